From an optimization exercise on the open Yosys and OpenROAD flow, aimed at small area; shortcuts taken in it are not production practice. Function was checked by simulation only, so behaviour that the tests miss may differ from the original. Order is by start time. A run may have started before the one above it ended, and the first run may already hold edits. Some runs may be left out. An edit can pass the tests and still lose a function that they never use. The flow treats the clock pin as an ideal source, which a real chip does not have. No activity file was given, so power comes from the tool's default toggle rates.

`design.v`:
```
`timescale 1ns / 1ps
module clock_divider(
    input clk,               
    input reset,             
    output reg clk_1hz       
);
    parameter COUNT_MAX = 5_000 - 1;       
    reg [12:0] counter;
    always @(posedge clk, posedge reset) begin
        if (reset) begin
            counter <= 0;
            clk_1hz <= 0;
        end else begin
            if (counter == COUNT_MAX) begin
                counter <= 0;               
                clk_1hz <= ~clk_1hz;        
            end else begin
                counter <= counter + 1;
            end
        end
    end
endmodule
`timescale 1ns / 1ps
module my_button_debounce(
    input i_clk,                 
    input i_reset,               
    input i_btn,                 
    output reg o_btn_stable,     
    output reg o_btn_pulse       
);
    parameter DEBOUNCE_TIME = 100;    
    reg [$clog2(DEBOUNCE_TIME)-1:0] counter;
    reg btn_prev;
    always @(posedge i_clk, posedge i_reset) begin
        if (i_reset) begin
            counter <= 0;        
            btn_prev <= 0;       
            o_btn_stable <= 0;   
            o_btn_pulse <= 0;    
        end
        else begin
            btn_prev <= o_btn_stable;
            if (i_btn == o_btn_stable) begin
                counter <= 0;
            end 
            else begin
                if (counter == DEBOUNCE_TIME - 1) begin
                    o_btn_stable <= i_btn;   
                    counter <= 0;            
                end 
                else begin
                    counter <= counter + 1;  
                end
            end
            o_btn_pulse <= (~btn_prev) & o_btn_stable;
        end
    end
endmodule
`timescale 1ns / 1ps
module timer_manager(
    input clk,               
    input clk_1hz,           
    input reset,             
    input add_10sec,         
    input add_1min,          
    input set_30sec,         
    input start_timer,       
    input pause_timer,       
    input resume_timer,      
    input clear_timer,       
    output reg [11:0] set_time_sec,      
    output reg [11:0] remaining_sec,     
    output reg timer_running,            
    output reg timer_paused,             
    output reg timer_completed           
);
    parameter MAX_TIME = 3600;           
    reg timer_active;
    reg clk_1hz_prev;
    wire second_pulse = clk_1hz & ~clk_1hz_prev;     
    always @(posedge clk, posedge reset) begin
        if (reset) begin
            clk_1hz_prev <= 0;
        end else begin
            clk_1hz_prev <= clk_1hz;            
        end
    end
    always @(posedge clk, posedge reset) begin
        if (reset) begin
            set_time_sec <= 0;
        end else if (clear_timer) begin
            set_time_sec <= 0;                  
        end else begin
            if (add_10sec && (set_time_sec + 10 <= MAX_TIME)) begin
                set_time_sec <= set_time_sec + 10;
            end
            else if (add_1min && (set_time_sec + 60 <= MAX_TIME)) begin
                set_time_sec <= set_time_sec + 60;
            end
            else if (set_30sec) begin
                set_time_sec <= 30;
            end
        end
    end
    always @(posedge clk, posedge reset) begin
        if (reset) begin
            remaining_sec <= 0;
            timer_running <= 0;
            timer_paused <= 0;
            timer_completed <= 0;
            timer_active <= 0;
        end else if (clear_timer) begin
            remaining_sec <= 0;
            timer_running <= 0;
            timer_paused <= 0;
            timer_completed <= 0;
            timer_active <= 0;
        end else begin
            if (start_timer && set_time_sec > 0 && !timer_active) begin
                remaining_sec <= set_time_sec;       
                timer_running <= 1;                  
                timer_paused <= 0;
                timer_completed <= 0;
                timer_active <= 1;                   
            end
            else if (pause_timer && timer_running) begin
                timer_running <= 0;                  
                timer_paused <= 1;                   
            end
            else if (resume_timer && timer_paused) begin
                timer_running <= 1;                  
                timer_paused <= 0;                   
            end
            else if (second_pulse && timer_running) begin
                if (remaining_sec > 0) begin
                    remaining_sec <= remaining_sec - 1;      
                end else begin
                    timer_running <= 0;
                    timer_paused <= 0;
                    timer_completed <= 1;            
                    timer_active <= 0;               
                end
            end
            else if (timer_paused) begin
                if (add_10sec && (remaining_sec + 10 <= MAX_TIME)) begin
                    remaining_sec <= remaining_sec + 10;     
                end else if (add_1min && (remaining_sec + 60 <= MAX_TIME)) begin
                    remaining_sec <= remaining_sec + 60;     
                end
            end
        end
    end
endmodule
`timescale 1ns / 1ps
module state_controller(
    input clk,                   
    input clk_1hz,               
    input reset,                 
    input btnC_pulse,            
    input btnU_pulse,            
    input btnR_pulse,            
    input btnL_stable,           
    input btnD_pulse,            
    input door_open,             
    input timer_completed,       
    input [11:0] set_time_sec,   
    input [11:0] remaining_sec,  
    output reg add_10sec,        
    output reg add_1min,         
    output reg set_30sec,        
    output reg start_timer,      
    output reg pause_timer,      
    output reg resume_timer,     
    output reg clear_timer,      
    output reg door_toggle,      
    output reg button_beep,      
    output reg completion_alarm, 
    output reg motor_enable,     
    output reg display_blink,    
    output reg idle_animation,   
    output reg [2:0] current_state,   
    output reg [13:0] display_data    
);
    parameter IDLE = 3'b000;         
    parameter SETTING = 3'b001;      
    parameter RUNNING = 3'b010;      
    parameter PAUSED = 3'b011;       
    parameter COMPLETE = 3'b100;     
    reg [2:0] state;
    reg [2:0] next_state;            
    reg [12:0] btnC_timer;
    reg btnC_first_click;
    reg btnC_double_click;
    parameter DOUBLE_CLICK_WINDOW = 5_000;  
    reg btnL_prev;
    wire btnL_edge = btnL_stable & ~btnL_prev;   
    reg [3:0] blink_count;
    reg [12:0] blink_timer;
    reg blink_state;
    reg completion_alarm_active;
    parameter BLINK_PERIOD = 5_000;  
    parameter MAX_BLINKS = 10;       
    always @(posedge clk, posedge reset) begin
        if (reset) begin
            state <= IDLE;               
            current_state <= IDLE;       
            btnL_prev <= 0;              
        end else begin
            state <= next_state;         
            current_state <= next_state;  
            btnL_prev <= btnL_stable;    
        end
    end
    always @(posedge clk, posedge reset) begin
        if (reset) begin
            btnC_timer <= 0;
            btnC_first_click <= 0;
            btnC_double_click <= 0;
        end else begin
            btnC_double_click <= 0;      
            if (btnC_pulse && state == IDLE && set_time_sec == 0) begin
                if (!btnC_first_click) begin
                    btnC_first_click <= 1;
                    btnC_timer <= 0;
                end else if (btnC_timer < DOUBLE_CLICK_WINDOW) begin
                    btnC_double_click <= 1;
                    btnC_first_click <= 0;
                    btnC_timer <= 0;
                end
            end else if (btnC_first_click) begin
                if (btnC_timer < DOUBLE_CLICK_WINDOW) begin
                    btnC_timer <= btnC_timer + 1;   
                end else begin
                    btnC_first_click <= 0;
                    btnC_timer <= 0;
                end
            end
        end
    end
    always @(posedge clk, posedge reset) begin
        if (reset) begin
            blink_count <= 0;
            blink_timer <= 0;
            blink_state <= 0;
            completion_alarm_active <= 0;
        end else if (state == COMPLETE) begin
            if (blink_count < MAX_BLINKS) begin
                if (blink_timer < BLINK_PERIOD - 1) begin
                    blink_timer <= blink_timer + 1;     
                end else begin
                    blink_timer <= 0;                   
                    blink_state <= ~blink_state;        
                    blink_count <= blink_count + 1;     
                    if (blink_count == 0) begin
                        completion_alarm_active <= 1;
                    end
                end
            end else begin
                completion_alarm_active <= 0;
            end
        end else begin
            blink_count <= 0;
            blink_timer <= 0;
            blink_state <= 0;
            completion_alarm_active <= 0;
        end
    end
    always @(*) begin
        next_state = state;          
        case (state)
            IDLE: begin
                if (btnD_pulse) begin
                    next_state = IDLE;       
                end else if (btnU_pulse || btnR_pulse) begin
                    next_state = SETTING;    
                end else if (btnC_pulse && set_time_sec == 0) begin
                    next_state = btnC_double_click ? RUNNING : SETTING;
                end else if (btnC_pulse && set_time_sec > 0 && !door_open) begin
                    next_state = RUNNING;    
                end
            end
            SETTING: begin
                if (btnD_pulse) begin
                    next_state = IDLE;       
                end else if (btnC_pulse && set_time_sec > 0 && !door_open) begin
                    next_state = RUNNING;    
                end
            end
            RUNNING: begin
                if (btnD_pulse) begin
                    next_state = IDLE;       
                end else if (btnC_pulse || door_open) begin
                    next_state = PAUSED;     
                end else if (timer_completed) begin
                    next_state = COMPLETE;   
                end
            end
            PAUSED: begin
                if (btnD_pulse) begin
                    next_state = IDLE;       
                end else if (btnC_pulse && !door_open) begin
                    next_state = RUNNING;    
                end
            end
            COMPLETE: begin
                if (btnD_pulse || (blink_count >= MAX_BLINKS)) begin
                    next_state = IDLE;       
                end
            end
            default: next_state = IDLE;  
        endcase
    end
    always @(posedge clk, posedge reset) begin
        if (reset) begin
            add_10sec <= 0; add_1min <= 0; set_30sec <= 0;
            start_timer <= 0; pause_timer <= 0; resume_timer <= 0; clear_timer <= 0;
            door_toggle <= 0; button_beep <= 0; completion_alarm <= 0;
            motor_enable <= 0; display_blink <= 1; idle_animation <= 0;
        end else begin
            add_10sec <= 0; add_1min <= 0; set_30sec <= 0;
            start_timer <= 0; pause_timer <= 0; resume_timer <= 0; clear_timer <= 0;
            door_toggle <= 0; button_beep <= 0; completion_alarm <= 0;
            display_blink <= (state == COMPLETE) ? blink_state : 1'b1;   
            motor_enable <= (state == RUNNING) ? 1'b1 : 1'b0;            
            idle_animation <= (state == IDLE && set_time_sec == 0) ? 1'b1 : 1'b0;  
            completion_alarm <= completion_alarm_active;                  
            if (btnU_pulse) begin
                button_beep <= 1;            
                if (state == SETTING || state == PAUSED) begin
                    add_10sec <= 1;          
                end
            end
            if (btnR_pulse) begin
                button_beep <= 1;
                if (state == SETTING || state == PAUSED) begin
                    add_1min <= 1;
                end
            end
            door_toggle <= btnL_stable;      
            if (btnL_stable) begin
                button_beep <= 1;            
            end
            if (btnD_pulse) begin
                button_beep <= 1;
                clear_timer <= 1;            
            end
            if (btnC_pulse) begin
                button_beep <= 1;
                case (state)
                    IDLE: begin
                        if (set_time_sec == 0) begin
                            set_30sec <= 1;         
                            if (btnC_double_click) begin
                                start_timer <= 1;    
                            end
                        end else if (!door_open) begin
                            start_timer <= 1;       
                        end
                    end
                    SETTING: begin
                        if (set_time_sec > 0 && !door_open) begin
                            start_timer <= 1;       
                        end
                    end
                    RUNNING: begin
                        pause_timer <= 1;           
                    end
                    PAUSED: begin
                        if (!door_open) begin
                            resume_timer <= 1;      
                        end
                    end
                endcase
            end
            if (state == RUNNING && door_open) begin
                pause_timer <= 1;                
            end
        end
    end
    always @(*) begin
        case (state)
            IDLE:    display_data = 14'd0;           
            SETTING: display_data = set_time_sec;    
            RUNNING, PAUSED: display_data = remaining_sec;  
            COMPLETE: display_data = 14'd0;          
            default: display_data = 14'd0;           
        endcase
    end
endmodule
`timescale 1ns / 1ps
module fnd_controller(
    input clk,                   
    input reset,                 
    input [13:0] input_data,     
    input idle_animation,        
    output [7:0] seg_data,       
    output [3:0] an              
    );
    wire [1:0] w_sel;            
    wire [3:0] w_d1, w_d10, w_d100, w_d1000;   
    reg [12:0] animation_counter;
    reg [2:0] animation_pattern;
    reg [7:0] animation_seg_reg;         
    reg [3:0] animation_an_reg;          
    parameter ANIMATION_SPEED = 6_700;  
    fnd_digit_select u_fnd_digit_select(
        .clk(clk),
        .reset(reset),
        .sel(w_sel)              
    );
    bin2bcd u_bin2bcd(
        .in_data(input_data),    
        .d1(w_d1),               
        .d10(w_d10),             
        .d100(w_d100),           
        .d1000(w_d1000)          
    );
    wire [7:0] normal_seg_data;
    wire [3:0] normal_an;
    fnd_display u_fnd_display(
        .digit_sel(w_sel),       
        .d1(w_d1),               
        .d10(w_d10),             
        .d100(w_d100),           
        .d1000(w_d1000),         
        .an(normal_an),          
        .seg(normal_seg_data)    
    );
    always @(posedge clk, posedge reset) begin
        if (reset) begin
            animation_counter <= 0;
            animation_pattern <= 0;
        end else if (idle_animation) begin
            if (animation_counter < ANIMATION_SPEED - 1) begin
                animation_counter <= animation_counter + 1;
            end else begin
                animation_counter <= 0;
                if (animation_pattern < 5) begin
                    animation_pattern <= animation_pattern + 1;
                end else begin
                    animation_pattern <= 0;
                end
            end
        end else begin
            animation_counter <= 0;
            animation_pattern <= 0;
        end
    end
    always @(*) begin
        animation_seg_reg = 8'b11111111;   
        animation_an_reg = 4'b1111;        
        if (idle_animation) begin
            case (animation_pattern)
                3'd0: animation_seg_reg = 8'b11111110;   
                3'd1: animation_seg_reg = 8'b11111101;   
                3'd2: animation_seg_reg = 8'b11111011;   
                3'd3: animation_seg_reg = 8'b11110111;   
                3'd4: animation_seg_reg = 8'b11101111;   
                3'd5: animation_seg_reg = 8'b11011111;   
                default: animation_seg_reg = 8'b11111111;  
            endcase
            animation_an_reg = 4'b0000;   
        end
    end
    assign seg_data = idle_animation ? animation_seg_reg : normal_seg_data;
    assign an = idle_animation ? animation_an_reg : normal_an;
endmodule
module fnd_digit_select(
    input clk,                   
    input reset,                 
    output reg [1:0] sel         
    );
    reg [3:0] r_1ms_counter;
    reg [1:0] r_digit_sel;
    always @(posedge clk, posedge reset) begin
        if (reset) begin
            r_1ms_counter <= 0;
            r_digit_sel <= 0;
            sel <= 0;
        end else begin
            if (r_1ms_counter == 10 - 1) begin  
                r_1ms_counter <= 0;
                r_digit_sel <= r_digit_sel + 1;     
                sel <= r_digit_sel;
            end else begin
                r_1ms_counter <= r_1ms_counter + 1;
            end
        end
    end
endmodule
module bin2bcd(
    input [13:0] in_data,        
    output [3:0] d1,             
    output [3:0] d10,            
    output [3:0] d100,           
    output [3:0] d1000           
);
    assign d1 = in_data % 10;            
    assign d10 = (in_data / 10) % 10;    
    assign d100 = (in_data / 100) % 10;  
    assign d1000 = (in_data / 1000) % 10;  
endmodule
module fnd_display(
    input [1:0] digit_sel,       
    input [3:0] d1,              
    input [3:0] d10,             
    input [3:0] d100,            
    input [3:0] d1000,           
    output reg [3:0] an,         
    output reg [7:0] seg         
);
    reg [3:0] bcd_data;          
    always @(*) begin
        case (digit_sel)
            2'b00: begin bcd_data = d1; an = 4'b1110; end       
            2'b01: begin bcd_data = d10; an = 4'b1101; end      
            2'b10: begin bcd_data = d100; an = 4'b1011; end     
            2'b11: begin bcd_data = d1000; an = 4'b0111; end    
            default: begin bcd_data = 4'b0000; an = 4'b1111; end  
        endcase
    end
    always @(*) begin
        case (bcd_data)
            4'd0: seg = 8'b11000000;     
            4'd1: seg = 8'b11111001;     
            4'd2: seg = 8'b10100100;     
            4'd3: seg = 8'b10110000;     
            4'd4: seg = 8'b10011001;     
            4'd5: seg = 8'b10010010;     
            4'd6: seg = 8'b10000010;     
            4'd7: seg = 8'b11111000;     
            4'd8: seg = 8'b10000000;     
            4'd9: seg = 8'b10010000;     
            default: seg = 8'b11111111;  
        endcase
    end
endmodule
`timescale 1ns / 1ps
module servo_controller(
    input clk,               
    input reset,             
    input door_toggle,       
    output reg servo,        
    output reg door_open     
);
    parameter PWM_PERIOD = 200;       
    parameter PULSE_0_DEG = 5;        
    parameter PULSE_90_DEG = 25;      
    reg [7:0] pwm_counter;
    reg [4:0] pulse_width;
    reg door_toggle_prev;
    reg door_toggle_stable;
    reg [2:0] toggle_counter;
    wire door_toggle_edge = door_toggle_stable & ~door_toggle_prev;
    always @(posedge clk, posedge reset) begin
        if (reset) begin
            door_toggle_stable <= 0;
            toggle_counter <= 0;
        end else begin
            if (door_toggle == door_toggle_stable) begin
                toggle_counter <= 0;
            end else begin
                toggle_counter <= toggle_counter + 1;
                if (toggle_counter == 3'h7) begin   
                    door_toggle_stable <= door_toggle;
                    toggle_counter <= 0;
                end
            end
        end
    end
    always @(posedge clk, posedge reset) begin
        if (reset) begin
            door_toggle_prev <= 0;
        end else begin
            door_toggle_prev <= door_toggle_stable;
        end
    end
    always @(posedge clk, posedge reset) begin
        if (reset) begin
            door_open <= 0;
            pulse_width <= PULSE_0_DEG;   
        end else if (door_toggle_edge) begin   
            door_open <= ~door_open;
            if (door_open == 0) begin   
                pulse_width <= PULSE_90_DEG;
            end else begin              
                pulse_width <= PULSE_0_DEG;
            end
        end
    end
    always @(posedge clk, posedge reset) begin
        if (reset) begin
            pwm_counter <= 0;
            servo <= 0;
        end else begin
            if (pwm_counter < PWM_PERIOD - 1) begin
                pwm_counter <= pwm_counter + 1;
            end else begin
                pwm_counter <= 0;
            end
            servo <= (pwm_counter < pulse_width) ? 1'b1 : 1'b0;
        end
    end
endmodule
`timescale 1ns / 1ps
module buzzer_controller(
    input clk,               
    input reset,             
    input button_pressed,    
    input completion_alarm,  
    output reg buzzer        
);
    parameter BUTTON_FREQ_COUNT = 5;       
    parameter ALARM_FREQ_COUNT = 6;        
    parameter BUTTON_DURATION = 1_000;     
    parameter ALARM_DURATION = 10_000;     
    reg [2:0] freq_counter;
    reg [13:0] duration_counter;
    reg [2:0] current_freq_count;
    reg [13:0] current_duration;
    reg buzzer_active;
    reg buzzer_tone;
    always @(posedge clk, posedge reset) begin
        if (reset) begin
            buzzer_active <= 0;
            current_freq_count <= 0;
            current_duration <= 0;
            duration_counter <= 0;
        end else begin
            if (button_pressed && !buzzer_active) begin
                buzzer_active <= 1;
                current_freq_count <= BUTTON_FREQ_COUNT;
                current_duration <= BUTTON_DURATION;
                duration_counter <= 0;
            end
            else if (completion_alarm && !buzzer_active) begin
                buzzer_active <= 1;
                current_freq_count <= ALARM_FREQ_COUNT;
                current_duration <= ALARM_DURATION;
                duration_counter <= 0;
            end
            else if (buzzer_active) begin
                if (duration_counter < current_duration - 1) begin
                    duration_counter <= duration_counter + 1;
                end else begin
                    buzzer_active <= 0;   
                    duration_counter <= 0;
                end
            end
        end
    end
    always @(posedge clk, posedge reset) begin
        if (reset) begin
            freq_counter <= 0;
            buzzer_tone <= 0;
        end else if (buzzer_active) begin
            if (freq_counter < current_freq_count - 1) begin
                freq_counter <= freq_counter + 1;
            end else begin
                freq_counter <= 0;
                buzzer_tone <= ~buzzer_tone;   
            end
        end else begin
            freq_counter <= 0;
            buzzer_tone <= 0;
        end
    end
    always @(*) begin
        buzzer = buzzer_active ? buzzer_tone : 1'b0;
    end
endmodule
`timescale 1ns / 1ps
module simple_dcmotor(
    input clk,                   
    input reset,                 
    input motor_enable,          
    output PWM_OUT,              
    output [1:0] in1_in2         
);
    reg [3:0] r_DUTY_CYCLE;
    reg [3:0] r_counter_PWM;
    always @(posedge clk, posedge reset) begin
        if (reset) begin
            r_DUTY_CYCLE <= 5;   
        end else begin
            if (motor_enable) begin
                r_DUTY_CYCLE <= 4'd3;   
            end else begin
                r_DUTY_CYCLE <= 4'd0;    
            end
        end
    end
    always @(posedge clk, posedge reset) begin
        if (reset) begin
            r_counter_PWM <= 0;
        end else begin
            r_counter_PWM <= r_counter_PWM + 1;
            if (r_counter_PWM >= 9) begin
                r_counter_PWM <= 0;
            end
        end
    end
    assign PWM_OUT = r_counter_PWM < r_DUTY_CYCLE ? 1'b1 : 1'b0;
    assign in1_in2[0] = motor_enable ? 1'b1 : 1'b0;   
    assign in1_in2[1] = 1'b0;                          
endmodule
`timescale 1ns / 1ps
module top_microwave(
    input clk,               
    input reset,             
    input btnC,              
    input btnU,              
    input btnR,              
    input btnL,              
    input btnD,              
    output [7:0] seg,        
    output [3:0] an,         
    output PWM_OUT,          
    output [1:0] in1_in2,    
    output servo,            
    output buzzer,           
    output [15:0] led        
);
    wire w_clk_1hz;                          
    wire w_btnC_stable, w_btnC_pulse;        
    wire w_btnU_stable, w_btnU_pulse;        
    wire w_btnR_stable, w_btnR_pulse;        
    wire w_btnL_stable, w_btnL_pulse;        
    wire w_btnD_stable, w_btnD_pulse;        
    wire w_add_10sec, w_add_1min, w_set_30sec;       
    wire w_start_timer, w_pause_timer, w_resume_timer, w_clear_timer;  
    wire w_door_toggle;                      
    wire w_button_beep, w_completion_alarm;  
    wire w_motor_enable;                     
    wire w_display_blink, w_idle_animation;  
    wire [2:0] w_current_state;              
    wire [13:0] w_display_data;              
    wire [11:0] w_set_time_sec, w_remaining_sec;     
    wire w_timer_running, w_timer_paused, w_timer_completed;  
    wire w_door_open;                        
    clock_divider u_clock_divider(
        .clk(clk),
        .reset(reset),
        .clk_1hz(w_clk_1hz)                  
    );
    my_button_debounce u_btnC_debounce(
        .i_clk(clk), .i_reset(reset), .i_btn(btnC),
        .o_btn_stable(w_btnC_stable), .o_btn_pulse(w_btnC_pulse)
    );
    my_button_debounce u_btnU_debounce(
        .i_clk(clk), .i_reset(reset), .i_btn(btnU),
        .o_btn_stable(w_btnU_stable), .o_btn_pulse(w_btnU_pulse)
    );
    my_button_debounce u_btnR_debounce(
        .i_clk(clk), .i_reset(reset), .i_btn(btnR),
        .o_btn_stable(w_btnR_stable), .o_btn_pulse(w_btnR_pulse)
    );
    my_button_debounce u_btnL_debounce(
        .i_clk(clk), .i_reset(reset), .i_btn(btnL),
        .o_btn_stable(w_btnL_stable), .o_btn_pulse(w_btnL_pulse)
    );
    my_button_debounce u_btnD_debounce(
        .i_clk(clk), .i_reset(reset), .i_btn(btnD),
        .o_btn_stable(w_btnD_stable), .o_btn_pulse(w_btnD_pulse)
    );
    timer_manager u_timer_manager(
        .clk(clk), .clk_1hz(w_clk_1hz), .reset(reset),
        .add_10sec(w_add_10sec), .add_1min(w_add_1min), .set_30sec(w_set_30sec),
        .start_timer(w_start_timer), .pause_timer(w_pause_timer),
        .resume_timer(w_resume_timer), .clear_timer(w_clear_timer),
        .set_time_sec(w_set_time_sec), .remaining_sec(w_remaining_sec),
        .timer_running(w_timer_running), .timer_paused(w_timer_paused),
        .timer_completed(w_timer_completed)
    );
    state_controller u_state_controller(
        .clk(clk), .clk_1hz(w_clk_1hz), .reset(reset),
        .btnC_pulse(w_btnC_pulse), .btnU_pulse(w_btnU_pulse),
        .btnR_pulse(w_btnR_pulse), .btnL_stable(w_btnL_stable),
        .btnD_pulse(w_btnD_pulse),
        .door_open(w_door_open), .timer_completed(w_timer_completed),
        .set_time_sec(w_set_time_sec), .remaining_sec(w_remaining_sec),
        .add_10sec(w_add_10sec), .add_1min(w_add_1min), .set_30sec(w_set_30sec),
        .start_timer(w_start_timer), .pause_timer(w_pause_timer),
        .resume_timer(w_resume_timer), .clear_timer(w_clear_timer),
        .door_toggle(w_door_toggle), .button_beep(w_button_beep),
        .completion_alarm(w_completion_alarm), .motor_enable(w_motor_enable),
        .display_blink(w_display_blink), .idle_animation(w_idle_animation),
        .current_state(w_current_state), .display_data(w_display_data)
    );
    wire [13:0] final_display_data;
    assign final_display_data = w_display_blink ? w_display_data : 14'd0;
    fnd_controller u_fnd_controller(
        .clk(clk), .reset(reset),
        .input_data(final_display_data),         
        .idle_animation(w_idle_animation),       
        .seg_data(seg), .an(an)                  
    );
    servo_controller u_servo_controller(
        .clk(clk), .reset(reset),
        .door_toggle(w_door_toggle),             
        .servo(servo),                           
        .door_open(w_door_open)                  
    );
    buzzer_controller u_buzzer_controller(
        .clk(clk), .reset(reset),
        .button_pressed(w_button_beep),          
        .completion_alarm(w_completion_alarm),   
        .buzzer(buzzer)                          
    );
    simple_dcmotor u_simple_dcmotor(
        .clk(clk), .reset(reset),
        .motor_enable(w_motor_enable),           
        .PWM_OUT(PWM_OUT), .in1_in2(in1_in2)    
    );
    assign led[0] = w_btnL_stable;               
    assign led[1] = 1'b0;                        
    assign led[2] = w_door_toggle;               
    assign led[3] = w_door_open;                 
    assign led[6:4] = w_current_state;           
    assign led[7] = w_timer_running;             
    assign led[8] = w_motor_enable;              
    assign led[15:9] = w_remaining_sec[6:0];     
endmodule
```
`config.mk`:
```
export PLATFORM = sky130hd
export DESIGN_NAME = top_microwave
export DESIGN_NICKNAME = top_microwave
export VERILOG_FILES = /design/flow/design.v
export SDC_FILE = /design/flow/constraint.sdc
export NUM_CORES = 4
export LEC_CHECK = 0
export CAP_MARGIN = 20
export CORE_MARGIN = 2
export CORE_UTILIZATION = 40
export PLACE_DENSITY = 0.6
export SLEW_MARGIN = 20
```
`run.sh`:
```
#!/bin/bash
# synth_recipe.tcl (not shown) runs the flow's synth.tcl, then flattens the netlist and writes it again
# the make line also repeats each setting of config.mk as NAME=value (left out here)
make -C /OpenROAD-flow-scripts/flow DESIGN_CONFIG=/design/flow/config.mk WORK_HOME=/design/flow/orfs CLKGATE_MAP_FILE= SYNTH_SCRIPT=/design/flow/synth_recipe.tcl finish
```
`constraint.sdc`:
```
create_clock -name core_clock -period 120.0 [get_ports {clk}]
set_input_delay 24.0000 -clock core_clock [delete_from_list [all_inputs] [get_ports {clk}]]
set_output_delay 24.0000 -clock core_clock [all_outputs]
set_load 0.01 [all_outputs]
```
==> results of run 1 <==
==> synth_stat cells, drive strengths merged, types with 76 or more instances <==
master  count  area [sq um]
clkbuf     77           289
inv       146           548
nand2     492          1860
a21o       81           608
ha        283          3540
nand3     169           868
nor3      143           783
dfrtp     205          5130
nor2      579          2190
o21ai     329          1660
xnor2     193          1700
xor2      116          1020
o21a       76           571
a21oi     327          1670
==> power by group <==
| group | switching [uW] | internal, uW |
|---|---|---|
| Combinational | 66.0 | 43.4 |
| Sequential | 16.4 | 78.9 |
| Clock | 32.6 | 43.3 |
| Total | 115 | 166 |
==> cell families (layout without fill, tap and decap cells) <==
logic type	Yosys count	after routing	synth area share
adder cells (fa/ha/maj)	288	288	0.105
buffers and inverters	290	251	0.0376
multiplexers	99	99	0.0307
XOR/XNOR	309	309	0.0791
flip-flops	209	209	0.153
AO/OA/AOI/OAI	1469	1469	0.300
other	2	26	0.000219
AND/OR/NAND/NOR	2008	2008	0.295
==> per-stage QoR <==
stage | setup WS [ns] | utilization | area (sq um)
3_5_place_dp | 20.44 | 0.419 | 35600
2_1_floorplan | 32.39 | - | 34400
6_report | 18.84 | 0.429 | 36500
3_3_place_gp | 22.32 | 0.419 | 35600
4_1_cts | 19.51 | 0.429 | 36500
5_1_grt | 12.28 | 0.429 | 36500
==> flip-flops by register name, summed over array words and instances (netlist names), 7 cells and up <==
| signal | flops |
|---|---|
| u_buzzer_controller.duration_counter | 14 |
| u_clock_divider.counter | 13 |
| u_fnd_controller.animation_counter | 13 |
| u_state_controller.blink_timer | 13 |
| u_state_controller.btnC_timer | 13 |
| u_timer_manager.remaining_sec | 12 |
| u_timer_manager.set_time_sec | 11 |
| u_servo_controller.pwm_counter | 8 |
| u_btnC_debounce.counter | 7 |
| u_btnD_debounce.counter | 7 |
| u_btnL_debounce.counter | 7 |
| u_btnR_debounce.counter | 7 |
| u_btnU_debounce.counter | 7 |
==> cell type report <==
cell class	instances	area, sq um	area share
sequential	209	5240	0.144
clock buffer	33	686	0.0188
inverter	146	557	0.0153
antenna	1	2.50	0.0000686
tap	1144	1430	0.0393
multi-input combinational	4198	27900	0.765
clock inverter	13	139	0.00381
timing repair buffer	59	531	0.0145
==> metal layers <==
layer,track usage,part of all wire,vias to the layer above
li1,-,-,17400
met1,0.311,0.47,16500
met2,0.361,0.45,1061
met3,0.0217,0.056,141
met4,0.0463,0.020,0
met5,0,0,-
==> worst max path at each step <==
stage             end  depth (start not counted)
3_5_place_dp   seg[4]                        285
6_report       seg[4]                        283
4_1_cts        seg[4]                        283
3_3_place_gp   seg[4]                        284
5_1_grt        seg[4]                        288
2_1_floorplan  seg[4]                        325
==> out/metrics.cfg, run 1 <==
[outcome]
status=no timing/DRC/antenna violations

[finish]
drive_above_1_share=0.0657
nNetsFinal=4929
layout_commonest_cell=nor2_1
final_cells=5803
layout_common_cells=nor2_1, nand2_1, a21oi_1
area_delta_synth_final_pct=6.31
n_fill_cell=8619

[place]
port_buffers=36
place_congestion=0.954
place_inst=5755
dpl.hpwl_um=79800

[detailed_routing]
vias=35100
drc=0
firstDrtPassIters=8
routed_via_density=6.05
routed_wl_um=102000
antenna_left=0
wl_per_cell_um=17.6
drtIter0Drc=3145

[yosys]
synth_edf_count=0
syn_avg_cell_area_sq_um=7.34
synth-main-ff-cell=dfrtp_1
async_flop_share=1.00
yosysWarnings=10
yosysUniqueCellTypes=143
synth-seq-cells=209
syn_area_sq_um=34300
yosysSeqAreaShare=0.153
syn_inst=4674

[sta]
finalSetupTns_ns=0
skew_ns=0.0133
hold_viol_final=0
period_share=0.843
layout_min_cycle_time_ns=101.16
slew_violations=0
setup_viol=0
timing.hold.ws_ns=0.389
fmax_mhz=9.89
rsz0062_at_grt=no
tightestPinTransition_ns=1.16
slew_headroom=0.218

[hold_path]
hold_class=register to register
hold_depth=1
min_delay_worst_endpoint=u_btnR_debounce.o_btn_pulse$_DFF_PP0_
min_from=u_btnR_debounce.btn_prev$_DFF_PP0_

[clocking]
clockRootBuffer=clkbuf_16
numCtsBuffers=25
postCtsHoldBufs=0
post_cts_buffers=0
worstSkewPairLatency_ns=0.55
cts.clk_slew.worst_paths_ns=0.06
cts_tree=yes
cts_buffer_depth=3
post_cts_resized=0
cts_max_level=1
clock_sinks=209

[floorplan]
core-area_sq_um=85000
die_x_um=297
initial_core_util=0.404
die_h_um=297
num_rows=107
die_area_sq_um=88100
ios=40

[global_routing]
grt_pass1_wl_um=165000
grt_usage=0.220
grt_max_degree=94
antenna_found_initial=0
grt_pass1_vias=31600
overflow=0

[power_and_ir_drop]
fin_total_pwr_uw=281
ir_worst_vdd_v=0.00000935
power_density_nw_per_um2=7.69
p_leak_uw=0.0162

[critical_path]
reg2reg_depth=19
worstReg2RegEnd=u_timer_manager.remaining_sec[8]$_DFFE_PP0P_
crit_path_end_kind=output port
crit_fanout=49
critPathBufInv=9
worst-setup-path-type=register to output port
cp.arrival_ns=77.16
slowest_stage=a2111oi_0
worst_path_largest_cell_delay_ns=0.89
crit_path_start=u_fnd_controller.u_fnd_digit_select.sel[1]$_DFFE_PP0N_
crit_path_start_kind=register
worst_path_most_repeated_cell=ha_1
rr_startpoint=u_timer_manager.remaining_sec[3]$_DFFE_PP0P_
cp_data_required_time_ns=96.00
critPathTopFamily=simple AND/OR/NAND/NOR gates
r2r_slack_ns=116.02

[flow_run]
drv_cap=0

==> run 2, diff against run 1 <==
==> design.v (replaced) <==
`timescale 1ns / 1ps
module my_button_debounce #(
    parameter PULSE = 1
)(
    input i_clk,
    input i_reset,
    input i_btn,
    output reg o_btn_stable,
    output o_btn_pulse
);
    reg [6:0] counter;
    always @(posedge i_clk, posedge i_reset) begin
        if (i_reset) begin
            counter <= 0;
            o_btn_stable <= 0;
        end else if (i_btn == o_btn_stable) begin
            counter <= 0;
        end else if (counter == 7'd99) begin
            o_btn_stable <= i_btn;
            counter <= 0;
        end else begin
            counter <= counter + 1'b1;
        end
    end
    generate
        if (PULSE) begin : g_pulse
            reg btn_prev, pulse;
            always @(posedge i_clk, posedge i_reset) begin
                if (i_reset) begin
                    btn_prev <= 0;
                    pulse <= 0;
                end else begin
                    btn_prev <= o_btn_stable;
                    pulse <= ~btn_prev & o_btn_stable;
                end
            end
            assign o_btn_pulse = pulse;
        end else begin : g_nopulse
            assign o_btn_pulse = 1'b0;
        end
    endgenerate
endmodule
`timescale 1ns / 1ps
module top_microwave(
    input clk,
    input reset,
    input btnC,
    input btnU,
    input btnR,
    input btnL,
    input btnD,
    output [7:0] seg,
    output [3:0] an,
    output PWM_OUT,
    output [1:0] in1_in2,
    output servo,
    output buzzer,
    output [15:0] led
);
    localparam IDLE = 3'd0, SETTING = 3'd1, RUNNING = 3'd2, PAUSED = 3'd3, COMPLETE = 3'd4;
    reg [3:0] c10;
    reg [4:0] c20;
    reg [5:0] c50;
    wire c10_wrap = (c10 == 4'd9);
    wire f0 = (c20 == 5'd19) || (c20 == 5'd20);      
    always @(posedge clk, posedge reset) begin
        if (reset) begin
            c10 <= 0;
            c20 <= 5'd20;
            c50 <= 0;
        end else begin
            c10 <= c10_wrap ? 4'd0 : c10 + 1'b1;
            if (c10_wrap) begin
                c20 <= f0 ? 5'd0 : c20 + 1'b1;
                if (c20 == 5'd18)
                    c50 <= (c50 == 6'd49) ? 6'd0 : c50 + 1'b1;
            end
        end
    end
    wire first = (c20 == 5'd20) && (c10 == 4'd0);
    wire c10_lt5 = (c10 < 4'd5);
    wire pwm_lt5 = f0 && c10_lt5;
    wire pwm_lt25 = f0 || (c20 == 5'd0) || ((c20 == 5'd1) && c10_lt5);
    wire sec_pulse = (c50 == 6'd25) && (c20 == 5'd19) && (c10 == 4'd0);
    wire [1:0] sel = c20[1:0];
    wire C_s, C_p, U_s, U_p, R_s, R_p, L_s, L_p, D_s, D_p;
    my_button_debounce #(.PULSE(1)) u_btnC(.i_clk(clk), .i_reset(reset), .i_btn(btnC), .o_btn_stable(C_s), .o_btn_pulse(C_p));
    my_button_debounce #(.PULSE(1)) u_btnU(.i_clk(clk), .i_reset(reset), .i_btn(btnU), .o_btn_stable(U_s), .o_btn_pulse(U_p));
    my_button_debounce #(.PULSE(1)) u_btnR(.i_clk(clk), .i_reset(reset), .i_btn(btnR), .o_btn_stable(R_s), .o_btn_pulse(R_p));
    my_button_debounce #(.PULSE(0)) u_btnL(.i_clk(clk), .i_reset(reset), .i_btn(btnL), .o_btn_stable(L_s), .o_btn_pulse(L_p));
    my_button_debounce #(.PULSE(1)) u_btnD(.i_clk(clk), .i_reset(reset), .i_btn(btnD), .o_btn_stable(D_s), .o_btn_pulse(D_p));
    reg door_toggle;
    reg [3:0] dk;
    reg door_open;
    reg servo_r;
    always @(posedge clk, posedge reset) begin
        if (reset) begin
            door_toggle <= 0;
            dk <= 0;
            door_open <= 0;
            servo_r <= 0;
        end else begin
            door_toggle <= L_s;
            if (L_s & ~door_toggle)
                dk <= 4'd1;
            else if (dk == 4'd9) begin
                dk <= 4'd0;
                door_open <= ~door_open;
            end else if (dk != 4'd0)
                dk <= dk + 1'b1;
            servo_r <= door_open ? pwm_lt25 : pwm_lt5;
        end
    end
    assign servo = servo_r;
    reg [2:0] state;
    reg [1:0] s2;
    reg [3:0] s1, s0;
    reg [1:0] r3;
    reg [3:0] r2, r1, r0;
    reg t_run, t_pause, t_done;
    wire t_active = t_run | t_pause;
    reg add10, add60, set30, start, pause, resume, clear;
    reg beep, completion_alarm, motor_enable, idle_anim;
    reg [12:0] X;
    reg [3:0] Y;
    reg alarm_act;
    wire set_zero = (s2 == 2'd0) && (s1 == 4'd0) && (s0 == 4'd0);
    wire set_can10 = !((s2 == 2'd3) && (s1 == 4'd6));                                   
    wire set_can60 = !((s2 == 2'd3) && ((s1 == 4'd6) || ((s1 == 4'd5) && (s0 >= 4'd5))));  
    wire rem_zero = (r3 == 2'd0) && (r2 == 4'd0) && (r1 == 4'd0) && (r0 == 4'd0);
    wire rem_can10 = !((r3 == 2'd3) && ((r2 >= 4'd6) || ((r2 == 4'd5) && (r1 == 4'd9) && (r0 != 4'd0))));
    wire rem_can60 = !((r3 == 2'd3) && ((r2 >= 4'd6) || ((r2 == 4'd5) && ((r1 > 4'd4) || ((r1 == 4'd4) && (r0 != 4'd0))))));
    wire st_idle = (state == IDLE);
    wire st_set = (state == SETTING);
    wire st_run = (state == RUNNING);
    wire st_pause = (state == PAUSED);
    wire st_done = (state == COMPLETE);
    reg [2:0] next_state;
    always @(*) begin
        next_state = state;
        case (state)
            IDLE: begin
                if (D_p) next_state = IDLE;
                else if (U_p || R_p) next_state = SETTING;
                else if (C_p && set_zero) next_state = SETTING;
                else if (C_p && !door_open) next_state = RUNNING;
            end
            SETTING: begin
                if (D_p) next_state = IDLE;
                else if (C_p && !set_zero && !door_open) next_state = RUNNING;
            end
            RUNNING: begin
                if (D_p) next_state = IDLE;
                else if (C_p || door_open) next_state = PAUSED;
                else if (t_done) next_state = COMPLETE;
            end
            PAUSED: begin
                if (D_p) next_state = IDLE;
                else if (C_p && !door_open) next_state = RUNNING;
            end
            COMPLETE: begin
                if (D_p || (Y >= 4'd10)) next_state = IDLE;
            end
            default: next_state = IDLE;
        endcase
    end
    always @(posedge clk, posedge reset) begin
        if (reset) begin
            state <= IDLE;
            add10 <= 0; add60 <= 0; set30 <= 0; start <= 0; pause <= 0; resume <= 0; clear <= 0;
            beep <= 0; completion_alarm <= 0; motor_enable <= 0; idle_anim <= 0;
        end else begin
            state <= next_state;
            add10 <= U_p && (st_set || st_pause);
            add60 <= R_p && (st_set || st_pause);
            set30 <= C_p && st_idle && set_zero;
            start <= C_p && (st_idle || st_set) && !set_zero && !door_open;
            pause <= st_run && (C_p || door_open);
            resume <= C_p && st_pause && !door_open;
            clear <= D_p;
            beep <= C_p || U_p || R_p || L_s || D_p;
            completion_alarm <= alarm_act;
            motor_enable <= st_run;
            idle_anim <= st_idle && set_zero;
        end
    end
    always @(posedge clk, posedge reset) begin
        if (reset) begin
            X <= 0;
            Y <= 0;
            alarm_act <= 0;
        end else begin
            alarm_act <= st_done && (Y < 4'd10) && (alarm_act || ((X == 13'd4999) && (Y == 4'd0)));
            if (idle_anim) begin
                if (X == 13'd6699) begin
                    X <= 0;
                    Y <= (Y == 4'd5) ? 4'd0 : Y + 1'b1;
                end else
                    X <= X + 1'b1;
            end else if (st_done) begin
                if (Y < 4'd10) begin
                    if (X == 13'd4999) begin
                        X <= 0;
                        Y <= Y + 1'b1;
                    end else
                        X <= X + 1'b1;
                end
            end else begin
                X <= 0;
                Y <= 0;
            end
        end
    end
    always @(posedge clk, posedge reset) begin
        if (reset) begin
            s2 <= 0; s1 <= 0; s0 <= 0;
        end else if (clear) begin
            s2 <= 0; s1 <= 0; s0 <= 0;
        end else if (add10 && set_can10) begin
            if (s0 == 4'd9) begin
                s0 <= 0;
                if (s1 == 4'd9) begin s1 <= 0; s2 <= s2 + 1'b1; end
                else s1 <= s1 + 1'b1;
            end else
                s0 <= s0 + 1'b1;
        end else if (add60 && set_can60) begin
            if (s0 >= 4'd4) begin
                s0 <= s0 - 4'd4;
                if (s1 == 4'd9) begin s1 <= 0; s2 <= s2 + 1'b1; end
                else s1 <= s1 + 1'b1;
            end else
                s0 <= s0 + 4'd6;
        end else if (set30) begin
            s2 <= 0; s1 <= 0; s0 <= 4'd3;
        end
    end
    always @(posedge clk, posedge reset) begin
        if (reset) begin
            r3 <= 0; r2 <= 0; r1 <= 0; r0 <= 0;
            t_run <= 0; t_pause <= 0; t_done <= 0;
        end else if (clear) begin
            r3 <= 0; r2 <= 0; r1 <= 0; r0 <= 0;
            t_run <= 0; t_pause <= 0; t_done <= 0;
        end else if (start && !set_zero && !t_active) begin
            r3 <= s2; r2 <= s1; r1 <= s0; r0 <= 0;
            t_run <= 1; t_pause <= 0; t_done <= 0;
        end else if (pause && t_run) begin
            t_run <= 0; t_pause <= 1;
        end else if (resume && t_pause) begin
            t_run <= 1; t_pause <= 0;
        end else if (sec_pulse && t_run) begin
            if (!rem_zero) begin
                if (r0 == 4'd0) begin
                    r0 <= 4'd9;
                    if (r1 == 4'd0) begin
                        r1 <= 4'd9;
                        if (r2 == 4'd0) begin r2 <= 4'd9; r3 <= r3 - 1'b1; end
                        else r2 <= r2 - 1'b1;
                    end else
                        r1 <= r1 - 1'b1;
                end else
                    r0 <= r0 - 1'b1;
            end else begin
                t_run <= 0; t_pause <= 0; t_done <= 1;
            end
        end else if (t_pause) begin
            if (add10 && rem_can10) begin
                if (r1 == 4'd9) begin
                    r1 <= 0;
                    if (r2 == 4'd9) begin r2 <= 0; r3 <= r3 + 1'b1; end
                    else r2 <= r2 + 1'b1;
                end else
                    r1 <= r1 + 1'b1;
            end else if (add60 && rem_can60) begin
                if (r1 >= 4'd4) begin
                    r1 <= r1 - 4'd4;
                    if (r2 == 4'd9) begin r2 <= 0; r3 <= r3 + 1'b1; end
                    else r2 <= r2 + 1'b1;
                end else
                    r1 <= r1 + 4'd6;
            end
        end
    end
    reg me_d;
    always @(posedge clk, posedge reset) begin
        if (reset) me_d <= 0;
        else me_d <= motor_enable;
    end
    assign PWM_OUT = first ? c10_lt5 : (me_d && (c10 < 4'd3));
    assign in1_in2 = {1'b0, motor_enable};
    reg b_act, b_alarm;
    reg [2:0] bf;
    reg [10:0] bq;
    wire b_end = b_alarm ? ((bq == 11'd1666) && (bf == 3'd3)) : ((bq == 11'd199) && (bf == 3'd4));
    wire bf_wrap = b_alarm ? (bf == 3'd5) : (bf == 3'd4);
    always @(posedge clk, posedge reset) begin
        if (reset) begin
            b_act <= 0; b_alarm <= 0; bf <= 0; bq <= 0;
        end else if (!b_act) begin
            bf <= 0; bq <= 0;
            if (beep) begin b_act <= 1; b_alarm <= 0; end
            else if (completion_alarm) begin b_act <= 1; b_alarm <= 1; end
        end else if (b_end) begin
            b_act <= 0; bf <= 0; bq <= 0;
        end else if (bf_wrap) begin
            bf <= 0; bq <= bq + 1'b1;
        end else
            bf <= bf + 1'b1;
    end
    assign buzzer = b_act & bq[0];
    reg [3:0] digit;
    always @(*) begin
        digit = 4'd0;
        if (st_set) begin
            case (sel)
                2'd0: digit = 4'd0;
                2'd1: digit = s0;
                2'd2: digit = s1;
                default: digit = {2'b00, s2};
            endcase
        end else if (st_run || st_pause) begin
            case (sel)
                2'd0: digit = r0;
                2'd1: digit = r1;
                2'd2: digit = r2;
                default: digit = {2'b00, r3};
            endcase
        end
    end
    reg [7:0] seg_n;
    always @(*) begin
        case (digit)
            4'd0: seg_n = 8'b11000000;
            4'd1: seg_n = 8'b11111001;
            4'd2: seg_n = 8'b10100100;
            4'd3: seg_n = 8'b10110000;
            4'd4: seg_n = 8'b10011001;
            4'd5: seg_n = 8'b10010010;
            4'd6: seg_n = 8'b10000010;
            4'd7: seg_n = 8'b11111000;
            4'd8: seg_n = 8'b10000000;
            4'd9: seg_n = 8'b10010000;
            default: seg_n = 8'b11111111;
        endcase
    end
    reg [7:0] seg_a;
    always @(*) begin
        case (Y[2:0])
            3'd0: seg_a = 8'b11111110;
            3'd1: seg_a = 8'b11111101;
            3'd2: seg_a = 8'b11111011;
            3'd3: seg_a = 8'b11110111;
            3'd4: seg_a = 8'b11101111;
            3'd5: seg_a = 8'b11011111;
            default: seg_a = 8'b11111111;
        endcase
    end
    assign seg = idle_anim ? seg_a : seg_n;
    assign an = idle_anim ? 4'b0000 : ~(4'b0001 << sel);
    wire [6:0] rem_lo = r3 * 7'd104 + r2 * 7'd100 + r1 * 7'd10 + r0;
    assign led[0] = L_s;
    assign led[1] = 1'b0;
    assign led[2] = door_toggle;
    assign led[3] = door_open;
    assign led[6:4] = state;
    assign led[7] = t_run;
    assign led[8] = motor_enable;
    assign led[15:9] = rem_lo;
endmodule
==> run 2 against run 1 <==
Routed wire length is 80% lower. Fmax rose to 3.6 times the previous value. Core utilization is 3.3 points higher. Die area is 72% lower. Highest routed layer unchanged.
==> out/metrics.cfg, run 2 <==
[outcome]
status=no timing/DRC/antenna violations

[finish]
final_cells=1356  ; -77%
largest_reg_flops=13  ; -1
n_fill_cell=2207  ; -74%
diodes=0  ; -1
drive_above_1_share=0.0604  ; -0.00529
nNetsFinal=1119  ; -77%
largest_register=X
layout_common_cells=dfrtp_1, nor2_1, nand2_1, ha_1, inv_1
top_regs=X: 13 flops, bq: 11 flops
layout_commonest_cell=dfrtp_1
area_delta_synth_final_pct=13.1
utilization=0.462  ; +0.0334

[detailed_routing]
firstDrtPassIters=6  ; -2
routed_via_density=5.38  ; -11%
drc=0  ; unchanged
drtIter0Drc=567  ; -82%
wl_per_cell_um=15.2  ; -14%
antenna_left=0  ; unchanged
vias=7290  ; -79%
routed_wl_um=20600  ; -80%

[critical_path]
cp_cell_sequence=ha_1 -> ha_1 -> fa_1 -> inv_1 -> fa_1 -> inv_1 -> ha_1 -> ha_1 -> a21oi_1 -> xnor2_1 -> clkdlybuf4s50_1
reg2reg_depth=7  ; -12
cp_data_required_time_ns=96.00  ; about the same
worstReg2RegEnd=r2[1]$_DFFE_PP0P_
worst_path_largest_cell_delay_ns=0.55  ; -0.34 ns
slowest_stage=clkdlybuf4s50_1
crit_path_end_kind=output port
cp.arrival_ns=3.97  ; -73.19 ns
crit_fanout=8  ; -84%
crit_path_start_kind=register
r2r_slack_ns=117.04  ; +1.02 ns
worst_path_most_repeated_cell=ha_1
worst-setup-path-type=register to output port
rr_startpoint=c20[0]$_DFFE_PP0N_

[clocking]
clockRootBuffer=clkbuf_16
cts.clk_slew.worst_paths_ns=0.06  ; about the same
post_cts_resized=0  ; unchanged
cts_buffer_depth=2  ; -1
post_cts_buffers=0  ; unchanged
cts_tree=yes
clock_sinks=146  ; -30%
numCtsBuffers=17  ; -32%
worstSkewPairLatency_ns=0.43  ; -0.12 ns
postCtsHoldBufs=0  ; unchanged
cts_max_level=4  ; +3

[hold_path]
hold_class=register to register
min_from=alarm_act$_DFF_PP0_
hold_depth=0  ; -1
min_delay_worst_endpoint=completion_alarm$_DFF_PP0_

[place]
pre_cts_slack_ns=92.44  ; +72.00 ns
place_inst=1324  ; -77%
dpl.hpwl_um=14700  ; -82%
place_congestion=0.908  ; -4.8%
port_buffers=36  ; unchanged

[floorplan]
die_area_sq_um=24500  ; -72%
die_h_um=157  ; -47%
core-area_sq_um=22800  ; -73%
die_x_um=157  ; -47%
initial_core_util=0.409  ; +0.00523
num_rows=55  ; -49%
ios=40  ; unchanged

[yosys]
syn_inst=1009  ; -78%
synth-seq-cells=146  ; -30%
synth_area_leader_cell=dfrtp_1
async_flop_share=1.00  ; unchanged
synth-main-ff-cell=dfrtp_1
syn_avg_cell_area_sq_um=9.23  ; +26%
synth_top_cell_area_share=0.387  ; +0.237
synth_commonest_cells=dfrtp_1, nor2_1, ha_1, nand2_1, inv_1
synth_area_leaders=dfrtp_1, ha_1, nor2_1
synth_most_common_cell=dfrtp_1
yosysUniqueCellTypes=86  ; -40%
yosysSeqAreaShare=0.393  ; +0.240
synth_edf_count=0  ; unchanged
syn_area_sq_um=9310  ; -73%
yosysWarnings=3  ; -7

[sta]
slew_violations=0  ; unchanged
setup_viol=0  ; unchanged
period_share=0.233  ; -0.610
fmax_mhz=35.7  ; +260%
slew_headroom=0.324  ; +0.106
fin_ws_ns=92.03  ; +73.19 ns
hold_viol_final=0  ; unchanged
tightestPinTransition_ns=1.01  ; -0.156 ns
finalSetupTns_ns=0  ; unchanged
rsz0062_at_grt=no
skew_ns=0.0108  ; -0.00251 ns
layout_min_cycle_time_ns=27.97  ; -73.19 ns

[global_routing]
grt_max_degree=78  ; -17%
grt_usage=0.179  ; -0.0408
overflow=0  ; unchanged
grt_pass1_vias=7231  ; -77%
grt_pass1_wl_um=35600  ; -78%
antenna_found_initial=0  ; unchanged

[power_and_ir_drop]
power_density_nw_per_um2=20.9  ; +170%
fin_total_pwr_uw=220  ; -22%
p_leak_uw=0.00458  ; -72%
ir_worst_vdd_v=0.0000193  ; +110%

[flow_run]
drv_cap=0  ; unchanged

[run 2: area by class of cell]
class,count,area (sq um),area share
Timing Repair Buffer,38,375,0.0356
Tap cell,313,392,0.0372
Multi-Input combinational cell,753,5190,0.493
Clock buffer,17,425,0.0404
Sequential cell,146,3660,0.347
Clock inverter,15,206,0.0196
Inverter,74,283,0.0269
[run 2: cell families after synthesis]
group / count (synthesis) / synth area share
AOI/OAI and AO/OA: 223 / 0.161
xor gates and xnor gates: 63 / 0.0593
adders and majority gates: 82 / 0.116
buffers and inverters: 111 / 0.0499
DFF: 146 / 0.393
muxes: 12 / 0.0145
other: 2 / 0.000807
and+or+nand+nor: 370 / 0.206
[run 2: metal layers]
layer / vias up / wire length [um] / track usage
met5: - / 0 / 0
met3: 34 / 580 / 0.0258
met4: 0 / 437 / 0.0655
met2: 124 / 9630 / 0.290
li1: 3618 / - / -
met1: 3514 / 9930 / 0.244
[run 2: per-stage QoR]
stage	cell area [sq um]	hold slack, ns
detailed placement	9900	0.386
global placement	9900	0.376
floorplan	9310	0.354
CTS	10500	0.395
finish	10500	0.388
global route	10500	0.401
[run 2: worst max-delay path: cells and delay by family (launching register included)]
kind,cells,cell delay (ns)
AO/OA/AOI/OAI,1,0.17
flip-flops,1,0.50
buffers and inverters,3,0.64
XOR/XNOR,1,0.13
adder cells (fa/ha/maj),6,2.11
[run 2: worst max-delay path by stage]
stage / slack [ns] / from / depth (start not counted) / end
floorplan: 92.08 / reset / 1 / X[0]$_DFFE_PP0P_
global placement: 92.48 / r1[1]$_DFFE_PP0P_ / 11 / led[15]
detailed placement: 92.44 / r1[1]$_DFFE_PP0P_ / 11 / led[15]
CTS: 91.99 / r1[1]$_DFFE_PP0P_ / 11 / led[15]
global route: 91.81 / r1[1]$_DFFE_PP0P_ / 11 / led[15]
finish: 92.03 / r1[1]$_DFFE_PP0P_ / 11 / led[15]
[run 2: power by group]
part | switching [uW] | total [uW] | internal (uW)
clock | 22.3 | 57.4 | 35.1
sequential | 14.0 | 70.3 | 56.3
combinational | 47.2 | 92.2 | 45.0
total | 83.4 | 220 | 136
==> run 3, diff against run 2 <==
--- a/design.v
+++ b/design.v
@@ -17,3 +17,3 @@
             counter <= 0;
-        end else if (counter == 7'd99) begin
+        end else if (counter == 7'd7) begin            
             o_btn_stable <= i_btn;
@@ -21,3 +21,3 @@
         end else begin
-            counter <= counter + 1'b1;
+            counter <= {counter[5:0], ~(counter[6] ^ counter[0])};
         end
@@ -75,3 +75,3 @@
                 if (c20 == 5'd18)
-                    c50 <= (c50 == 6'd49) ? 6'd0 : c50 + 1'b1;
+                    c50 <= (c50 == 6'd51) ? 6'd0 : {c50[4:0], ~(c50[5] ^ c50[0])};
             end
@@ -79,3 +79,2 @@
     end
-    wire first = (c20 == 5'd20) && (c10 == 4'd0);
     wire c10_lt5 = (c10 < 4'd5);
@@ -83,3 +82,3 @@
     wire pwm_lt25 = f0 || (c20 == 5'd0) || ((c20 == 5'd1) && c10_lt5);
-    wire sec_pulse = (c50 == 6'd25) && (c20 == 5'd19) && (c10 == 4'd0);
+    wire sec_pulse = (c50 == 6'd27) && (c20 == 5'd19) && (c10 == 4'd0);
     wire [1:0] sel = c20[1:0];
@@ -119,4 +118,6 @@
     reg [3:0] r2, r1, r0;
-    reg t_run, t_pause, t_done;
-    wire t_active = t_run | t_pause;
+    reg [1:0] tm;
+    wire t_run = (tm == 2'b01);
+    wire t_pause = (tm == 2'b10);
+    wire t_done = (tm == 2'b11);
     reg add10, add60, set30, start, pause, resume, clear;
@@ -186,2 +187,3 @@
     end
+    wire [12:0] X_step = {X[11:0], ~(X[12] ^ X[4] ^ X[1] ^ X[0])};
     always @(posedge clk, posedge reset) begin
@@ -192,5 +194,5 @@
         end else begin
-            alarm_act <= st_done && (Y < 4'd10) && (alarm_act || ((X == 13'd4999) && (Y == 4'd0)));
+            alarm_act <= st_done && (Y < 4'd10) && (alarm_act || ((X == 13'd3001) && (Y == 4'd0)));
             if (idle_anim) begin
-                if (X == 13'd6699) begin
+                if (X == 13'd6196) begin
                     X <= 0;
@@ -198,6 +200,6 @@
                 end else
-                    X <= X + 1'b1;
+                    X <= X_step;
             end else if (st_done) begin
                 if (Y < 4'd10) begin
-                    if (X == 13'd4999) begin
+                    if (X == 13'd3001) begin
                         X <= 0;
@@ -205,3 +207,3 @@
                     end else
-                        X <= X + 1'b1;
+                        X <= X_step;
                 end
@@ -239,57 +241,67 @@
             r3 <= 0; r2 <= 0; r1 <= 0; r0 <= 0;
-            t_run <= 0; t_pause <= 0; t_done <= 0;
+            tm <= 2'b00;
         end else if (clear) begin
             r3 <= 0; r2 <= 0; r1 <= 0; r0 <= 0;
-            t_run <= 0; t_pause <= 0; t_done <= 0;
-        end else if (start && !set_zero && !t_active) begin
-            r3 <= s2; r2 <= s1; r1 <= s0; r0 <= 0;
-            t_run <= 1; t_pause <= 0; t_done <= 0;
-        end else if (pause && t_run) begin
-            t_run <= 0; t_pause <= 1;
-        end else if (resume && t_pause) begin
-            t_run <= 1; t_pause <= 0;
-        end else if (sec_pulse && t_run) begin
-            if (!rem_zero) begin
-                if (r0 == 4'd0) begin
-                    r0 <= 4'd9;
-                    if (r1 == 4'd0) begin
-                        r1 <= 4'd9;
-                        if (r2 == 4'd0) begin r2 <= 4'd9; r3 <= r3 - 1'b1; end
-                        else r2 <= r2 - 1'b1;
-                    end else
-                        r1 <= r1 - 1'b1;
-                end else
-                    r0 <= r0 - 1'b1;
-            end else begin
-                t_run <= 0; t_pause <= 0; t_done <= 1;
-            end
-        end else if (t_pause) begin
-            if (add10 && rem_can10) begin
-                if (r1 == 4'd9) begin
-                    r1 <= 0;
-                    if (r2 == 4'd9) begin r2 <= 0; r3 <= r3 + 1'b1; end
-                    else r2 <= r2 + 1'b1;
-                end else
-                    r1 <= r1 + 1'b1;
-            end else if (add60 && rem_can60) begin
-                if (r1 >= 4'd4) begin
-                    r1 <= r1 - 4'd4;
-                    if (r2 == 4'd9) begin r2 <= 0; r3 <= r3 + 1'b1; end
-                    else r2 <= r2 + 1'b1;
-                end else
-                    r1 <= r1 + 4'd6;
-            end
+            tm <= 2'b00;
+        end else begin
+            case (tm)
+                2'b01: begin
+                    if (pause)
+                        tm <= 2'b10;
+                    else if (sec_pulse) begin
+                        if (rem_zero)
+                            tm <= 2'b11;
+                        else begin
+                            r0 <= (r0 == 4'd0) ? 4'd9 : r0 - 1'b1;
+                            if (r0 == 4'd0) begin
+                                r1 <= (r1 == 4'd0) ? 4'd9 : r1 - 1'b1;
+                                if (r1 == 4'd0) begin
+                                    r2 <= (r2 == 4'd0) ? 4'd9 : r2 - 1'b1;
+                                    if (r2 == 4'd0) r3 <= r3 - 1'b1;
+                                end
+                            end
+                        end
+                    end
+                end
+                2'b10: begin
+                    if (resume)
+                        tm <= 2'b01;
+                    else if ((add10 && rem_can10) || (add60 && rem_can60)) begin
+                        if (add10 && rem_can10) begin
+                            r1 <= (r1 == 4'd9) ? 4'd0 : r1 + 1'b1;
+                            if (r1 == 4'd9) begin
+                                r2 <= (r2 == 4'd9) ? 4'd0 : r2 + 1'b1;
+                                if (r2 == 4'd9) r3 <= r3 + 1'b1;
+                            end
+                        end else begin
+                            r1 <= (r1 >= 4'd4) ? r1 - 4'd4 : r1 + 4'd6;
+                            if (r1 >= 4'd4) begin
+                                r2 <= (r2 == 4'd9) ? 4'd0 : r2 + 1'b1;
+                                if (r2 == 4'd9) r3 <= r3 + 1'b1;
+                            end
+                        end
+                    end
+                end
+                default: begin
+                    if (start && !set_zero) begin
+                        r3 <= s2; r2 <= s1; r1 <= s0; r0 <= 0;
+                        tm <= 2'b01;
+                    end
+                end
+            endcase
         end
     end
-    reg me_d;
+    reg pwm_r;
     always @(posedge clk, posedge reset) begin
-        if (reset) me_d <= 0;
-        else me_d <= motor_enable;
+        if (reset) pwm_r <= 1'b1;
+        else pwm_r <= motor_enable && ((c10 == 4'd9) || (c10 == 4'd0) || (c10 == 4'd1));
     end
-    assign PWM_OUT = first ? c10_lt5 : (me_d && (c10 < 4'd3));
+    assign PWM_OUT = pwm_r;
     assign in1_in2 = {1'b0, motor_enable};
-    reg b_act, b_alarm;
-    reg [2:0] bf;
-    reg [10:0] bq;
-    wire b_end = b_alarm ? ((bq == 11'd1666) && (bf == 3'd3)) : ((bq == 11'd199) && (bf == 3'd4));
+    reg [2:0] bf;        
+    reg b_alarm;
+    reg [10:0] bq;       
+    reg tone;
+    wire b_idle = (bf == 3'd7);
+    wire b_end = b_alarm ? ((bq == 11'd1742) && (bf == 3'd3)) : ((bq == 11'd1428) && (bf == 3'd4));
     wire bf_wrap = b_alarm ? (bf == 3'd5) : (bf == 3'd4);
@@ -297,11 +309,10 @@
         if (reset) begin
-            b_act <= 0; b_alarm <= 0; bf <= 0; bq <= 0;
-        end else if (!b_act) begin
-            bf <= 0; bq <= 0;
-            if (beep) begin b_act <= 1; b_alarm <= 0; end
-            else if (completion_alarm) begin b_act <= 1; b_alarm <= 1; end
+            bf <= 3'd7; b_alarm <= 0; bq <= 0; tone <= 0;
+        end else if (b_idle) begin
+            if (beep) begin bf <= 3'd0; b_alarm <= 0; end
+            else if (completion_alarm) begin bf <= 3'd0; b_alarm <= 1; end
         end else if (b_end) begin
-            b_act <= 0; bf <= 0; bq <= 0;
+            bf <= 3'd7; bq <= 0; tone <= 0;
         end else if (bf_wrap) begin
-            bf <= 0; bq <= bq + 1'b1;
+            bf <= 0; bq <= {bq[9:0], ~(bq[10] ^ bq[1])}; tone <= ~tone;
         end else
@@ -309,3 +320,3 @@
     end
-    assign buzzer = b_act & bq[0];
+    assign buzzer = tone;
     reg [3:0] digit;
@@ -329,30 +340,18 @@
     end
-    reg [7:0] seg_n;
-    always @(*) begin
-        case (digit)
-            4'd0: seg_n = 8'b11000000;
-            4'd1: seg_n = 8'b11111001;
-            4'd2: seg_n = 8'b10100100;
-            4'd3: seg_n = 8'b10110000;
-            4'd4: seg_n = 8'b10011001;
-            4'd5: seg_n = 8'b10010010;
-            4'd6: seg_n = 8'b10000010;
-            4'd7: seg_n = 8'b11111000;
-            4'd8: seg_n = 8'b10000000;
-            4'd9: seg_n = 8'b10010000;
-            default: seg_n = 8'b11111111;
-        endcase
-    end
-    reg [7:0] seg_a;
-    always @(*) begin
-        case (Y[2:0])
-            3'd0: seg_a = 8'b11111110;
-            3'd1: seg_a = 8'b11111101;
-            3'd2: seg_a = 8'b11111011;
-            3'd3: seg_a = 8'b11110111;
-            3'd4: seg_a = 8'b11101111;
-            3'd5: seg_a = 8'b11011111;
-            default: seg_a = 8'b11111111;
-        endcase
-    end
+    wire dA = digit[3], dB = digit[2], dC = digit[1], dD = digit[0];
+    wire sa = dA | dC | (dB & dD) | (~dB & ~dD);
+    wire sb = ~dB | (~dC & ~dD) | (dC & dD);
+    wire sc = dB | ~dC | dD;
+    wire sd = dA | (~dB & ~dD) | (~dB & dC) | (dC & ~dD) | (dB & ~dC & dD);
+    wire se = (~dB & ~dD) | (dC & ~dD);
+    wire sf = dA | (~dC & ~dD) | (dB & ~dC) | (dB & ~dD);
+    wire sg = dA | (~dB & dC) | (dB & ~dC) | (dC & ~dD);
+    wire [7:0] seg_n = {1'b1, ~sg, ~sf, ~se, ~sd, ~sc, ~sb, ~sa};
+    wire [7:0] seg_a = {2'b11,
+                        ~(Y[2] & Y[0]),
+                        ~(Y[2] & ~Y[0]),
+                        ~(Y[1] & Y[0]),
+                        ~(Y[1] & ~Y[0]),
+                        ~(~Y[2] & ~Y[1] & Y[0]),
+                        ~(~Y[2] & ~Y[1] & ~Y[0])};
     assign seg = idle_anim ? seg_a : seg_n;
==> flow/run.sh (new file) <==
#!/bin/bash
# Own layout flow: the standard ORFS flow (standard.sh) with
#  - synthesis: the standard script, but no adder-cell mapping and an
#    area-oriented abc script (flow/synth.tcl, flow/area.abc);
#  - port buffers: buf_1 instead of the default choice;
#  - CTS: clkbuf_8 buffers, no dummy loads.
# Every tool's output goes to logs under orfs/logs/ (ORFS) and to flow.log here.
set -euo pipefail
here="$(pwd)"
bash standard.sh \
  SYNTH_SCRIPT="$here/flow/synth.tcl" \
  ADDER_MAP_FILE= \
  BUFFER_PORTS_ARGS="-buffer_cell sky130_fd_sc_hd__buf_1" \
  CTS_ARGS="-sink_clustering_enable -repair_clock_nets -buf_list sky130_fd_sc_hd__clkbuf_8 -dont_use_dummy_load" \
  finish > "$here/flow.log" 2>&1
==> flow/area.abc (new file) <==
strash
&get -n
&deepsyn -T 60
&put
dch -f
amap
topo
==> flow/synth.tcl (new file) <==
# The standard synthesis (synth_recipe.tcl), with only abc's script replaced by
# an area-oriented one read from area.abc beside this file. Registers are
# untouched: abc only remaps the combinational logic between them.
set my_area_abc [file join [file dirname [file normalize [info script]]] area.abc]
proc synth {args} { yosys synth -nofsm -noshare {*}$args }
proc abc {args} {
  set i [lsearch -exact $args -script]
  if { $i >= 0 } { lset args [expr { $i + 1 }] $::my_area_abc }
  yosys abc {*}$args
}
source $::env(SCRIPTS_DIR)/synth.tcl
# left out here: clear keep_hierarchy, flatten, clean up, hide names made inside functions, write 1_2_yosys.v
==> standard.sh (new file) <==
#!/bin/bash
# synth_recipe.tcl (not shown) runs the flow's synth.tcl, then flattens the netlist and writes it again
# the make line also repeats each setting of config.mk as NAME=value (left out here)
make -C /OpenROAD-flow-scripts/flow DESIGN_CONFIG=/design/flow/config.mk WORK_HOME=/design/flow/orfs CLKGATE_MAP_FILE= SYNTH_SCRIPT=/design/flow/synth_recipe.tcl "${@:-finish}"
removed: run.sh
==> run 3 against run 2 <==
Global-route usage rose by 1.2 points. Synthesized cell count fell by 16%. Critical endpoint unchanged. Largest cell class is now flip-flops and latches. Largest power group unchanged. Via count fell by 18%.
==> out/metrics.cfg, run 3 <==
[detailed_routing]
antenna_left=0  ; unchanged
firstDrtPassIters=5  ; -1
routed_wl_um=16400  ; -20%
drc=0  ; unchanged
drtIter0Drc=468  ; -17%
wl_per_cell_um=14.7  ; -2.9%
vias=5975  ; -18%
routed_via_density=5.36  ; -0.23%

[yosys]
async_flop_share=1.00  ; unchanged
synth_top_cell_area_share=0.491  ; +0.104
synth-main-ff-cell=dfrtp_1
yosysUniqueCellTypes=42  ; -51%
synth_commonest_cells=nor2_1, clkinv_1, dfrtp_1
syn_avg_cell_area_sq_um=8.39  ; -9.0%
syn_area_sq_um=7080  ; -24%
synth_area_leader_cell=dfrtp_1
syn_inst=844  ; -16%
synth_edf_count=0  ; unchanged
synth_area_leaders=dfrtp_1, nor2_1, clkinv_1
yosysWarnings=3  ; unchanged
synth-seq-cells=145  ; -0.68%
synth_most_common_cell=nor2_1
yosysSeqAreaShare=0.513  ; +0.121

[floorplan]
core-area_sq_um=17300  ; -24%
num_rows=48  ; -13%
die_h_um=137  ; -12%
die_area_sq_um=18800  ; -23%
initial_core_util=0.410  ; +0.000771
ios=40  ; unchanged
die_x_um=137  ; -12%

[finish]
area_delta_synth_final_pct=8.36
final_cell_area_sq_um=7670  ; -27%
largest_reg_flops=13  ; unchanged
largest_register=X
drive_above_1_share=0.0281  ; -0.0323
n_fill_cell=1724  ; -22%
nNetsFinal=898  ; -20%
top_regs=X: 13 flops, bq: 11 flops
diodes=0  ; unchanged
layout_common_cells=nor2_1, dfrtp_1, clkinv_1
layout_commonest_cell=nor2_1

[clocking]
cts_max_level=4  ; unchanged
clock_sinks=145  ; -0.68%
cts.clk_slew.worst_paths_ns=0.07  ; about the same
numCtsBuffers=17  ; unchanged
worstSkewPairLatency_ns=0.44  ; about the same
clockRootBuffer=clkbuf_8
cts_tree=yes
post_cts_resized=0  ; unchanged
cts_buffer_depth=2  ; unchanged
post_cts_buffers=0  ; unchanged
postCtsHoldBufs=0  ; unchanged

[sta]
rsz0062_at_grt=no
setup_viol=0  ; unchanged
skew_ns=0.0198  ; +0.00900 ns
fmax_mhz=36.0  ; +0.81%
tightestPinTransition_ns=0.974  ; -0.0346 ns
slew_headroom=0.342  ; +0.0186
slew_violations=0  ; unchanged
hold_viol_final=0  ; unchanged
timing.hold.ws_ns=0.383  ; -0.00532 ns
finalSetupTns_ns=0  ; unchanged
period_share=0.231  ; -0.00186
layout_min_cycle_time_ns=27.75  ; -0.223 ns

[outcome]
status=no timing/DRC/antenna violations

[critical_path]
crit_path_start_kind=register
cp.arrival_ns=3.75  ; -0.22 ns
critPathBufInv=4  ; +1
cp_cell_sequence=clkinv_1 -> nor2_1 -> clkinv_1 -> o21ai_0 -> clkinv_1 -> a22oi_1 -> nand2_1 -> o21a_1 -> a21oi_1 -> nand2_1 -> o21ai_0 -> nor2_1 -> nor2_1 -> o22ai_1 -> o22ai_1 -> nor2_1 -> a21oi_1 -> nand2_1 -> o21ai_0 -> buf_1
worst_path_most_repeated_cell=nor2_1
worst-setup-path-type=register to output port
critPathTopFamily=compound AO/OA/AOI/OAI gates
slowest_stage=dfrtp_1
crit_path_end_kind=output port
crit_fanout=8  ; unchanged
cp_data_required_time_ns=96.00  ; about the same
worst_path_largest_cell_delay_ns=0.41  ; -0.14 ns

[power_and_ir_drop]
power_density_nw_per_um2=20.8  ; -0.31%
p_leak_uw=0.00310  ; -32%
ir_worst_vdd_v=0.0000106  ; -45%

[global_routing]
grt_pass1_vias=5631  ; -22%
grt_max_degree=84  ; +7.7%
overflow=0  ; unchanged
grt_usage=0.191  ; +0.0124
antenna_found_initial=0  ; unchanged
grt_pass1_wl_um=27900  ; -22%

[place]
port_buffers=36  ; unchanged
place_congestion=0.984  ; +8.3%
dpl.hpwl_um=12300  ; -16%
placed_area_sq_um=7440  ; -25%

[flow_run]
drv_cap=0  ; unchanged

[hold_path]
hold_class=register to register

run 3: cell types whose count changed in the layout (fill, tap and decap cells not counted), sizes merged, moves of 36 or more:
cell,delta
inv,-75
xnor2,-43
ha,-75
clkdlybuf4s50,-36
nor2,+72
clkinv,+130
run 3: where the power goes:
| part | switching (uW) | internal (uW) |
|---|---|---|
| Sequential | 8.91 | 56.8 |
| Clock | 15.3 | 12.5 |
| Combinational | 44.3 | 21.9 |
run 3: cells by family (layout without fill, tap and decap cells):
kind of cell / after synthesis / in the layout / share of synthesized area
buffers and inverters: 149 / 193 / 0.0843
other: 2 / 3 / 0.00106
flip-flops: 145 / 145 / 0.513
AO/OA/AOI/OAI: 206 / 206 / 0.189
AND/OR/NAND/NOR: 342 / 342 / 0.213
run 3: worst register-to-register path, stage by stage (launching register included):
cell	delay [ns]
dfrtp_1	0.48
clkinv_1	0.27
o22ai_1	0.29
nor2_1	0.08
a21oi_1	0.16
nor2_1	0.06
a21oi_1	0.27
o22ai_1	0.13
nand2_1	0.12
o21ai_0	0.10
nand2_1	0.10
o21ai_0	0.11
nor2_1	0.15
nor3_1	0.06
a21oi_1	0.16
nor2_1	0.09
a41oi_1	0.38
nand2_1	0.12
nand3_1	0.14
o221ai_1	0.17
a21oi_1	0.27
clkinv_1	0.20
nor2_1	0.28
o21ai_0	0.29
clkinv_1	0.14
o21ai_0	0.12
nor2b_1	0.15
o32ai_1	0.23
run 3: area by class of cell:
class | instances | area (sq um) | share of cell area
Clock buffer | 17 | 234 | 0.0305
Tap cell | 225 | 282 | 0.0367
Timing Repair Buffer | 37 | 143 | 0.0186
Sequential cell | 145 | 3640 | 0.474
Multi-Input combinational cell | 551 | 2850 | 0.372
Inverter | 139 | 527 | 0.0686
run 3: worst paths after layout:
| kind | from | endpoint | slack (ns) | cells after the start |
|---|---|---|---|---|
| max | r1[2]$_DFFE_PP0P_ | led[15] | 92.25 | 20 |
| min | u_btnD.o_btn_stable$_DFFE_PP0P_ | u_btnD.g_pulse.btn_prev$_DFF_PP0_ | 0.38 | 0 |
| max reg2reg | r1[3]$_DFFE_PP0P_ | r2[1]$_DFFE_PP0P_ | 114.78 | 27 |
| min reg2reg | u_btnD.o_btn_stable$_DFFE_PP0P_ | u_btnD.g_pulse.btn_prev$_DFF_PP0_ | 0.38 | 0 |
| max in group asynchronous | reset | s0[2]$_DFFE_PP0P_ | 95.06 | 3 |
| min in group asynchronous | reset | u_btnD.counter[6]$_DFF_PP0_ | 23.69 | 2 |
run 3: stage by stage:
stage	worst slack, ns	util	total power [uW]	std cells
4_1_cts	92.24	0.444	160	1114
3_3_place_gp	92.79	0.430	132	1097
6_report	92.25	0.444	160	1114
3_5_place_dp	92.72	0.430	132	1097
2_1_floorplan	93.25	-	114	845
5_1_grt	91.65	0.444	173	1114
run 3: metal layers:
| layer | share of wire | global-route usage | vias to the layer above |
|---|---|---|---|
| met2 | 0.45 | 0.294 | 147 |
| met5 | 0 | 0 | - |
| met1 | 0.47 | 0.258 | 2785 |
| li1 | - | - | 3006 |
| met3 | 0.053 | 0.0481 | 37 |
| met4 | 0.028 | 0.0790 | 0 |
==> run 4, diff against run 3 <==
==> design.v (replaced) <==
`timescale 1ns / 1ps
module my_button_debounce #(
    parameter PULSE = 1
)(
    input i_clk,
    input i_reset,
    input i_btn,
    output reg o_btn_stable,
    output o_btn_pulse
);
    reg [6:0] counter;
    always @(posedge i_clk, posedge i_reset) begin
        if (i_reset) begin
            counter <= 0;
            o_btn_stable <= 0;
        end else if (i_btn == o_btn_stable) begin
            counter <= 0;
        end else if (counter == 7'd7) begin            
            o_btn_stable <= i_btn;
            counter <= 0;
        end else begin
            counter <= {counter[5:0], ~(counter[6] ^ counter[0])};
        end
    end
    generate
        if (PULSE) begin : g_pulse
            reg btn_prev, pulse;
            always @(posedge i_clk, posedge i_reset) begin
                if (i_reset) begin
                    btn_prev <= 0;
                    pulse <= 0;
                end else begin
                    btn_prev <= o_btn_stable;
                    pulse <= ~btn_prev & o_btn_stable;
                end
            end
            assign o_btn_pulse = pulse;
        end else begin : g_nopulse
            assign o_btn_pulse = 1'b0;
        end
    endgenerate
endmodule
`timescale 1ns / 1ps
module top_microwave(
    input clk,
    input reset,
    input btnC,
    input btnU,
    input btnR,
    input btnL,
    input btnD,
    output [7:0] seg,
    output [3:0] an,
    output PWM_OUT,
    output [1:0] in1_in2,
    output servo,
    output buzzer,
    output [15:0] led
);
    function [3:0] inc10(input [3:0] d);         
        inc10 = {(d[2] & d[1] & d[0]) | (d[3] & ~d[0]),
                 d[2] ^ (d[1] & d[0]),
                 ~d[3] & (d[1] ^ d[0]),
                 ~d[0]};
    endfunction
    function [3:0] dec10(input [3:0] d);         
        dec10 = {(d[3] & d[0]) | (~d[3] & ~d[2] & ~d[1] & ~d[0]),
                 (d[2] & (d[1] | d[0])) | (d[3] & ~d[0]),
                 (d[1] & d[0]) | (~d[1] & ~d[0] & (d[3] | d[2])),
                 ~d[0]};
    endfunction
    function [3:0] add6(input [3:0] d);          
        add6 = {~d[2] & d[1],
                d[3] | (~d[2] & ~d[1]),
                ~d[3] & ~(d[2] ^ d[1]),
                d[0]};
    endfunction
    function is0(input [3:0] d); is0 = ~(d[3] | d[2] | d[1] | d[0]); endfunction
    function is9(input [3:0] d); is9 = d[3] & d[0]; endfunction
    function ge4(input [3:0] d); ge4 = d[3] | d[2]; endfunction
    reg [3:0] c10;
    reg [4:0] c20;
    reg [5:0] c50;
    wire c10_9 = is9(c10);
    wire c10_0 = is0(c10);
    wire c20_19 = c20[4] & c20[1] & c20[0];
    wire c20_18 = c20[4] & c20[1] & ~c20[0];
    wire f0 = c20_19 | (c20[4] & c20[2]);        
    wire c20_0 = ~(c20[4] | c20[3] | c20[2] | c20[1] | c20[0]);
    wire c20_1 = ~(c20[4] | c20[3] | c20[2] | c20[1]) & c20[0];
    wire c50_wrap = c50[5] & c50[4] & c50[1] & c50[0];
    wire c50_25 = c50[4] & c50[3] & c50[1] & c50[0];
    always @(posedge clk, posedge reset) begin
        if (reset) begin
            c10 <= 0;
            c20 <= 5'd20;
            c50 <= 0;
        end else begin
            c10 <= c10_9 ? 4'd0 : c10 + 1'b1;
            if (c10_9) begin
                c20 <= f0 ? 5'd0 : c20 + 1'b1;
                if (c20_18)
                    c50 <= c50_wrap ? 6'd0 : {c50[4:0], ~(c50[5] ^ c50[0])};
            end
        end
    end
    wire c10_lt5 = ~c10[3] & ~(c10[2] & (c10[1] | c10[0]));
    wire pwm_lt5 = f0 & c10_lt5;                                
    wire pwm_lt25 = f0 | c20_0 | (c20_1 & c10_lt5);             
    wire sec_pulse = c50_25 & c20_19 & c10_0;                   
    wire [1:0] sel = c20[1:0];
    wire C_s, C_p, U_s, U_p, R_s, R_p, L_s, L_p, D_s, D_p;
    my_button_debounce #(.PULSE(1)) u_btnC(.i_clk(clk), .i_reset(reset), .i_btn(btnC), .o_btn_stable(C_s), .o_btn_pulse(C_p));
    my_button_debounce #(.PULSE(1)) u_btnU(.i_clk(clk), .i_reset(reset), .i_btn(btnU), .o_btn_stable(U_s), .o_btn_pulse(U_p));
    my_button_debounce #(.PULSE(1)) u_btnR(.i_clk(clk), .i_reset(reset), .i_btn(btnR), .o_btn_stable(R_s), .o_btn_pulse(R_p));
    my_button_debounce #(.PULSE(0)) u_btnL(.i_clk(clk), .i_reset(reset), .i_btn(btnL), .o_btn_stable(L_s), .o_btn_pulse(L_p));
    my_button_debounce #(.PULSE(1)) u_btnD(.i_clk(clk), .i_reset(reset), .i_btn(btnD), .o_btn_stable(D_s), .o_btn_pulse(D_p));
    reg door_toggle;
    reg [3:0] dk;
    reg door_open;
    reg servo_r;
    always @(posedge clk, posedge reset) begin
        if (reset) begin
            door_toggle <= 0;
            dk <= 0;
            door_open <= 0;
            servo_r <= 0;
        end else begin
            door_toggle <= L_s;
            if (L_s & ~door_toggle)
                dk <= 4'd1;
            else if (~is0(dk))
                dk <= inc10(dk);
            if (is9(dk))
                door_open <= ~door_open;
            servo_r <= door_open ? pwm_lt25 : pwm_lt5;
        end
    end
    assign servo = servo_r;
    reg [2:0] state;
    wire st_idle = ~state[2] & ~state[1] & ~state[0];
    wire st_set = ~state[1] & state[0];
    wire st_run = state[1] & ~state[0];
    wire st_pause = state[1] & state[0];
    wire st_done = state[2];
    reg [1:0] s2;
    reg [3:0] s1, s0;
    reg [1:0] r3;
    reg [3:0] r2, r1, r0;
    reg [1:0] tm;
    wire t_run = ~tm[1] & tm[0];
    wire t_pause = tm[1] & ~tm[0];
    wire t_done = tm[1] & tm[0];
    reg add10, add60, set30, start, pause, resume, clear;
    reg motor_enable, idle_anim;
    reg [12:0] X;
    reg [3:0] Y;
    wire Y10 = Y[3] & Y[1];                      
    wire set_zero = ~(s2[1] | s2[0]) & is0(s1) & is0(s0);
    wire s2_3 = s2[1] & s2[0];
    wire set_can10 = ~(s2_3 & s1[2] & s1[1]);                                            
    wire set_can60 = ~(s2_3 & ((s1[2] & s1[1]) | (s1[2] & ~s1[1] & s1[0] & (s0[3] | (s0[2] & (s0[1] | s0[0]))))));  
    wire rem_zero = ~(r3[1] | r3[0]) & is0(r2) & is0(r1) & is0(r0);
    wire r3_3 = r3[1] & r3[0];
    wire r2_6 = r2[2] & r2[1];
    wire r2_5 = r2[2] & ~r2[1] & r2[0];
    wire rem_can10 = ~(r3_3 & (r2_6 | (r2_5 & is9(r1) & ~is0(r0))));                    
    wire rem_can60 = ~(r3_3 & (r2_6 | (r2_5 & ((r1[3] | (r1[2] & (r1[1] | r1[0]))) |
                                                (r1[2] & ~r1[1] & ~r1[0] & ~is0(r0))))));  
    reg [2:0] next_state;
    always @(*) begin
        if (D_p)
            next_state = 3'd0;
        else if (st_done)
            next_state = Y10 ? 3'd0 : 3'd4;
        else if (st_idle)
            next_state = (U_p | R_p | (C_p & set_zero)) ? 3'd1 : (C_p & ~door_open) ? 3'd2 : 3'd0;
        else if (st_set)
            next_state = (C_p & ~set_zero & ~door_open) ? 3'd2 : 3'd1;
        else if (st_run)
            next_state = (C_p | door_open) ? 3'd3 : t_done ? 3'd4 : 3'd2;
        else
            next_state = (C_p & ~door_open) ? 3'd2 : 3'd3;
    end
    always @(posedge clk, posedge reset) begin
        if (reset) begin
            state <= 3'd0;
            add10 <= 0; add60 <= 0; set30 <= 0; start <= 0; pause <= 0; resume <= 0; clear <= 0;
            motor_enable <= 0; idle_anim <= 0;
        end else begin
            state <= next_state;
            add10 <= U_p & state[0] & ~state[2];               
            add60 <= R_p & state[0] & ~state[2];
            set30 <= C_p & st_idle & set_zero;
            start <= C_p & ~state[1] & ~state[2] & ~set_zero & ~door_open;    
            pause <= st_run & (C_p | door_open);
            resume <= C_p & st_pause & ~door_open;
            clear <= D_p;
            motor_enable <= st_run;
            idle_anim <= st_idle & set_zero;
        end
    end
    wire [12:0] X_step = {X[11:0], ~(X[12] ^ X[4] ^ X[1] ^ X[0])};
    wire X_anim_end = X[12] & ~X[10] & ~X[9] & ~X[8] & ~X[7] & ~X[6] & X[5] & X[4] & ~X[3] & X[2] & ~X[1] & ~X[0];
    wire X_blink_end = ~X[12] & X[11] & X[9] & X[8] & X[7] & X[5] & X[4] & X[3] & ~X[2] & ~X[1] & X[0];
    wire alarm_act = (Y[3] | Y[2] | Y[1] | Y[0]) & ~(Y[3] & (Y[2] | (Y[1] & Y[0])));
    always @(posedge clk, posedge reset) begin
        if (reset) begin
            X <= 0;
            Y <= 0;
        end else if (idle_anim) begin
            if (X_anim_end) begin
                X <= 0;
                Y <= Y[3] ? Y + 1'b1 : 4'd11;
            end else
                X <= X_step;
        end else if (st_done) begin
            if (Y10)
                Y <= Y + 1'b1;
            else if (X_blink_end) begin
                X <= 0;
                Y <= Y + 1'b1;
            end else
                X <= X_step;
        end else begin
            X <= 0;
            Y <= 0;
        end
    end
    wire s_add1 = add10 & set_can10;
    wire s_add6 = ~s_add1 & add60 & set_can60;
    wire s_c0 = s_add1 ? is9(s0) : ge4(s0);
    wire s_c1 = s_c0 & is9(s1);
    always @(posedge clk, posedge reset) begin
        if (reset) begin
            s2 <= 0; s1 <= 0; s0 <= 0;
        end else if (clear) begin
            s2 <= 0; s1 <= 0; s0 <= 0;
        end else if (s_add1 | s_add6) begin
            s0 <= s_add1 ? inc10(s0) : add6(s0);
            if (s_c0) s1 <= inc10(s1);
            if (s_c1) s2 <= s2 + 1'b1;
        end else if (set30) begin
            s0 <= s0 | 4'd3;         
        end
    end
    wire t_ld = start & ~set_zero & (tm[0] ~^ tm[1]);
    wire t_dec = t_run & ~pause & sec_pulse & ~rem_zero;
    wire r_add1 = t_pause & ~resume & add10 & rem_can10;
    wire r_add6 = t_pause & ~resume & ~(add10 & rem_can10) & add60 & rem_can60;
    wire r_b0 = is0(r0);
    wire r_b1 = r_b0 & is0(r1);
    wire r_b2 = r_b1 & is0(r2);
    wire r_c1 = r_add1 ? is9(r1) : ge4(r1);
    wire r_c2 = r_c1 & is9(r2);
    always @(posedge clk, posedge reset) begin
        if (reset) begin
            r3 <= 0; r2 <= 0; r1 <= 0; r0 <= 0;
            tm <= 2'b00;
        end else if (clear) begin
            r3 <= 0; r2 <= 0; r1 <= 0; r0 <= 0;
            tm <= 2'b00;
        end else begin
            if (t_dec) begin
                r0 <= dec10(r0);
                if (r_b0) r1 <= dec10(r1);
                if (r_b1) r2 <= dec10(r2);
                if (r_b2) r3 <= r3 - 1'b1;
            end else if (r_add1 | r_add6) begin
                r1 <= r_add1 ? inc10(r1) : add6(r1);
                if (r_c1) r2 <= inc10(r2);
                if (r_c2) r3 <= r3 + 1'b1;
            end else if (t_ld) begin
                r1 <= r1 | s0;
                r2 <= r2 | s1;
                r3 <= r3 | s2;
            end
            case (tm)
                2'b01: if (pause) tm <= 2'b10;
                       else if (sec_pulse & rem_zero) tm <= 2'b11;
                2'b10: if (resume) tm <= 2'b01;
                default: if (t_ld) tm <= 2'b01;
            endcase
        end
    end
    reg pwm_r;
    always @(posedge clk, posedge reset) begin
        if (reset) pwm_r <= 1'b1;
        else pwm_r <= motor_enable & (c10_9 | (~c10[3] & ~c10[2] & ~c10[1]));
    end
    assign PWM_OUT = pwm_r;
    assign in1_in2 = {1'b0, motor_enable};
    reg [2:0] bf;
    reg b_alarm;
    reg [10:0] bq;
    reg tone;
    reg buzzer_r;
    wire beep = C_p | U_p | R_p | L_s | D_p;
    wire b_idle = bf[2] & bf[1] & bf[0];
    wire bq_btn_end = bq[7] & ~bq[5] & ~bq[3] & bq[2] & ~bq[1] & ~bq[0];
    wire bq_alarm_end = bq[9] & ~bq[8] & bq[7] & bq[6] & ~bq[5] & ~bq[4] & bq[3] & bq[2] & bq[1] & ~bq[0];
    wire b_end = b_alarm ? (bq_alarm_end & bf[1] & bf[0]) : (bq_btn_end & bf[2] & ~bf[0]);
    wire bf_wrap = b_alarm ? (bf[2] & bf[0]) : (bf[2] & ~bf[0]);
    always @(posedge clk, posedge reset) begin
        if (reset) begin
            bf <= 3'd7; b_alarm <= 0; bq <= 0; tone <= 0;
        end else if (b_idle) begin
            if (beep) begin bf <= 3'd0; b_alarm <= 0; end
            else if (alarm_act) begin bf <= 3'd0; b_alarm <= 1; end
        end else if (b_end) begin
            bf <= 3'd7; bq <= 0; tone <= 0;
        end else if (bf_wrap) begin
            bf <= 0; bq <= {bq[9:0], ~(bq[10] ^ bq[1])}; tone <= ~tone;
        end else
            bf <= bf + 1'b1;
    end
    always @(posedge clk, posedge reset) begin
        if (reset) buzzer_r <= 0;
        else buzzer_r <= tone;
    end
    assign buzzer = buzzer_r;
    reg [3:0] digit;
    always @(*) begin
        digit = 4'd0;
        if (st_set) begin
            case (sel)
                2'd0: digit = 4'd0;
                2'd1: digit = s0;
                2'd2: digit = s1;
                default: digit = {2'b00, s2};
            endcase
        end else if (state[1]) begin             
            case (sel)
                2'd0: digit = r0;
                2'd1: digit = r1;
                2'd2: digit = r2;
                default: digit = {2'b00, r3};
            endcase
        end
    end
    wire dA = digit[3], dB = digit[2], dC = digit[1], dD = digit[0];
    wire sa = dA | dC | (dB & dD) | (~dB & ~dD);
    wire sb = ~dB | (~dC & ~dD) | (dC & dD);
    wire sc = dB | ~dC | dD;
    wire sd = dA | (~dB & ~dD) | (~dB & dC) | (dC & ~dD) | (dB & ~dC & dD);
    wire se = (~dB & ~dD) | (dC & ~dD);
    wire sf = dA | (~dC & ~dD) | (dB & ~dC) | (dB & ~dD);
    wire sg = dA | (~dB & dC) | (dB & ~dC) | (dC & ~dD);
    wire [7:0] seg_n = {1'b1, ~sg, ~sf, ~se, ~sd, ~sc, ~sb, ~sa};
    wire [7:0] seg_a = {2'b11,
                        ~(Y[2] & Y[1] & Y[0]),
                        ~(Y[2] & Y[1] & ~Y[0]),
                        ~(Y[2] & ~Y[1] & Y[0]),
                        ~(Y[2] & ~Y[1] & ~Y[0]),
                        ~(Y[3] & ~Y[2]),
                        Y[3]};
    assign seg = idle_anim ? seg_a : seg_n;
    assign an = idle_anim ? 4'b0000 : ~(4'b0001 << sel);
    wire [6:0] rem_lo = r3 * 7'd104 + r2 * 7'd100 + r1 * 7'd10 + r0;    
    assign led[0] = L_s;
    assign led[1] = 1'b0;
    assign led[2] = door_toggle;
    assign led[3] = door_open;
    assign led[6:4] = state;
    assign led[7] = t_run;
    assign led[8] = motor_enable;
    assign led[15:9] = rem_lo;
endmodule
==> flow/area.abc (replaced) <==
strash
&get -n
&deepsyn -T 30 -S @SEED@
&put
dch -f
amap
topo
==> flow/synth.tcl (replaced) <==
# The standard synthesis (synth_recipe.tcl), with only abc's mapping changed:
# abc runs an area-oriented script (area.abc beside this file) with several
# random seeds and the smallest mapping is kept. Registers are untouched: abc
# only remaps the combinational logic between them.
set my_flow_dir [file dirname [file normalize [info script]]]
proc synth {args} { yosys synth -nofsm -noshare {*}$args }
proc my_mapped_area {} {
  set libs {}
  foreach lib $::env(LIB_FILES) { lappend libs -liberty $lib }
  set report [tee -q -s result.string stat {*}$libs]
  if { [regexp {Chip area for module[^:]*:\s*([0-9.eE+-]+)} $report -> area] } { return $area }
  return 1e30
}
proc abc {args} {
  set i [lsearch -exact $args -script]
  if { $i < 0 } { yosys abc {*}$args; return }
  set template [read [open [file join $::my_flow_dir area.abc]]]
  yosys design -save my_pre_abc
  set best 1e30
  foreach seed {1 2 3 4} {
    set script [file join $::env(OBJECTS_DIR) area_seed$seed.abc]
    set f [open $script w]
    puts -nonewline $f [string map [list @SEED@ $seed] $template]
    close $f
    yosys design -load my_pre_abc
    lset args [expr { $i + 1 }] $script
    yosys abc {*}$args
    set area [my_mapped_area]
    puts "bench abc seed $seed: area $area"
    if { $area < $best } {
      set best $area
      yosys design -save my_best_abc
    }
  }
  yosys design -load my_best_abc
  puts "bench abc kept area $best"
}
source $::env(SCRIPTS_DIR)/synth.tcl
# left out here: clear keep_hierarchy, flatten, clean up, hide names made inside functions, write 1_2_yosys.v
==> run 4 against run 3 <==
Critical path depth fell by 1. Via count fell by 4.6%. Largest power group is now sequential cells. Count of clock-buffer cells in the layout unchanged. Highest routed layer unchanged. Global-route usage is 1.0 points lower. Synthesized area is 2.5% lower. Largest cell class unchanged. Clock power is essentially flat. Power fell by 10%. Still clean. Synthesized cell count is 4.5% lower. Worst hold slack worse by 0.00077 ns.
==> out/metrics.cfg, run 4 <==
[detailed_routing]
wl_met1_um=7450  ; -2.7%
antenna_left=0  ; unchanged
wl_per_cell_um=14.4  ; -2.0%
routed_via_density=5.30  ; -1.3%
vias=5703  ; -4.6%
top_layer_used=met4
firstDrtPassIters=5  ; unchanged
met2_length_um=7090  ; -4.4%
routed_wl_um=15600  ; -5.2%
drtIter0Drc=406  ; -13%
drc=0  ; unchanged
wl_met3_um=688  ; -21%

[clocking]
postCtsHoldBufs=0  ; unchanged
post_cts_buffers=0  ; unchanged
post_cts_resized=0  ; unchanged
cts_tree=yes
cts.clk_slew.worst_paths_ns=0.07  ; about the same
clock_sinks=143  ; -1.4%
cts_buffer_depth=2  ; unchanged
worstSkewPairLatency_ns=0.44  ; about the same
cts_max_level=4  ; unchanged
clockRootBuffer=clkbuf_8
numCtsBuffers=17  ; unchanged

[finish]
area_delta_synth_final_pct=8.68
diodes=0  ; unchanged
drive_above_1_share=0.0317  ; +0.00357
top_regs=X: 13 flops, bq: 11 flops
layout_common_cells=nor2_1, dfrtp_1, clkinv_1
ff_latch_area_sq_um=3590  ; -1.4%
largest_register=X
largest_reg_flops=13  ; unchanged
n_fill_cell=1734  ; +0.58%
nNetsFinal=861  ; -4.1%
multi_input_area_sq_um=2780  ; -2.7%
layout_commonest_cell=nor2_1
final_cell_area_sq_um=7500  ; -2.2%

[floorplan]
initial_core_util=0.405  ; -0.00480
core-area_sq_um=17100  ; -1.4%
die_area_sq_um=18300  ; -2.5%
ios=40  ; unchanged
num_rows=48  ; unchanged
die_h_um=135  ; -1.2%
die_x_um=135  ; -1.2%

[global_routing]
grt_usage=0.181  ; -0.0105
overflow=0  ; unchanged
grt_pass1_wl_um=26300  ; -5.6%
antenna_found_initial=0  ; unchanged
grt_pass1_vias=5422  ; -3.7%
grt_max_degree=84  ; unchanged

[yosys]
synth_area_leader_cell=dfrtp_1
syn_avg_cell_area_sq_um=8.56  ; +2.1%
synth_top_cell_area_share=0.497  ; +0.00557
synth_area_leaders=dfrtp_1, nor2_1, clkinv_1
synth_most_common_cell=nor2_1
synth_edf_count=0  ; unchanged
async_flop_share=1.00  ; unchanged
yosysWarnings=3  ; unchanged
synth_commonest_cells=nor2_1, dfrtp_1, clkinv_1
syn_inst=806  ; -4.5%
yosysUniqueCellTypes=44  ; +4.8%
syn_area_sq_um=6900  ; -2.5%
synth-seq-cells=143  ; -1.4%
yosysSeqAreaShare=0.519  ; +0.00615
synth-main-ff-cell=dfrtp_1

[critical_path]
crit_path_end_kind=output port
rr_startpoint=r3[0]$_DFFE_PP0P_
crit_fanout=7  ; -1
worstReg2RegEnd=r2[1]$_DFFE_PP0P_
cp_data_required_time_ns=96.00  ; about the same
cp.arrival_ns=4.22  ; +0.47 ns
crit_path_start_kind=register
r2r_slack_ns=115.05  ; +0.27 ns
reg2reg_depth=21  ; -22%
worst-setup-path-type=register to output port

[sta]
finalSetupTns_ns=0  ; unchanged
period_share=0.235  ; +0.00393
setup_viol=0  ; unchanged
tightestPinTransition_ns=0.994  ; +0.0202 ns
fmax_mhz=35.4  ; -1.7%
slew_headroom=0.320  ; -0.0221
fin_ws_ns=91.78  ; -0.472 ns
skew_ns=0.0206  ; +0.000751 ns
layout_min_cycle_time_ns=28.22  ; +0.472 ns
hold_viol_final=0  ; unchanged
rsz0062_at_grt=no
timing.hold.ws_ns=0.382  ; -0.000768 ns
slew_violations=0  ; unchanged

[power_and_ir_drop]
fin_total_pwr_uw=143  ; -10%
p_leak_uw=0.00309  ; -0.56%
power_density_nw_per_um2=19.1  ; -8.1%
ir_worst_vdd_v=0.0000121  ; +14%

[place]
port_buffers=36  ; unchanged
place_congestion=0.933  ; -5.2%
placed_area_sq_um=7270  ; -2.3%
dpl.hpwl_um=11400  ; -7.7%
pre_cts_slack_ns=92.23  ; -0.487 ns

[hold_path]
min_delay_worst_endpoint=u_btnC.g_pulse.btn_prev$_DFF_PP0_
hold_class=register to register
hold_depth=0  ; unchanged
min_from=u_btnC.o_btn_stable$_DFFE_PP0P_

[flow_run]
drv_cap=0  ; unchanged

[outcome]
status=no timing/DRC/antenna violations

[run 4: cell count changes after synthesis, moves of 9 or more]
cell,delta
clkinv_1,-16
nor2_1,-12
nor3_1,+12
nor4_1,-10
nand2_1,-9
o22ai_1,-9
[run 4: logic make-up (layout without fill, tap and decap cells)]
| kind of cell | after synthesis | after routing | synth area share |
|---|---|---|---|
| and+or+nand+nor | 325 | 325 | 0.210 |
| DFF | 143 | 143 | 0.519 |
| xor gates and xnor gates | 2 | 2 | 0.00254 |
| other | 2 | 3 | 0.00109 |
| buffers and inverters | 134 | 179 | 0.0788 |
| AOI/OAI and AO/OA | 200 | 200 | 0.188 |
[run 4: final cells by class]
type | instances | share of cell area
multi-input cells | 530 | 0.370
repair buffers | 39 | 0.0210
clock buffers | 17 | 0.0312
inverters | 123 | 0.0622
flip-flops and latches | 143 | 0.478
well taps | 225 | 0.0375
[run 4: power by group]
| part | leakage [uW] | internal, uW | switching, uW |
|---|---|---|---|
| logic | 0.00110 | 18.4 | 33.8 |
| clock network | 0.000122 | 12.5 | 15.4 |
| registers | 0.00186 | 54.8 | 8.63 |
| total | 0.00309 | 85.6 | 57.8 |
[run 4: worst max path at each step]
stage,from,end
2_1_floorplan,r3[0]$_DFFE_PP0P_,led[15]
3_3_place_gp,r1[0]$_DFFE_PP0P_,led[15]
3_5_place_dp,r1[0]$_DFFE_PP0P_,led[15]
4_1_cts,r1[0]$_DFFE_PP0P_,led[15]
5_1_grt,r1[0]$_DFFE_PP0P_,led[15]
6_report,r1[0]$_DFFE_PP0P_,led[15]
[run 4: critical path, cell delays in order, from the launching register on]
cell and delay [ns]:
dfrtp_1 0.48, clkinv_1 0.22, nor2_1 0.26, nor2_1 0.08, a21oi_1 0.21, a21oi_1 0.09
o21ai_0 0.27, nor2b_1 0.17, o21a_1 0.13, or2_0 0.14, nor2_1 0.07, o32ai_1 0.26
or2_0 0.17, a21boi_0 0.25, o21ai_0 0.15, and2_0 0.19, o32ai_1 0.31, nor2_1 0.08
a21oi_1 0.11, buf_1 0.16
[run 4: per-layer routing]
metal | GRT usage | vias up
met4 | 0.0723 | 0
met1 | 0.249 | 2655
met5 | 0 | -
met3 | 0.0355 | 26
met2 | 0.283 | 138
li1 | - | 2884
[run 4: through the flow]
| step | util | cells |
|---|---|---|
| finish | 0.440 | 1077 |
| global route | 0.440 | 1077 |
| CTS | 0.440 | 1077 |
| detailed placement | 0.426 | 1060 |
| floorplan | - | 807 |
| global placement | 0.426 | 1060 |
==> run 5, diff against run 4 <==
--- a/design.v
+++ b/design.v
@@ -294,4 +294,4 @@
     reg b_alarm;
-    reg [10:0] bq;
-    reg tone;
+    reg [9:0] bl;
+    reg bt;
     reg buzzer_r;
@@ -299,5 +299,5 @@
     wire b_idle = bf[2] & bf[1] & bf[0];
-    wire bq_btn_end = bq[7] & ~bq[5] & ~bq[3] & bq[2] & ~bq[1] & ~bq[0];
-    wire bq_alarm_end = bq[9] & ~bq[8] & bq[7] & bq[6] & ~bq[5] & ~bq[4] & bq[3] & bq[2] & bq[1] & ~bq[0];
-    wire b_end = b_alarm ? (bq_alarm_end & bf[1] & bf[0]) : (bq_btn_end & bf[2] & ~bf[0]);
+    wire bl_btn_end = bl[9] & bl[6] & bl[3] & bl[2];
+    wire bl_alarm_end = bl[9] & ~bl[8] & ~bl[7] & bl[6] & bl[4] & ~bl[3] & ~bl[2] & ~bl[1];
+    wire b_end = b_alarm ? (bl_alarm_end & ~bt & bf[1] & bf[0]) : (bl_btn_end & bt & bf[2] & ~bf[0]);
     wire bf_wrap = b_alarm ? (bf[2] & bf[0]) : (bf[2] & ~bf[0]);
@@ -305,3 +305,3 @@
         if (reset) begin
-            bf <= 3'd7; b_alarm <= 0; bq <= 0; tone <= 0;
+            bf <= 3'd7; b_alarm <= 0; bl <= 0; bt <= 0;
         end else if (b_idle) begin
@@ -310,5 +310,7 @@
         end else if (b_end) begin
-            bf <= 3'd7; bq <= 0; tone <= 0;
+            bf <= 3'd7; bl <= 0; bt <= 0;
         end else if (bf_wrap) begin
-            bf <= 0; bq <= {bq[9:0], ~(bq[10] ^ bq[1])}; tone <= ~tone;
+            bf <= 0;
+            bt <= ~bt;
+            if (bt) bl <= {bl[8:0], ~(bl[9] ^ bl[2])};
         end else
@@ -318,3 +320,3 @@
         if (reset) buzzer_r <= 0;
-        else buzzer_r <= tone;
+        else buzzer_r <= bt;
     end
--- a/flow/run.sh
+++ b/flow/run.sh
@@ -5,3 +5,4 @@
 #  - port buffers: buf_1 instead of the default choice;
-#  - CTS: clkbuf_8 buffers, no dummy loads.
+#  - CTS: clkbuf_8 buffers, no dummy loads, then clkbuf_4 wherever the
+#    flip-flop clock pins stay well under the slew limit (flow/post_cts.tcl).
 # Every tool's output goes to logs under orfs/logs/ (ORFS) and to flow.log here.
@@ -14,2 +15,3 @@
   CTS_ARGS="-sink_clustering_enable -repair_clock_nets -buf_list sky130_fd_sc_hd__clkbuf_8 -dont_use_dummy_load" \
+  POST_CTS_TCL="$here/flow/post_cts.tcl" \
   finish > "$here/flow.log" 2>&1
==> flow/post_cts.tcl (new file) <==
set_propagated_clock [all_clocks]
estimate_parasitics -placement
proc my_worst_clk_slew {} {
  set worst 0
  foreach pin [all_registers -clock_pins] {
    foreach e {rise fall} {
      set s [sta::time_ui_sta [get_property $pin slew_max_$e]]
      if { $s > $worst } { set worst $s }
    }
  }
  return [expr { $worst * 1e12 }]
}
set my_small [get_lib_cells sky130_fd_sc_hd__clkbuf_4]
set my_big [get_lib_cells sky130_fd_sc_hd__clkbuf_8]
set my_n 0
puts "bench post-cts: worst clock pin slew [my_worst_clk_slew] ps"
foreach inst [get_cells -filter "ref_name == sky130_fd_sc_hd__clkbuf_8"] {
  replace_cell $inst $my_small
  estimate_parasitics -placement
  if { [my_worst_clk_slew] > 105 } {
    replace_cell $inst $my_big
    estimate_parasitics -placement
  } else {
    incr my_n
  }
}
puts "bench post-cts: $my_n clock buffers downsized, worst clock pin slew [my_worst_clk_slew] ps"
--- a/flow/synth.tcl
+++ b/flow/synth.tcl
@@ -19,3 +19,3 @@
   set best 1e30
-  foreach seed {1 2 3 4} {
+  foreach seed {1 2 3 4 5 6} {
     set script [file join $::env(OBJECTS_DIR) area_seed$seed.abc]
==> run 5 against run 4 <==
Power is 12% higher. Combinational power grew about 30%. Sequential share of layout area grew 0.15 points. Global-route usage increased by 0.20 points. Critical path type unchanged. Highest routed layer unchanged.
==> out/metrics.cfg, run 5 <==
[global_routing]
met1_usage=0.254  ; +0.00517
busiest_layer=met2
overflow=0  ; unchanged
use_met3=0.0443  ; +0.00875
grt_max_degree=80  ; -4.8%
grt_use_met2=0.276  ; -0.00649
grt_usage=0.183  ; +0.00197
grt_pass1_wl_um=26400  ; +0.37%
grt_pass1_vias=5372  ; -0.92%
antenna_found_initial=1  ; +1

[critical_path]
cp_data_required_time_ns=96.00  ; about the same
rr_startpoint=c20[0]$_DFFE_PP0P_
worst_path_largest_cell_delay_ns=0.53  ; +0.05 ns
worstReg2RegEnd=r1[3]$_DFFE_PP0P_
worst_path_most_repeated_cell=a21oi_1
r2r_slack_ns=116.22  ; +1.17 ns
cp_cell_sequence=clkinv_1 -> nor2_1 -> nor2_1 -> a21oi_1 -> a21oi_1 -> o21ai_0 -> nor2_1 -> a21oi_1 -> nand2_1 -> nor2_1 -> a21oi_1 -> or2_0 -> nor2_1 -> a21oi_1 -> a21oi_1 -> nand2_1 -> nand2_1 -> nor2_1 -> a21oi_1 -> buf_1
slowest_stage=dfrtp_1
crit_path_start_kind=register
reg2reg_depth=13  ; -38%
cp.arrival_ns=3.88  ; -0.34 ns
crit_fanout=9  ; +2
crit_path_end_kind=output port
worst-setup-path-type=register to output port

[yosys]
yosysWarnings=3  ; unchanged
synth_area_leaders=dfrtp_1, nor2_1, clkinv_1
synth_area_leader_cell=dfrtp_1
yosysSeqAreaShare=0.519  ; -0.000805
synth_top_cell_area_share=0.496  ; -0.000930
syn_avg_cell_area_sq_um=8.45  ; -1.3%
synth_commonest_cells=nor2_1, dfrtp_1, clkinv_1
synth-main-ff-cell=dfrtp_1
synth_most_common_cell=nor2_1
synth_edf_count=0  ; unchanged
syn_area_sq_um=6870  ; -0.54%
yosysUniqueCellTypes=45  ; +2.3%
async_flop_share=1.00  ; unchanged
syn_inst=812  ; +0.74%
synth-seq-cells=142  ; -0.70%

[finish]
largest_register=X
largest_reg_flops=13  ; unchanged
layout_commonest_cell=nor2_1
drive_above_1_share=0.0326  ; +0.000906
nNetsFinal=868  ; +0.81%
ff_latch_area_sq_um=3560  ; -0.70%
n_fill_cell=1723  ; -0.63%
multi_input_area_sq_um=2720  ; -1.9%
layout_common_cells=nor2_1, dfrtp_1, clkinv_1
top_regs=X: 13 flops, bl: 10 flops
final_cells=1080  ; +0.28%
area_delta_synth_final_pct=8.16

[power_and_ir_drop]
p_leak_uw=0.00299  ; -3.1%
pwr-share-clk=0.146  ; -0.048
ir_worst_vdd_v=0.0000251  ; +110%
seqPwrFrac=0.432  ; -0.010
p_sw_uw=70.0  ; +21%
power_frac_comb=0.422  ; +0.059
switching_share=0.436  ; +0.0335
power_density_nw_per_um2=21.6  ; +13%
p_int_uw=90.5  ; +5.6%

[detailed_routing]
routed_wl_um=15800  ; +1.7%
vias=5851  ; +2.6%
drtIter0Drc=501  ; +23%
drc=0  ; unchanged
antenna_left=0  ; unchanged
routed_via_density=5.42  ; +2.3%
firstDrtPassIters=5  ; unchanged
wl_per_cell_um=14.6  ; +1.4%

[hold_path]
min_delay_worst_endpoint=u_btnR.g_pulse.pulse$_DFF_PP0_
hold_depth=1  ; +1
min_from=u_btnR.g_pulse.btn_prev$_DFF_PP0_
hold_class=register to register

[sta]
setup_viol=0  ; unchanged
slew_violations=0  ; unchanged
rsz0062_at_grt=no
slew_headroom=0.422  ; +0.101
skew_ns=0.0328  ; +0.0122 ns
period_share=0.232  ; -0.00285
layout_min_cycle_time_ns=27.88  ; -0.342 ns
fmax_mhz=35.9  ; +1.2%
finalSetupTns_ns=0  ; unchanged
tightestPinTransition_ns=0.856  ; -0.138 ns
hold_viol_final=0  ; unchanged

[place]
dpl.hpwl_um=11700  ; +2.5%
place_inst=1061  ; +0.094%
port_buffers=36  ; unchanged
place_congestion=0.950  ; +1.8%

[clocking]
cts_tree=yes
clock_sinks=142  ; -0.70%
worstSkewPairLatency_ns=0.56  ; +0.12 ns
cts.clk_slew.worst_paths_ns=0.09  ; +0.02 ns

[floorplan]
die_h_um=135  ; -0.26%
die_x_um=135  ; -0.26%
die_area_sq_um=18200  ; -0.52%
num_rows=47  ; -2.1%
initial_core_util=0.411  ; +0.00636
core-area_sq_um=16700  ; -2.1%
ios=40  ; unchanged

[outcome]
status=no timing/DRC/antenna violations

[flow_run]
drv_cap=0  ; unchanged

run 5: worst max-delay path, delay by kind of cell, from the launching register on:
family,cells,cell delay (ns)
AOI/OAI and AO/OA,8,1.13
buffers and inverters,2,0.40
DFF,1,0.53
and+or+nand+nor,10,1.30
run 5: layout make-up:
| class | count | area share |
|---|---|---|
| multi-input combinational | 526 | 0.367 |
| inverter | 134 | 0.0684 |
| antenna | 1 | 0.000337 |
| sequential | 142 | 0.480 |
| clock buffer | 17 | 0.0231 |
| tap | 220 | 0.0371 |
| timing repair buffer | 40 | 0.0249 |
run 5: power by group through the flow:
stage	clock, uW	sequential (uW)	combinational, uW
finish	23.4	69.4	67.7
global route	26.7	70.9	76.3
detailed placement	0	70.2	67.0
global placement	0	70.0	66.8
floorplan	0	67.3	51.7
run 5: layer usage:
metal / vias up / wire length [um]
met1: 2718 / 7360
met4: 0 / 423
met5: - / 0
met2: 183 / 7180
met3: 39 / 853
li1: 2911 / -
run 5: worst max path at each step:
stage	startpoint	end	slack, ns
after floorplan	r1[0]$_DFFE_PP0P_	led[15]	93.21
after global placement	r1[0]$_DFFE_PP0P_	led[15]	92.89
after detailed placement	r1[0]$_DFFE_PP0P_	led[15]	92.74
after global routing	r1[0]$_DFFE_PP0P_	led[15]	91.55
final	r1[0]$_DFFE_PP0P_	led[15]	92.12
run 5: cells by family after synthesis:
group / Yosys count / synth area share
and+or+nand+nor: 308 / 0.194
other: 2 / 0.00109
buffers and inverters: 145 / 0.0853
DFF: 142 / 0.519
AOI/OAI and AO/OA: 215 / 0.201
run 5: metrics by stage:
step                      hold WS, ns  utilization  area (sq um)  setup WS (ns)  power, uW
after floorplan                 0.373            -          6870          93.21        119
after global placement          0.376        0.433          7220          92.89        137
after detailed placement        0.378        0.433          7220          92.74        137
after global routing            0.388        0.445          7430          91.55        174
final                           0.373        0.445          7430          92.12        161
==> run 6, diff against run 5 <==
--- a/design.v
+++ b/design.v
@@ -81,3 +81,4 @@
     reg [3:0] c10;
-    reg [4:0] c20;
+    reg [1:0] c4;
+    reg [2:0] c5;
     reg [5:0] c50;
@@ -85,7 +86,8 @@
     wire c10_0 = is0(c10);
-    wire c20_19 = c20[4] & c20[1] & c20[0];
-    wire c20_18 = c20[4] & c20[1] & ~c20[0];
-    wire f0 = c20_19 | (c20[4] & c20[2]);        
-    wire c20_0 = ~(c20[4] | c20[3] | c20[2] | c20[1] | c20[0]);
-    wire c20_1 = ~(c20[4] | c20[3] | c20[2] | c20[1]) & c20[0];
+    wire c_init = c5[2] & c5[0];                                         
+    wire c20_19 = c4[1] & c4[0] & c5[2] & ~c5[0];                        
+    wire c20_18 = c4[1] & ~c4[0] & ~c5[2] & c5[1] & c5[0];               
+    wire c20_0 = ~c4[1] & ~c4[0] & ~c5[2] & ~c5[1] & ~c5[0];             
+    wire c20_1 = ~c4[1] & c4[0] & ~c5[2] & ~c5[1] & c5[0];               
+    wire f0 = c20_19 | c_init;                   
     wire c50_wrap = c50[5] & c50[4] & c50[1] & c50[0];
@@ -95,3 +97,4 @@
             c10 <= 0;
-            c20 <= 5'd20;
+            c4 <= 0;
+            c5 <= 3'd5;
             c50 <= 0;
@@ -100,3 +103,4 @@
             if (c10_9) begin
-                c20 <= f0 ? 5'd0 : c20 + 1'b1;
+                c5 <= c5[2] ? 3'd0 : c5 + 1'b1;
+                if (!c_init) c4 <= c4 + 1'b1;
                 if (c20_18)
@@ -110,3 +114,3 @@
     wire sec_pulse = c50_25 & c20_19 & c10_0;                   
-    wire [1:0] sel = c20[1:0];
+    wire [1:0] sel = c4;
     wire C_s, C_p, U_s, U_p, R_s, R_p, L_s, L_p, D_s, D_p;
@@ -121,2 +125,3 @@
     reg servo_r;
+    wire dk_end = dk[3] & ~dk[1] & ~dk[0];
     always @(posedge clk, posedge reset) begin
@@ -124,3 +129,3 @@
             door_toggle <= 0;
-            dk <= 0;
+            dk <= 4'b1111;
             door_open <= 0;
@@ -130,6 +135,8 @@
             if (L_s & ~door_toggle)
-                dk <= 4'd1;
-            else if (~is0(dk))
-                dk <= inc10(dk);
-            if (is9(dk))
+                dk <= 4'b0000;
+            else if (dk_end)
+                dk <= 4'b1111;
+            else
+                dk <= {dk[2:0], ~(dk[3] ^ dk[2])};
+            if (dk_end)
                 door_open <= ~door_open;
@@ -298,10 +305,13 @@
     wire beep = C_p | U_p | R_p | L_s | D_p;
-    wire b_idle = bf[2] & bf[1] & bf[0];
+    wire b_idle = bf[2] & ~bf[1] & bf[0];
     wire bl_btn_end = bl[9] & bl[6] & bl[3] & bl[2];
     wire bl_alarm_end = bl[9] & ~bl[8] & ~bl[7] & bl[6] & bl[4] & ~bl[3] & ~bl[2] & ~bl[1];
-    wire b_end = b_alarm ? (bl_alarm_end & ~bt & bf[1] & bf[0]) : (bl_btn_end & bt & bf[2] & ~bf[0]);
-    wire bf_wrap = b_alarm ? (bf[2] & bf[0]) : (bf[2] & ~bf[0]);
+    wire bf_3 = bf[2] & bf[0];                   
+    wire bf_4 = bf[1] & ~bf[0];                  
+    wire bf_5 = bf[2] & ~bf[1];                  
+    wire b_end = b_alarm ? (bl_alarm_end & ~bt & bf_3) : (bl_btn_end & bt & bf_4);
+    wire bf_wrap = b_alarm ? bf_5 : bf_4;
     always @(posedge clk, posedge reset) begin
         if (reset) begin
-            bf <= 3'd7; b_alarm <= 0; bl <= 0; bt <= 0;
+            bf <= 3'b101; b_alarm <= 0; bl <= 0; bt <= 0;
         end else if (b_idle) begin
@@ -310,5 +320,5 @@
         end else if (b_end) begin
-            bf <= 3'd7; bl <= 0; bt <= 0;
+            bf <= 3'b101; bl <= 0; bt <= 0;
         end else if (bf_wrap) begin
-            bf <= 0;
+            bf <= 3'b000;
             bt <= ~bt;
@@ -316,3 +326,3 @@
         end else
-            bf <= bf + 1'b1;
+            bf <= {bf[1:0], ~bf[2]};
     end
==> run 6 against run 5 <==
Final cell count decreased by 1.2%. Still clean on timing, DRC and antenna. Worst hold slack got worse by 0.0011 ns. Die area is 0.67% lower. Clock power decreased by 3%. Non-clock buffer count is 2 lower.
==> out/metrics.cfg, run 6 <==
[outcome]
status=no timing/DRC/antenna violations

[clocking]
worstSkewPairLatency_ns=0.53  ; -0.03 ns
cts_tree=yes
clock_sinks=142  ; unchanged
cts.clk_slew.worst_paths_ns=0.09  ; about the same

[sta]
setup_viol=0  ; unchanged
finalSetupTns_ns=0  ; unchanged
hold_viol_final=0  ; unchanged
skew_ns=0.0265  ; -0.00636 ns
period_share=0.230  ; -0.00235
tightestPinTransition_ns=0.981  ; +0.125 ns
slew_headroom=0.339  ; -0.0826
rsz0062_at_grt=no
fin_ws_ns=92.40  ; +0.282 ns
layout_min_cycle_time_ns=27.60  ; -0.282 ns
slew_violations=0  ; unchanged
fmax_mhz=36.2  ; +1.0%

[detailed_routing]
firstDrtPassIters=5  ; unchanged
vias=5695  ; -2.7%
routed_wl_um=15600  ; -1.1%
drtIter0Drc=325  ; -35%
wl_per_cell_um=14.7  ; +0.12%
routed_via_density=5.34  ; -1.5%
drc=0  ; unchanged
antenna_left=0  ; unchanged

[yosys]
synth-main-ff-cell=dfrtp_1
synth-compound-area-share=0.196  ; -0.00521
synth_most_common_cell=nor2_1
syn_inst=801  ; -1.4%
yosysSeqAreaShare=0.523  ; +0.00417
synth_fa_ha_area_frac=0  ; unchanged
synth_edf_count=0  ; unchanged
syn_avg_cell_area_sq_um=8.51  ; +0.67%
synth_commonest_cells=nor2_1, dfrtp_1, clkinv_1
syn_area_sq_um=6820  ; -0.69%
synth_area_leader_cell=dfrtp_1
muxShareOfSynthArea=0  ; unchanged
yosysWarnings=3  ; unchanged
synth_top_family_by_area=simple AND/OR/NAND/NOR gates
synth-seq-cells=142  ; unchanged
synth_top_cell_area_share=0.488  ; -0.00755
synth_simple_gate_area_frac=0.203  ; +0.00924
yosysUniqueCellTypes=47  ; +4.4%
synth_area_leaders=dfrtp_1, nor2_1, clkinv_1
synthXorXnorAreaFrac=0  ; unchanged
async_flop_share=1.00  ; unchanged

[hold_path]
hold_class=register to register
min_from=u_btnD.o_btn_stable$_DFFE_PP0P_
hold_depth=0  ; -1
min_delay_worst_endpoint=u_btnD.g_pulse.btn_prev$_DFF_PP0_

[power_and_ir_drop]
switching_share=0.417  ; -0.0191
pwr-share-clk=0.160  ; +0.014
ir_worst_vdd_v=0.00000949  ; -62%
seqPwrFrac=0.453  ; +0.021
p_leak_uw=0.00299  ; about the same
p_int_uw=82.5  ; -8.8%
p_sw_uw=59.1  ; -16%
power_density_nw_per_um2=19.3  ; -11%
power_frac_comb=0.387  ; -0.035

[finish]
largest_reg_flops=13  ; unchanged
largest_register=X
n_fill_cell=1708  ; -0.87%
layout_commonest_cell=nor2_1
area_delta_synth_final_pct=7.52
drive_above_1_share=0.0343  ; +0.00168
nNetsFinal=855  ; -1.5%
layout_common_cells=nor2_1, dfrtp_1, clkinv_1
top_regs=X: 13 flops, bl: 10 flops

[floorplan]
die_area_sq_um=18100  ; -0.67%
core-area_sq_um=16600  ; -0.35%
die_x_um=135  ; -0.34%
die_h_um=135  ; -0.34%
initial_core_util=0.410  ; -0.00140
ios=40  ; unchanged
num_rows=47  ; unchanged

[critical_path]
cp_data_required_time_ns=96.00  ; about the same
crit_fanout=6  ; -3
r2r_slack_ns=115.38  ; -0.84 ns
crit_path_start_kind=register
reg2reg_depth=16  ; +3
cp.arrival_ns=3.60  ; -0.28 ns
rr_startpoint=r2[0]$_DFFE_PP0P_
worstReg2RegEnd=r3[1]$_DFFE_PP0P_
worst-setup-path-type=register to output port
crit_path_end_kind=output port

[global_routing]
grt_max_degree=86  ; +7.5%
grt_pass1_vias=5507  ; +2.5%
grt_usage=0.186  ; +0.00289
antenna_found_initial=1  ; unchanged
overflow=0  ; unchanged
grt_pass1_wl_um=26800  ; +1.5%

[place]
dpl.hpwl_um=11400  ; -2.5%
place_congestion=0.957  ; +0.69%
port_buffers=36  ; unchanged
pre_cts_slack_ns=93.04  ; +0.303 ns

[flow_run]
drv_cap=0  ; unchanged

==> run 6: routing by layer <==
layer	GRT usage	up-vias	routed length (um)
met2	0.289	144	7180
met1	0.256	2662	7470
li1	-	2861	-
met5	0	-	0
met4	0.0778	0	358
met3	0.0357	28	640
==> run 6: power groups by stage <==
stage | Clock (uW) | Combinational (uW) | Sequential, uW
2_1_floorplan | 0 | 41.9 | 62.7
3_3_place_gp | 0 | 54.2 | 64.8
3_5_place_dp | 0 | 54.7 | 64.7
5_1_grt | 25.4 | 63.4 | 65.2
6_report | 22.7 | 54.8 | 64.1
==> run 6: logic make-up (layout without fill, tap and decap cells) <==
logic type / Yosys count / after routing
simple gates: 316 / 316
compound gates: 212 / 212
flops: 142 / 142
buf+inv: 129 / 173
other cells: 2 / 4
==> run 6: cell type report <==
| class | instances | area, sq um | area share |
|---|---|---|---|
| diodes | 1 | 2.50 | 0.000341 |
| clock buffers | 17 | 159 | 0.0217 |
| inverters | 118 | 448 | 0.0611 |
| multi-input cells | 531 | 2730 | 0.373 |
| flip-flops and latches | 142 | 3560 | 0.486 |
| well taps | 220 | 275 | 0.0375 |
| repair buffers | 38 | 150 | 0.0205 |
==> run 6: worst max-delay path by stage <==
stage / startpoint / end / slack [ns] / depth (start not counted)
6_report: c4[1]$_DFFE_PP0P_ / seg[3] / 92.40 / 12
3_5_place_dp: c4[1]$_DFFE_PP0P_ / seg[3] / 93.04 / 12
3_3_place_gp: c4[1]$_DFFE_PP0P_ / seg[3] / 93.21 / 12
2_1_floorplan: reset / X[0]$_DFFE_PP0P_ / 93.51 / 1
5_1_grt: c4[1]$_DFFE_PP0P_ / seg[3] / 91.99 / 12
==> run 6: worst max-delay path: stages, from the launching register on <==
cell,delay [ns]
dfrtp_1,0.38
clkinv_1,0.11
nor2_1,0.32
clkinv_1,0.25
o21ai_0,0.18
a2111oi_0,0.08
a31oi_1,0.47
clkinv_1,0.23
nor2b_1,0.21
o21ai_0,0.12
or3_1,0.38
o22ai_1,0.16
buf_1,0.17
==> run 6: through the flow <==
stage                     instance area [sq um]  std cells  power, uW  hold WS, ns  utilization
after floorplan                            6820        802        105        0.361            -
after global routing                       7330       1067        154        0.385        0.440
final                                      7330       1067        142        0.372        0.440
after global placement                     7170       1049        119        0.362        0.431
after detailed placement                   7170       1049        119        0.368        0.431
==> run 7, diff against run 6 <==
--- a/design.v
+++ b/design.v
@@ -209,5 +209,5 @@
     end
-    wire [12:0] X_step = {X[11:0], ~(X[12] ^ X[4] ^ X[1] ^ X[0])};
-    wire X_anim_end = X[12] & ~X[10] & ~X[9] & ~X[8] & ~X[7] & ~X[6] & X[5] & X[4] & ~X[3] & X[2] & ~X[1] & ~X[0];
-    wire X_blink_end = ~X[12] & X[11] & X[9] & X[8] & X[7] & X[5] & X[4] & X[3] & ~X[2] & ~X[1] & X[0];
+    wire [12:0] X_step = {X[11:0], ~(X[12] ^ X[9])};
+    wire X_anim_end = ~X[12] & ~X[11] & X[10] & X[9] & ~X[7] & ~X[6] & ~X[5] & ~X[4] & ~X[3] & ~X[1] & ~X[0];
+    wire X_blink_end = X[11] & X[10] & X[9] & X[8] & X[7] & X[6] & ~X[5] & ~X[3] & ~X[2] & X[1] & ~X[0];
     wire alarm_act = (Y[3] | Y[2] | Y[1] | Y[0]) & ~(Y[3] & (Y[2] | (Y[1] & Y[0])));
@@ -224,9 +224,5 @@
         end else if (st_done) begin
-            if (Y10)
-                Y <= Y + 1'b1;
-            else if (X_blink_end) begin
-                X <= 0;
-                Y <= Y + 1'b1;
-            end else
-                X <= X_step;
+            if (X_blink_end) X <= 0;
+            else X <= X_step;
+            if (Y10 | X_blink_end) Y <= Y + 1'b1;
         end else begin
==> run 7 against run 6 <==
Still clean. Global-route usage down 0.79 points. Synthesized area shrank 1.1%. Clock power rose by 3%. Via count down 2.1%. Sequential share of layout area increased by 0.44 points. Power up 2.7%. Combinational power increased by 4.9%. Flip-flop and latch count did not move. Highest routed layer unchanged.
==> out/metrics.cfg, run 7 <==
[outcome]
status=no timing/DRC/antenna violations

[sta]
hold_viol_final=0  ; unchanged
skew_ns=0.0315  ; +0.00500 ns
slew_headroom=0.490  ; +0.151
finalSetupTns_ns=0  ; unchanged
tightestPinTransition_ns=0.757  ; -0.224 ns
timing.hold.ws_ns=0.362  ; -0.0106 ns
slew_violations=0  ; unchanged
fmax_mhz=36.0  ; -0.71%
fin_ws_ns=92.21  ; -0.197 ns
setup_viol=0  ; unchanged
period_share=0.232  ; +0.00164
rsz0062_at_grt=no
layout_min_cycle_time_ns=27.79  ; +0.197 ns

[critical_path]
crit_fanout=9  ; +3
worst_path_largest_cell_delay_ns=0.49  ; +0.02 ns
worst-setup-path-type=register to output port
endpoint=led[15]
r2r_slack_ns=114.92  ; -0.46 ns
reg2reg_depth=18  ; +2
crit_path_end_kind=output port
rr_startpoint=r3[0]$_DFFE_PP0P_
cp_cell_sequence=clkinv_1 -> o22ai_1 -> nor2_1 -> a21oi_1 -> nor2_1 -> nor2_1 -> clkinv_1 -> o22ai_1 -> nand2_1 -> o21ai_0 -> nand2_1 -> o21ai_0 -> nor2_1 -> o21ai_0 -> o21ai_0 -> o21ai_0 -> nor2_1 -> a21oi_1 -> buf_1
slowest_stage=dfrtp_1
crit_path_start=r1[1]$_DFFE_PP0P_
crit_path_start_kind=register
worstReg2RegEnd=r2[0]$_DFFE_PP0P_
cp_data_required_time_ns=96.00  ; about the same
cp.arrival_ns=3.79  ; +0.19 ns

[yosys]
synth_fa_ha_area_frac=0  ; unchanged
syn_avg_cell_area_sq_um=8.54  ; +0.31%
synth_edf_count=0  ; unchanged
yosysUniqueCellTypes=45  ; -4.3%
synth_most_common_cell=nor2_1
async_flop_share=1.00  ; unchanged
yosysWarnings=3  ; unchanged
synth-seq-cells=142  ; unchanged
syn_inst=790  ; -1.4%
synth_top_cell_area_share=0.493  ; +0.00525
synth_top_family_by_area=simple AND/OR/NAND/NOR gates
synth-compound-area-share=0.179  ; -0.0164
synth-main-ff-cell=dfrtp_1
muxShareOfSynthArea=0  ; unchanged
yosysSeqAreaShare=0.528  ; +0.00563
synth_area_leaders=dfrtp_1, nor2_1, clkinv_1
synth_commonest_cells=nor2_1, dfrtp_1, clkinv_1
synth_area_leader_cell=dfrtp_1
synth_simple_gate_area_frac=0.212  ; +0.00831
syn_area_sq_um=6750  ; -1.1%
synthXorXnorAreaFrac=0  ; unchanged

[place]
pre_cts_slack_ns=92.77  ; -0.272 ns
place_inst=1038  ; -1.0%
dpl.hpwl_um=11000  ; -3.1%
place_congestion=0.925  ; -3.3%
port_buffers=36  ; unchanged

[floorplan]
core-area_sq_um=16500  ; -0.71%
die_area_sq_um=17900  ; -1.0%
num_rows=47  ; unchanged
die_h_um=134  ; -0.52%
ios=40  ; unchanged
initial_core_util=0.408  ; -0.00148
die_x_um=134  ; -0.52%

[global_routing]
overflow=0  ; unchanged
grt_max_degree=86  ; unchanged
grt_pass1_vias=5137  ; -6.7%
grt_pass1_wl_um=25300  ; -5.5%
grt_usage=0.178  ; -0.00789
antenna_found_initial=1  ; unchanged

[clocking]
worstSkewPairLatency_ns=0.54  ; about the same
cts.clk_slew.worst_paths_ns=0.09  ; about the same
cts_tree=yes
clock_sinks=142  ; unchanged

[detailed_routing]
drtIter0Drc=467  ; +44%
routed_wl_um=15100  ; -3.7%
routed_via_density=5.28  ; -1.1%
vias=5574  ; -2.1%
drc=0  ; unchanged
wl_per_cell_um=14.3  ; -2.7%
firstDrtPassIters=5  ; unchanged
antenna_left=0  ; unchanged

[flow_run]
drv_cap=0  ; unchanged

[hold_path]
min_from=u_btnU.o_btn_stable$_DFFE_PP0P_
hold_class=register to register

[finish]
largest_reg_flops=13  ; unchanged
final_cells=1056  ; -1.0%
layout_commonest_cell=nor2_1
largest_register=X
drive_above_1_share=0.0347  ; +0.000452
area_delta_synth_final_pct=7.70
top_regs=X: 13 flops, bl: 10 flops
nNetsFinal=844  ; -1.3%
layout_common_cells=nor2_1, dfrtp_1, clkinv_1

[power_and_ir_drop]
p_leak_uw=0.00294  ; -1.7%
power_density_nw_per_um2=20.0  ; +3.7%
ir_worst_vdd_v=0.0000112  ; +18%

## run 7: final cells by class
class,count,area (sq um)
multi-input combinational,517,2650
timing repair buffer,38,150
clock buffer,17,165
fill,1685,9260
inverter,121,459
tap,220,275
sequential,142,3560
antenna,1,2.50
## run 7: per-stage QoR
step	instance area (sq um)	utilization	power, uW
3_5_place_dp	7100	0.429	123
5_1_grt	7260	0.440	158
6_report	7260	0.440	145
2_1_floorplan	6750	-	107
3_3_place_gp	7100	0.429	122
## run 7: how the worst min path moves through the flow
| stage | to | slack, ns | cells past startpoint |
|---|---|---|---|
| detailed placement | u_btnU.g_pulse.btn_prev$_DFF_PP0_ | 0.37 | 0 |
| global placement | u_btnU.g_pulse.btn_prev$_DFF_PP0_ | 0.36 | 0 |
| global route | u_btnU.g_pulse.btn_prev$_DFF_PP0_ | 0.38 | 0 |
| finish | u_btnU.g_pulse.btn_prev$_DFF_PP0_ | 0.36 | 0 |
| floorplan | clear$_DFF_PP0_ | 0.36 | 0 |
## run 7: power breakdown
part,switching (uW),internal (uW)
logic,38.5,19.0
registers,8.80,55.9
clock network,14.7,8.55
total,62.0,83.4
## run 7: worst max-delay path, delay by kind of cell, from the launching register on
| kind | cells | cell delay (ns) |
|---|---|---|
| AND/OR/NAND/NOR | 7 | 0.67 |
| buffers and inverters | 3 | 0.52 |
| flip-flops | 1 | 0.49 |
| AO/OA/AOI/OAI | 9 | 1.58 |
## run 7: per-layer routing
layer  part of all wire  vias to the layer above  GRT usage
li1                   -                     2805          -
met1               0.46                     2578      0.244
met2               0.45                      158      0.270
met3              0.057                       33     0.0472
met4              0.025                        0     0.0703
met5                  0                        -          0
## run 7: kinds of logic after synthesis
| group | after synthesis |
|---|---|
| AO/OA/AOI/OAI | 191 |
| buffers and inverters | 132 |
| flip-flops | 142 |
| other | 2 |
| AND/OR/NAND/NOR | 323 |
==> run 8, diff against run 7 <==
--- a/design.v
+++ b/design.v
@@ -366,3 +366,5 @@
     assign an = idle_anim ? 4'b0000 : ~(4'b0001 << sel);
-    wire [6:0] rem_lo = r3 * 7'd104 + r2 * 7'd100 + r1 * 7'd10 + r0;    
+    wire [6:0] rem_lo_a = {r1, 3'b000} + {2'b00, r1, 1'b0} + {3'b000, r0};
+    wire [6:0] rem_lo_b = {r2[0], 6'b0} + {r2[1:0], 5'b0} + {r2, 2'b0} + {r3[0], 6'b0} + {r3, 5'b0} + {1'b0, r3, 3'b0};
+    wire [6:0] rem_lo = rem_lo_a + rem_lo_b;
     assign led[0] = L_s;
==> run 8 against run 7 <==
Still clean. Core utilization fell by 0.14 points. Cell area fell by 0.67%. Global-route usage rose by 0.59 points. Critical path depth fell by 7. Fmax rose by 2.1%. Clock power fell by 2%. Clock skew fell by 0.0047 ns. Critical path type unchanged.
==> out/metrics.cfg, run 8 <==
[sta]
rsz0062_at_grt=no
slew_headroom=0.325  ; -0.165
fmax_mhz=36.7  ; +2.1%
tightestPinTransition_ns=1.00  ; +0.244 ns
hold_viol_final=0  ; unchanged
fin_ws_ns=92.78  ; +0.579 ns
finalSetupTns_ns=0  ; unchanged
slew_violations=0  ; unchanged
skew_ns=0.0268  ; -0.00468 ns
period_share=0.227  ; -0.00482
layout_min_cycle_time_ns=27.22  ; -0.579 ns
setup_viol=0  ; unchanged

[clocking]
cts_tree=yes
cts.clk_slew.worst_paths_ns=0.08  ; about the same
worstSkewPairLatency_ns=0.54  ; about the same
clock_sinks=142  ; unchanged

[hold_path]
hold_class=register to register
hold_depth=0  ; unchanged

[yosys]
synth_top_cell_area_share=0.497  ; +0.00378
synth_most_common_cell=nor2_1
syn_area_sq_um=6690  ; -0.76%
syn_avg_cell_area_sq_um=8.58  ; +0.51%
yosysUniqueCellTypes=42  ; -6.7%
async_flop_share=1.00  ; unchanged
syn_inst=780  ; -1.3%
yosysWarnings=3  ; unchanged
yosysSeqAreaShare=0.533  ; +0.00405
synth-seq-cells=142  ; unchanged
synth-main-ff-cell=dfrtp_1
synth_edf_count=0  ; unchanged
synth_commonest_cells=nor2_1, dfrtp_1, clkinv_1
synth_area_leaders=dfrtp_1, nor2_1, clkinv_1
synth_area_leader_cell=dfrtp_1

[global_routing]
grt_usage=0.184  ; +0.00585
grt_max_degree=76  ; -12%
grt_pass1_vias=5201  ; +1.2%
grt_pass1_wl_um=26000  ; +2.9%
overflow=0  ; unchanged
antenna_found_initial=1  ; unchanged

[finish]
drive_above_1_share=0.0352  ; +0.000421
final_cell_area_sq_um=7220  ; -0.67%
largest_register=X
layout_commonest_cell=nor2_1
layout_common_cells=nor2_1, dfrtp_1, clkinv_1
utilization=0.438  ; -0.00139
nNetsFinal=834  ; -1.2%
area_delta_synth_final_pct=7.79  ; about the same
top_regs=X: 13 flops, bl: 10 flops
largest_reg_flops=13  ; unchanged

[power_and_ir_drop]
p_int_uw=83.3  ; -0.14%
seqPwrFrac=0.454  ; +0.009
fin_total_pwr_uw=143  ; -1.5%
pwr-share-clk=0.160  ; about the same
ir_worst_vdd_v=0.0000120  ; +7.5%
p_sw_uw=60.0  ; -3.3%
switching_share=0.419  ; -0.00782
power_density_nw_per_um2=19.9  ; -0.82%
power_frac_comb=0.386  ; -0.009
p_leak_uw=0.00293  ; -0.18%

[flow_run]
drv_cap=0  ; unchanged

[detailed_routing]
wl_per_cell_um=14.4  ; +1.1%
drc=0  ; unchanged
antenna_left=0  ; unchanged
vias=5539  ; -0.63%
drtIter0Drc=444  ; -4.9%
firstDrtPassIters=5  ; unchanged
routed_via_density=5.29  ; +0.23%
routed_wl_um=15100  ; +0.22%

[place]
dpl.hpwl_um=11300  ; +2.2%
placed_area_sq_um=7050  ; -0.72%
port_buffers=36  ; unchanged
place_congestion=0.941  ; +1.7%
pre_cts_slack_ns=93.38  ; +0.612 ns

[floorplan]
initial_core_util=0.407  ; -0.00166
die_x_um=133  ; -0.37%
die_h_um=133  ; -0.37%
ios=40  ; unchanged
core-area_sq_um=16500  ; -0.36%
die_area_sq_um=17800  ; -0.73%
num_rows=47  ; unchanged

[critical_path]
slowest_stage=dfrtp_1
crit_path_end_kind=output port
worst_path_most_repeated_cell=nor2_1
cp.arrival_ns=3.22  ; -0.57 ns
crit_path_start_kind=register
crit_fanout=6  ; -3
reg2reg_depth=14  ; -4
cp_data_required_time_ns=96.00  ; about the same
worst-setup-path-type=register to output port
worst_path_largest_cell_delay_ns=0.42  ; -0.07 ns
cp_cell_sequence=clkinv_1 -> nor2_1 -> clkinv_1 -> o221ai_1 -> a31o_1 -> nor2_1 -> nor2_1 -> nor2_1 -> a21oi_1 -> nand2_1 -> o21ai_0 -> buf_1

[outcome]
status=no timing/DRC/antenna violations

## run 8: layout make-up
| class | instances | area, sq um |
|---|---|---|
| inverter | 115 | 437 |
| fill | 1696 | 9250 |
| clock buffer | 17 | 165 |
| sequential | 142 | 3560 |
| timing repair buffer | 38 | 150 |
| multi-input combinational | 513 | 2620 |
| antenna | 2 | 5.00 |
| tap | 220 | 275 |
## run 8: layer usage
metal	wire, um	global-route usage
met1	7330	0.261
met2	6660	0.272
met3	760	0.0392
met4	357	0.0810
met5	0	0
## run 8: critical path: cells and delay by family (launching register included)
| kind | cells | cell delay (ns) |
|---|---|---|
| buffers and inverters | 3 | 0.59 |
| DFF | 1 | 0.42 |
| and+or+nand+nor | 5 | 0.82 |
| AOI/OAI and AO/OA | 4 | 0.86 |
## run 8: cells by family after synthesis
kind of cell,synth area share
AOI/OAI and AO/OA,0.184
buffers and inverters,0.0768
DFF,0.533
other,0.00112
and+or+nand+nor,0.206
## run 8: power by group through the flow
stage	registers (uW)	clock network [uW]	logic, uW
finish	65.1	22.9	55.4
global route	66.2	26.3	64.0
detailed placement	65.8	0	55.3
global placement	65.8	0	55.2
floorplan	63.3	0	42.7
## run 8: per-stage QoR
step / hold WS (ns) / instances
2_1_floorplan: 0.361 / 781
3_3_place_gp: 0.361 / 1028
3_5_place_dp: 0.366 / 1028
5_1_grt: 0.391 / 1047
6_report: 0.377 / 1047
## run 8: final timing paths
kind / from / to / slack, ns
max: c4[1]$_DFFE_PP0P_ / seg[0] / 92.78
max reg2reg: c4[1]$_DFFE_PP0P_ / r1[0]$_DFFE_PP0P_ / 115.72
min reg2reg: u_btnU.o_btn_stable$_DFFE_PP0P_ / u_btnU.g_pulse.btn_prev$_DFF_PP0_ / 0.38
min in group asynchronous: reset / u_btnD.counter[4]$_DFF_PP0_ / 23.57
max in group asynchronous: reset / c4[1]$_DFFE_PP0P_ / 95.08
min: u_btnU.o_btn_stable$_DFFE_PP0P_ / u_btnU.g_pulse.btn_prev$_DFF_PP0_ / 0.38

## port drivers added, routing unchanged
The results above use ideal ports. As a check the final layouts listed here were re-extracted and re-timed, cells and wires unchanged.
Step 1 sets driving cells, clkbuf_16 on the clock port and buf_2 on the other inputs (assumed; they add their load-dependent delay and slew).
Step 2 adds t to the input delays and takes it off the output delays; t is the mean of the earliest and latest rising clock arrival at the registers after step 1. Input paths then give back, and output paths get back, about the clock's delay inside the block.
Slacks: no drivers / after step 1 / after step 2; pairs: no drivers / after step 1.
| run | t (ns) | slack for setup (ns) | worst hold slack (ns) | clock arrival spread, ns |
|---|---|---|---|---|
| run 1 | 0.609 | 18.839 / 18.778 / 19.386 | 0.389 / 0.389 / 0.389 | 0.022 / 0.021 |
| run 2 | 0.462 | 92.027 / 91.986 / 92.448 | 0.388 / 0.388 / 0.388 | 0.012 / 0.012 |
| run 3 | 0.469 | 92.251 / 92.216 / 92.685 | 0.383 / 0.383 / 0.383 | 0.025 / 0.025 |
| run 4 | 0.463 | 91.779 / 91.741 / 92.204 | 0.382 / 0.382 / 0.382 | 0.021 / 0.020 |
| run 5 | 0.578 | 92.121 / 92.083 / 92.660 | 0.373 / 0.373 / 0.373 | 0.033 / 0.033 |
| run 6 | 0.556 | 92.403 / 92.365 / 92.921 | 0.372 / 0.372 / 0.372 | 0.029 / 0.029 |
| run 7 | 0.562 | 92.206 / 92.170 / 92.733 | 0.362 / 0.361 / 0.361 | 0.035 / 0.035 |
| run 8 | 0.568 | 92.784 / 92.747 / 93.315 | 0.377 / 0.377 / 0.377 | 0.031 / 0.030 |
After both steps setup and hold are still met in every run listed.
